From an optimization exercise on the open Yosys and OpenROAD flow, aimed at small area; shortcuts taken in it are not production practice.
Only simulation tests tie the RTL to the original design; equivalence was not proved.
Runs are listed by start time; runs that overlapped did not see each other's results, and the first one shown may already differ from the original design.
Some runs may be left out. An edit can pass the tests and still lose a function that they never use.
Power figures rest on the tool's default switching activity, not on a simulated workload.

`flow/config.mk`:
```
export PLATFORM = sky130hd
export DESIGN_NAME = DSP
export DESIGN_NICKNAME = DSP
export VERILOG_FILES = /design/flow/design.v
export SDC_FILE = /design/flow/constraint.sdc
export NUM_CORES = 4
export LEC_CHECK = 0
export CAP_MARGIN = 20
export CORE_MARGIN = 2
export CORE_UTILIZATION = 40
export SLEW_MARGIN = 20
```
`flow/constraint.sdc`:
```
create_clock -name core_clock -period 10.0 [get_ports {clock}]
set_input_delay 2.0000 -clock core_clock [delete_from_list [all_inputs] [get_ports {clock}]]
set_output_delay 2.0000 -clock core_clock [all_outputs]
set_load 0.01 [all_outputs]
```
`flow/design.v`:
```
module enable_signal
(
    input clock,
    input i_reset,
    input [1:0] i_sw,
    output BR_clock
);
reg [1:0] count;
reg enable;
always @(posedge clock, negedge i_reset) begin
  if (!i_reset) begin
    count  <= 2'b00;
    enable <= 1'b0;
  end
  else if (i_sw[0] || i_sw[1]) begin
    count  <= count + 1'b1;
    enable <= (count == 2'b11);
  end
end
assign BR_clock = enable;
endmodule
module prbs
(
    input clock,
    input i_reset,
    input i_advance,
    output o_Q,
    output o_I,
    output [4:0] o_hist_Q,
    output [4:0] o_hist_I
);
reg [8:0] s;
reg [2:0] n_adv;    
always @(posedge clock, negedge i_reset) begin
  if (!i_reset) begin
    s     <= 9'h1AA;
    n_adv <= 3'd0;
  end
  else if (i_advance) begin
    s <= {s[7:0], s[8] ^ s[4]};
    if (n_adv != 3'd5)
      n_adv <= n_adv + 1'b1;
  end
end
wire [4:0] valid = {n_adv >= 3'd5, n_adv >= 3'd4, n_adv >= 3'd3,
                    n_adv >= 3'd2, n_adv != 3'd0};
assign o_Q = s[8];
assign o_I = s[6] ^ s[5];
assign o_hist_Q = valid & {s[0] ^ s[4] ^ s[5],
                           s[3] ^ s[8],
                           s[2] ^ s[7],
                           s[1] ^ s[6],
                           s[0] ^ s[5]};
assign o_hist_I = valid & {s[1] ^ s[2] ^ s[6] ^ s[7],
                           s[0] ^ s[1] ^ s[5] ^ s[6],
                           s[0] ^ s[5] ^ s[8],
                           s[7] ^ s[8],
                           s[6] ^ s[7]};
endmodule
module fir
(
    input i_sim,
    input [4:0] i_hist,
    input [1:0] i_phase,
    output signed [8:0] o_sum
);
reg signed [7:0] c0, c1, c2, c3, c4, c5;
always @(*) begin
  case (i_phase)
    2'd0: begin c0 = 8'sd0; c1 = 8'sd0;   c2 = 8'sd0;   c3 = 8'sd127; c4 = 8'sd0;   c5 = 8'sd0; end
    2'd1: begin c0 = 8'sd1; c1 = -8'sd7;  c2 = 8'sd34;  c3 = 8'sd114; c4 = -8'sd16; c5 = 8'sd3; end
    2'd2: begin c0 = 8'sd2; c1 = -8'sd15; c2 = 8'sd77;  c3 = 8'sd77;  c4 = -8'sd15; c5 = 8'sd2; end
    default: begin c0 = 8'sd3; c1 = -8'sd16; c2 = 8'sd114; c3 = 8'sd34; c4 = -8'sd7; c5 = 8'sd1; end
  endcase
end
wire signed [8:0] t0 = i_sim     ? -c0 : c0;
wire signed [8:0] t1 = i_hist[0] ? -c1 : c1;
wire signed [8:0] t2 = i_hist[1] ? -c2 : c2;
wire signed [8:0] t3 = i_hist[2] ? -c3 : c3;
wire signed [8:0] t4 = i_hist[3] ? -c4 : c4;
wire signed [8:0] t5 = i_hist[4] ? -c5 : c5;
assign o_sum = t0 + t1 + t2 + t3 + t4 + t5;
endmodule
module downsampling_slicer
(
    input clock,
    input i_reset,
    input i_fir_sign,
    input [1:0] i_sel_phase,
    output o_bit
);
reg [2:0] r_shift;
always @(posedge clock, negedge i_reset) begin
  if (!i_reset)
    r_shift <= 3'b000;
  else
    r_shift <= {r_shift[1:0], i_fir_sign};
end
wire [3:0] taps = {r_shift, i_fir_sign};
assign o_bit = taps[i_sel_phase];
endmodule
module BER
(
    input clock,
    input i_reset,
    input i_reset_sinc,     
    input i_shift,          
    input i_search,         
    input i_close,          
    input i_count,          
    input i_locked,
    input [8:0] i_pos,      
    input i_PRBS,
    input i_sim,
    output [63:0] o_error_count
);
reg [509:0] hist;
always @(posedge clock) begin
  if (i_shift)
    hist <= {hist[508:0], i_PRBS};
end
reg [8:0] errors_count;
reg [8:0] errors_min;
reg [8:0] index_min;
reg [63:0] error_count;
wire [510:0] taps = {hist, i_PRBS};
wire [8:0] idx = i_locked ? index_min : i_pos;
wire err = i_sim ^ taps[idx];
always @(posedge clock, negedge i_reset) begin
  if (!i_reset) begin
    errors_count <= 9'd0;
    errors_min   <= 9'd511;
    index_min    <= 9'd0;
    error_count  <= 64'd0;
  end
  else if (i_reset_sinc) begin
    errors_count <= 9'd0;
    errors_min   <= 9'd511;
    index_min    <= 9'd0;
    error_count  <= 64'd0;
  end
  else begin
    if (i_close) begin
      errors_count <= 9'd0;
      if (errors_count < errors_min) begin
        errors_min <= errors_count;
        index_min  <= i_pos;
      end
    end
    else if (i_search)
      errors_count <= errors_count + err;
    if (i_count)
      error_count <= error_count + err;
  end
end
assign o_error_count = error_count;
endmodule
module DSP
(
    input clock,
    input i_reset,
    input [3:0] i_sw,
    output signed [10:0] fir_Q,
    output signed [10:0] fir_I,
    output [63:0] o_bits_count_Q,
    output [63:0] o_error_count_Q,
    output [63:0] o_bits_count_I,
    output [63:0] o_error_count_I
);
localparam NB_CHECK = 511;
wire tick;
enable_signal u_enable_signal (
    .clock(clock),
    .i_reset(i_reset),
    .i_sw(i_sw[1:0]),
    .BR_clock(tick)
);
wire prbs_Q, prbs_I;
wire [4:0] hist_Q, hist_I;
prbs u_prbs (
    .clock(clock),
    .i_reset(i_reset),
    .i_advance(i_sw[0] & tick),
    .o_Q(prbs_Q),
    .o_I(prbs_I),
    .o_hist_Q(hist_Q),
    .o_hist_I(hist_I)
);
reg [1:0] address;
always @(posedge clock, negedge i_reset) begin
  if (!i_reset)
    address <= 2'b00;
  else if (tick)
    address <= 2'b00;
  else
    address <= address + 1'b1;
end
wire signed [8:0] sum_Q, sum_I;
fir u_fir_Q (.i_sim(prbs_Q), .i_hist(hist_Q), .i_phase(address), .o_sum(sum_Q));
fir u_fir_I (.i_sim(prbs_I), .i_hist(hist_I), .i_phase(address), .o_sum(sum_I));
reg signed [8:0] sal_fir_Q, sal_fir_I;
always @(posedge clock, negedge i_reset) begin
  if (!i_reset) begin
    sal_fir_Q <= 9'd0;
    sal_fir_I <= 9'd0;
  end
  else begin
    sal_fir_Q <= sum_Q;
    sal_fir_I <= sum_I;
  end
end
assign fir_Q = {{2{sal_fir_Q[8]}}, sal_fir_Q};
assign fir_I = {{2{sal_fir_I[8]}}, sal_fir_I};
wire bit_Q, bit_I;
downsampling_slicer u_slicer_Q (
    .clock(clock), .i_reset(i_reset), .i_fir_sign(sal_fir_Q[8]),
    .i_sel_phase(i_sw[3:2]), .o_bit(bit_Q));
downsampling_slicer u_slicer_I (
    .clock(clock), .i_reset(i_reset), .i_fir_sign(sal_fir_I[8]),
    .i_sel_phase(i_sw[3:2]), .o_bit(bit_I));
reg [1:0] sel_phase_reg;
reg reset_sinc;
always @(posedge clock, negedge i_reset) begin
  if (!i_reset) begin
    sel_phase_reg <= 2'b00;
    reset_sinc    <= 1'b0;
  end
  else begin
    sel_phase_reg <= i_sw[3:2];
    reset_sinc    <= (i_sw[2] & ~sel_phase_reg[0]) |
                     (i_sw[3] & ~sel_phase_reg[1]) |
                     ((sel_phase_reg != 2'b00) & (i_sw[3:2] == 2'b00));
  end
end
reg [8:0] checker_count;
reg [8:0] pos;
reg locked;
reg [63:0] bits_count;
wire shift  = i_sw[1] & tick;
wire ctick  = shift & ~reset_sinc;
wire last   = (checker_count == NB_CHECK-1);
wire close  = ctick & ~locked & last;
wire search = ctick & ~locked & ~last;
wire count  = ctick & locked;
always @(posedge clock, negedge i_reset) begin
  if (!i_reset) begin
    checker_count <= 9'd0;
    pos           <= 9'd0;
    locked        <= 1'b0;
    bits_count    <= 64'd0;
  end
  else if (reset_sinc) begin
    checker_count <= 9'd0;
    pos           <= 9'd0;
    locked        <= 1'b0;
    bits_count    <= 64'd0;
  end
  else begin
    if (close) begin
      checker_count <= 9'd0;
      if (pos == NB_CHECK-1) begin
        pos    <= 9'd0;
        locked <= 1'b1;
      end
      else
        pos <= pos + 1'b1;
    end
    else if (search)
      checker_count <= checker_count + 1'b1;
    if (count)
      bits_count <= bits_count + 1'b1;
  end
end
BER u_BER_Q (
    .clock(clock), .i_reset(i_reset), .i_reset_sinc(reset_sinc),
    .i_shift(shift), .i_search(search), .i_close(close), .i_count(count),
    .i_locked(locked), .i_pos(pos), .i_PRBS(prbs_Q), .i_sim(bit_Q),
    .o_error_count(o_error_count_Q));
BER u_BER_I (
    .clock(clock), .i_reset(i_reset), .i_reset_sinc(reset_sinc),
    .i_shift(shift), .i_search(search), .i_close(close), .i_count(count),
    .i_locked(locked), .i_pos(pos), .i_PRBS(prbs_I), .i_sim(bit_I),
    .o_error_count(o_error_count_I));
assign o_bits_count_Q = bits_count;
assign o_bits_count_I = bits_count;
endmodule
```
`flow/run.sh`:
```
#!/bin/bash
# synth_recipe.tcl (not shown) runs the flow's synth.tcl, then flattens the netlist and writes it again
# the make line also repeats each setting of config.mk as NAME=value (left out here)
make -C /OpenROAD-flow-scripts/flow DESIGN_CONFIG=/design/flow/config.mk WORK_HOME=/design/flow/orfs CLKGATE_MAP_FILE= SYNTH_SCRIPT=/design/flow/synth_recipe.tcl finish
```
==> results list, run 1 <==
* Detail Route Antenna Nets: 0
* Post-synth design cell area: 58000 um2
* CTS H-tree depth: 4
* Setup slack after layout: 2560 ps
- Met3 layer wire length in the routed design: ~7300 um
- Iteration-0 DRC Markers: 3227
- The floorplan step defined a core boundary enclosing 144000 um2.
- Inserted Clock Buffers: 137
* Post-place setup slack: 2670 ps
- Area of the multi-input gates: 17800 um2
- Cells with a size suffix above 1 make up 9.18% of the layout.
- Routability-driven placement finished with a final weighted congestion of 0.834.
* Type of element launching the critical path: flop
- STA puts the critical path data required time at 10600 ps.
* Final max-slew violation count: 0
- Max Cap Viol: 0
* Total grt overflow: 0
- Routed wire length: ~140000 um
- Tightest Hold Check Type: flop to flop
- Across the VDD grid, the largest voltage drop is 0.473 mV.
* Met1 layer wirelength in the final routing: 63300 um
- Fraction of the mapped netlist area in compound gates: under 10%
- Dividing the detail-routed via count by the number of cells gives 5.41.
- Count of clock tree sinks: 1328
* Top flip-flop cell by instance count after synthesis: sky130_fd_sc_hd__edfxtp_1
- Of the post-synthesis cell area, the dominant cell type holds 52.8%.
- Summing the areas of all xor and xnor instances in the mapped netlist gives 3.52% of the synthesized area.
- Fill cell total of the finished layout: roughly 13000
- Floorplan row count: approximately 140
- Worst-skew pair later-pin latency: 760 ps
- Simple-Gate Fraction of Synth Area: 11.8%
* Clk root buf: sky130_fd_sc_hd__clkbuf_16
- Sequential area share after synthesis: between 60% and 70%
- Sequential group share of total power: between 40% and 50%
* Comb power frac: 21.1%
* Overall global routing resource usage: 18.0%
- Area occupied by registers: between 30000 and 40000 um2
- The largest registers in the layout are u_BER_I.hist x510, u_BER_Q.hist x510.
- Synth warn: 6
- Cell internal power was estimated by the tool at 10.5 mW.
* Final hold slack: ~370 ps
- Clock tree from TritonCTS: done
- Measured along the y axis, the die boundary spans 385 um.
- Setup repair after global routing left no endpoint under its margin.
- The share of total power dissipated in the clock network is 34.7%.
- Global-route wire length before repair: 209000 um
* Crit path kind: flop to flop
- The number of setup buffers added after CTS is 0.
- Cell types occupying the most area after synthesis: sky130_fd_sc_hd__edfxtp_1, sky130_fd_sc_hd__dfrtp_1, sky130_fd_sc_hd__nand2_1
* Net count reported at finish: 4642
- In this run the count of I/O pins placed on the die edge is 284.
- The biggest area contributor in the post-synthesis netlist is sky130_fd_sc_hd__edfxtp_1.
- Clock-pin slew was measured on the worst setup and hold paths at 60 ps.
- Setup violators final: 0
- The worst setup path is captured at a flop.
- After detailed routing, no signal wire sits above met4.
- Entering global routing, the biggest net connects 170 pins.
- Port Buf Inserts: 283
- After synthesis, the largest family of logic cells by area is simple AND/OR/NAND/NOR gates.
- Multiplexer cells account for about 6.5% of the synthesized area.
- Synth Instances: 4330
- The number of hold buffers added after CTS was 0.
- Endpoints failing hold: 0
- The floorplan step defined a die boundary enclosing 148000 um2.
- Flop and latch count out of synthesis: 1328
* Count of antenna diodes in the layout: 0
- Achievable clock frequency: 0.134 GHz
* Post-layout util: 46.4%
* Synth Area per Inst: 13.4 um2
* Die width: 385 um
* Slew Limit Headroom: about 25%
- In this run the power density over the cells is 219 nW/um2.
- The library cells used most frequently in the layout, excluding fill and tap cells, are sky130_fd_sc_hd__edfxtp_1, sky130_fd_sc_hd__nand2_1, sky130_fd_sc_hd__nand3_1.
- Leading cell type in the layout, fill and taps excluded: sky130_fd_sc_hd__edfxtp_1
- Switching power of the nets: 4.15 mW
* Final critical delay including setup and external delays: 7440 ps
- The clock passes through at most 3 buffers.
* Leakage power: ~21 nW
- The routed design uses approximately 60000 um of met2 wire.
- The first detailed-routing pass took 6 iterations.
- Of the total power, the share spent switching nets is ~28%.
- Effective utilization at floorplan: 40.3%
- Counting flops with a built-in enable in the synthesized netlist gives 1020.
* DR DRC count: 0
- Across all layers, the routed design uses between 30000 and 40000 vias.
* Antenna violations before repair: 2
- Count of cells resized by post-cts repair: 0
- For the final database, setup skew stands at about 23 ps.
- The final critical path takes up roughly 74% of the cycle.
- Of all flip-flops after synthesis, the portion carrying an async set or reset was 23.2%.
- The area growth from synthesis to layout is 15.2%.
- Post-detail-place hpwl: ~83000 um
* Worst Max-Slew Pin Slew: 1130 ps
- After Yosys synthesis, full adders, half adders and majority gates account for 3.03% of the synthesized area.
- The flow ran to the end and the layout has no timing, DRC or antenna violations.
* Per-cell routed wire length: 20.7 um
* Distinct cell type count after synthesis: 77
- Largest fanout of any net on the critical path: 84
- Vias in the first global route: 34200
- WP data arrival: about 8000 ps
-- power by group through the flow --
stage,clock [mW],sequential [mW],combinational (mW)
6_report,5.08,6.45,3.09
4_1_cts,5.21,6.45,3.20
5_1_grt,5.42,6.47,3.60
3_5_place_dp,0,6.56,3.17
2_1_floorplan,0,7.16,2.37
3_3_place_gp,0,6.56,3.14
-- Yosys cell counts, types with 79 or more instances --
cell,instances
sky130_fd_sc_hd__xnor2_1,89
sky130_fd_sc_hd__xor2_1,144
sky130_fd_sc_hd__nand2_1,643
sky130_fd_sc_hd__nand3_1,306
sky130_fd_sc_hd__buf_4,93
sky130_fd_sc_hd__nor2_1,299
sky130_fd_sc_hd__a21oi_1,90
sky130_fd_sc_hd__edfxtp_1,1020
sky130_fd_sc_hd__buf_2,79
sky130_fd_sc_hd__inv_1,131
sky130_fd_sc_hd__o21ai_0,85
sky130_fd_sc_hd__mux4_2,85
sky130_fd_sc_hd__mux2i_1,157
sky130_fd_sc_hd__dfrtp_1,285
sky130_fd_sc_hd__clkbuf_1,90
-- area by class of cell --
class                   instances  area share [%]
inverters                     131           0.742
multi-input cells            2587            26.6
clock buffers                 175            5.47
well taps                    1903            3.56
repair buffers                338            5.00
clock inverters                79            1.18
flip-flops and latches       1328            57.4
-- layer usage --
metal	vias to the layer above	GRT usage (%)
li1	16200	-
met2	950	26.9
met4	0	5.58
met3	189	3.05
met5	-	0
met1	18100	26.9
-- path summary, 6_finish.rpt --
path,start,to,slack (ps),cells past startpoint
max,locked,u_BER_Q.error_count[61],2560,20
min,u_slicer_I.r_shift[1],u_slicer_I.r_shift[2],370,0
max reg2reg,locked,u_BER_Q.error_count[61],2560,20
min reg2reg,u_slicer_I.r_shift[1],u_slicer_I.r_shift[2],370,0
max in group asynchronous,i_reset,locked,7060,2
min in group asynchronous,i_reset,u_BER_Q.error_count[46],1360,1
-- critical path, stage by stage, from the launching register on --
cell and delay (ps):
sky130_fd_sc_hd__dfrtp_2 650, sky130_fd_sc_hd__buf_4 520, sky130_fd_sc_hd__mux2_8 710, sky130_fd_sc_hd__buf_4 640
sky130_fd_sc_hd__mux2i_1 170, sky130_fd_sc_hd__a221oi_1 370, sky130_fd_sc_hd__o21ai_0 160, sky130_fd_sc_hd__a21o_1 230
sky130_fd_sc_hd__a21oi_1 230, sky130_fd_sc_hd__a311oi_1 110, sky130_fd_sc_hd__a211oi_2 440, sky130_fd_sc_hd__xor2_1 430
sky130_fd_sc_hd__ha_1 280, sky130_fd_sc_hd__nand4_1 80, sky130_fd_sc_hd__nor2_1 460, sky130_fd_sc_hd__and3_1 360
sky130_fd_sc_hd__nand3_1 230, sky130_fd_sc_hd__nor4_1 670, sky130_fd_sc_hd__nand3_1 210, sky130_fd_sc_hd__xor2_1 170
sky130_fd_sc_hd__nor2_1 50
-- metrics by stage --
step	setup TNS, ps	total power, mW	cells	instance area [um2]
3_3_place_gp	0	9.70	6287	62400
6_report	0	14.6	6541	66800
3_5_place_dp	0	9.73	6287	62400
2_1_floorplan	-7989460	9.53	4330	58000
4_1_cts	0	14.9	6541	66800
5_1_grt	0	15.5	6541	66800
-- logic make-up (layout without fill, tap and decap cells) --
logic type | after synthesis | count (layout)
AOI/OAI and AO/OA | 456 | 456
muxes | 265 | 265
xor gates and xnor gates | 233 | 233
buffers and inverters | 415 | 723
DFF | 1328 | 1328
and+or+nand+nor | 1520 | 1520
adders and majority gates | 113 | 113
==> run 2, diff against run 1 <==
--- a/flow/design.v
+++ b/flow/design.v
@@ -19,6 +19,36 @@
 end
 assign BR_clock = enable;
 endmodule
+module counter64
+(
+    input clock,
+    input i_reset,
+    input i_clear,
+    input i_inc,
+    output [63:0] o_count
+);
+reg [63:0] q;
+wire [63:0] t;
+wire [8:0] bc;
+assign bc[0] = i_inc;
+genvar b, i;
+generate
+  for (b = 0; b < 8; b = b + 1) begin : blk
+    assign t[8*b] = bc[b];
+    for (i = 1; i < 8; i = i + 1) begin : bt
+      assign t[8*b+i] = t[8*b+i-1] & q[8*b+i-1];
+    end
+    assign bc[b+1] = bc[b] & (&q[8*b +: 8]);
+  end
+endgenerate
+always @(posedge clock, negedge i_reset) begin
+  if (!i_reset)
+    q <= 64'd0;
+  else
+    q <= i_clear ? 64'd0 : (q ^ t);
+end
+assign o_count = q;
+endmodule
 module prbs
 (
     input clock,
@@ -62,24 +92,101 @@
     input i_sim,
     input [4:0] i_hist,
     input [1:0] i_phase,
-    output signed [8:0] o_sum
+    output [8:0] o_sum
 );
-reg signed [7:0] c0, c1, c2, c3, c4, c5;
+reg [8:0] part_a;
+reg [6:0] part_b;
 always @(*) begin
-  case (i_phase)
-    2'd0: begin c0 = 8'sd0; c1 = 8'sd0;   c2 = 8'sd0;   c3 = 8'sd127; c4 = 8'sd0;   c5 = 8'sd0; end
-    2'd1: begin c0 = 8'sd1; c1 = -8'sd7;  c2 = 8'sd34;  c3 = 8'sd114; c4 = -8'sd16; c5 = 8'sd3; end
-    2'd2: begin c0 = 8'sd2; c1 = -8'sd15; c2 = 8'sd77;  c3 = 8'sd77;  c4 = -8'sd15; c5 = 8'sd2; end
-    default: begin c0 = 8'sd3; c1 = -8'sd16; c2 = 8'sd114; c3 = 8'sd34; c4 = -8'sd7; c5 = 8'sd1; end
+  case ({i_phase, i_hist[2], i_hist[1]})
+    4'd0: part_a = 9'h7f;
+    4'd1: part_a = 9'h7f;
+    4'd2: part_a = 9'h181;
+    4'd3: part_a = 9'h181;
+    4'd4: part_a = 9'h94;
+    4'd5: part_a = 9'h50;
+    4'd6: part_a = 9'h1b0;
+    4'd7: part_a = 9'h16c;
+    4'd8: part_a = 9'h9a;
+    4'd9: part_a = 9'h0;
+    4'd10: part_a = 9'h0;
+    4'd11: part_a = 9'h166;
+    4'd12: part_a = 9'h94;
+    4'd13: part_a = 9'h1b0;
+    4'd14: part_a = 9'h50;
+    4'd15: part_a = 9'h16c;
+    default: part_a = 9'h0;
   endcase
 end
-wire signed [8:0] t0 = i_sim     ? -c0 : c0;
-wire signed [8:0] t1 = i_hist[0] ? -c1 : c1;
-wire signed [8:0] t2 = i_hist[1] ? -c2 : c2;
-wire signed [8:0] t3 = i_hist[2] ? -c3 : c3;
-wire signed [8:0] t4 = i_hist[3] ? -c4 : c4;
-wire signed [8:0] t5 = i_hist[4] ? -c5 : c5;
-assign o_sum = t0 + t1 + t2 + t3 + t4 + t5;
+always @(*) begin
+  case ({i_phase, i_hist[4], i_hist[3], i_hist[0], i_sim})
+    6'd0: part_b = 7'h0;
+    6'd1: part_b = 7'h0;
+    6'd2: part_b = 7'h0;
+    6'd3: part_b = 7'h0;
+    6'd4: part_b = 7'h0;
+    6'd5: part_b = 7'h0;
+    6'd6: part_b = 7'h0;
+    6'd7: part_b = 7'h0;
+    6'd8: part_b = 7'h0;
+    6'd9: part_b = 7'h0;
+    6'd10: part_b = 7'h0;
+    6'd11: part_b = 7'h0;
+    6'd12: part_b = 7'h0;
+    6'd13: part_b = 7'h0;
+    6'd14: part_b = 7'h0;
+    6'd15: part_b = 7'h0;
+    6'd16: part_b = 7'h6d;
+    6'd17: part_b = 7'h6b;
+    6'd18: part_b = 7'h7b;
+    6'd19: part_b = 7'h79;
+    6'd20: part_b = 7'hd;
+    6'd21: part_b = 7'hb;
+    6'd22: part_b = 7'h1b;
+    6'd23: part_b = 7'h19;
+    6'd24: part_b = 7'h67;
+    6'd25: part_b = 7'h65;
+    6'd26: part_b = 7'h75;
+    6'd27: part_b = 7'h73;
+    6'd28: part_b = 7'h7;
+    6'd29: part_b = 7'h5;
+    6'd30: part_b = 7'h15;
+    6'd31: part_b = 7'h13;
+    6'd32: part_b = 7'h66;
+    6'd33: part_b = 7'h62;
+    6'd34: part_b = 7'h4;
+    6'd35: part_b = 7'h0;
+    6'd36: part_b = 7'h4;
+    6'd37: part_b = 7'h0;
+    6'd38: part_b = 7'h22;
+    6'd39: part_b = 7'h1e;
+    6'd40: part_b = 7'h62;
+    6'd41: part_b = 7'h5e;
+    6'd42: part_b = 7'h0;
+    6'd43: part_b = 7'h7c;
+    6'd44: part_b = 7'h0;
+    6'd45: part_b = 7'h7c;
+    6'd46: part_b = 7'h1e;
+    6'd47: part_b = 7'h1a;
+    6'd48: part_b = 7'h6d;
+    6'd49: part_b = 7'h67;
+    6'd50: part_b = 7'hd;
+    6'd51: part_b = 7'h7;
+    6'd52: part_b = 7'h7b;
+    6'd53: part_b = 7'h75;
+    6'd54: part_b = 7'h1b;
+    6'd55: part_b = 7'h15;
+    6'd56: part_b = 7'h6b;
+    6'd57: part_b = 7'h65;
+    6'd58: part_b = 7'hb;
+    6'd59: part_b = 7'h5;
+    6'd60: part_b = 7'h79;
+    6'd61: part_b = 7'h73;
+    6'd62: part_b = 7'h19;
+    6'd63: part_b = 7'h13;
+    default: part_b = 7'h0;
+  endcase
+end
+assign o_sum = part_a + {{2{part_b[6]}}, part_b};
 endmodule
 module downsampling_slicer
 (
@@ -109,7 +216,7 @@
     input i_close,          
     input i_count,          
     input i_locked,
-    input [8:0] i_pos,      
+    input [10:0] i_pos,     
     input i_PRBS,
     input i_sim,
     output [63:0] o_error_count
@@ -121,23 +228,38 @@
 end
 reg [8:0] errors_count;
 reg [8:0] errors_min;
-reg [8:0] index_min;
-reg [63:0] error_count;
-wire [510:0] taps = {hist, i_PRBS};
-wire [8:0] idx = i_locked ? index_min : i_pos;
-wire err = i_sim ^ taps[idx];
+reg [10:0] index_min;
+wire [10:0] idx = i_locked ? index_min : i_pos;
+wire [8:0] sel_c = 9'd1 << idx[3:0];
+wire [8:0] sel_b = 9'd1 << idx[7:4];
+wire [8:0] sel_a = 9'd1 << idx[10:8];
+wire [728:0] taps = {218'd0, hist, i_PRBS};
+wire [80:0] l1;
+wire [8:0] l2;
+wire ref_bit;
+genvar g;
+generate
+  for (g = 0; g < 57; g = g + 1) begin : lv1
+    mux9oh u (.d(taps[9*g +: 9]), .s(sel_c), .o(l1[g]));
+  end
+  for (g = 0; g < 7; g = g + 1) begin : lv2
+    mux9oh u (.d(l1[9*g +: 9]), .s(sel_b), .o(l2[g]));
+  end
+endgenerate
+assign l1[80:57] = 24'd0;
+assign l2[8:7] = 2'd0;
+mux9oh u_lv3 (.d(l2), .s(sel_a), .o(ref_bit));
+wire err = i_sim ^ ref_bit;
 always @(posedge clock, negedge i_reset) begin
   if (!i_reset) begin
     errors_count <= 9'd0;
     errors_min   <= 9'd511;
-    index_min    <= 9'd0;
-    error_count  <= 64'd0;
+    index_min    <= 11'd0;
   end
   else if (i_reset_sinc) begin
     errors_count <= 9'd0;
     errors_min   <= 9'd511;
-    index_min    <= 9'd0;
-    error_count  <= 64'd0;
+    index_min    <= 11'd0;
   end
   else begin
     if (i_close) begin
@@ -149,11 +271,31 @@
     end
     else if (i_search)
       errors_count <= errors_count + err;
-    if (i_count)
-      error_count <= error_count + err;
   end
 end
-assign o_error_count = error_count;
+counter64 u_error_count (
+    .clock(clock), .i_reset(i_reset), .i_clear(i_reset_sinc),
+    .i_inc(i_count & err), .o_count(o_error_count));
+endmodule
+module mux9oh
+(
+    input [8:0] d,
+    input [8:0] s,
+    output o
+);
+wire n0, n1, n2;
+aoi222 u0 (.d(d[2:0]), .s(s[2:0]), .o(n0));
+aoi222 u1 (.d(d[5:3]), .s(s[5:3]), .o(n1));
+aoi222 u2 (.d(d[8:6]), .s(s[8:6]), .o(n2));
+assign o = ~(n0 & n1 & n2);
+endmodule
+module aoi222
+(
+    input [2:0] d,
+    input [2:0] s,
+    output o
+);
+assign o = ~|(d & s);
 endmodule
 module DSP
 (
@@ -233,42 +375,55 @@
   end
 end
 reg [8:0] checker_count;
-reg [8:0] pos;
+reg [2:0] pos_a;
+reg [3:0] pos_b, pos_c;
 reg locked;
-reg [63:0] bits_count;
 wire shift  = i_sw[1] & tick;
 wire ctick  = shift & ~reset_sinc;
 wire last   = (checker_count == NB_CHECK-1);
 wire close  = ctick & ~locked & last;
 wire search = ctick & ~locked & ~last;
 wire count  = ctick & locked;
+wire [10:0] pos = {pos_a, pos_b, pos_c};
+wire pos_end = (pos_a == 3'd6) & (pos_b == 4'd2) & (pos_c == 4'd6);    
 always @(posedge clock, negedge i_reset) begin
   if (!i_reset) begin
     checker_count <= 9'd0;
-    pos           <= 9'd0;
+    pos_a         <= 3'd0;
+    pos_b         <= 4'd0;
+    pos_c         <= 4'd0;
     locked        <= 1'b0;
-    bits_count    <= 64'd0;
   end
   else if (reset_sinc) begin
     checker_count <= 9'd0;
-    pos           <= 9'd0;
+    pos_a         <= 3'd0;
+    pos_b         <= 4'd0;
+    pos_c         <= 4'd0;
     locked        <= 1'b0;
-    bits_count    <= 64'd0;
   end
   else begin
     if (close) begin
       checker_count <= 9'd0;
-      if (pos == NB_CHECK-1) begin
-        pos    <= 9'd0;
+      if (pos_end) begin
+        pos_a  <= 3'd0;
+        pos_b  <= 4'd0;
+        pos_c  <= 4'd0;
         locked <= 1'b1;
       end
-      else
-        pos <= pos + 1'b1;
+      else if (pos_c != 4'd8)
+        pos_c <= pos_c + 1'b1;
+      else begin
+        pos_c <= 4'd0;
+        if (pos_b != 4'd8)
+          pos_b <= pos_b + 1'b1;
+        else begin
+          pos_b <= 4'd0;
+          pos_a <= pos_a + 1'b1;
+        end
+      end
     end
     else if (search)
       checker_count <= checker_count + 1'b1;
-    if (count)
-      bits_count <= bits_count + 1'b1;
   end
 end
 BER u_BER_Q (
@@ -281,6 +436,10 @@
     .i_shift(shift), .i_search(search), .i_close(close), .i_count(count),
     .i_locked(locked), .i_pos(pos), .i_PRBS(prbs_I), .i_sim(bit_I),
     .o_error_count(o_error_count_I));
+wire [63:0] bits_count;
+counter64 u_bits_count (
+    .clock(clock), .i_reset(i_reset), .i_clear(reset_sinc),
+    .i_inc(count), .o_count(bits_count));
 assign o_bits_count_Q = bits_count;
 assign o_bits_count_I = bits_count;
 endmodule
--- a/flow/config.mk
+++ b/flow/config.mk
@@ -9,3 +9,4 @@
 export CORE_MARGIN = 2
 export CORE_UTILIZATION = 40
 export SLEW_MARGIN = 20
+export SYNTH_HIERARCHICAL = 1
==> run 2 against run 1 <==
  * Worst hold slack better by 8.0 ps
  * Via count down 11%
  * Still clean
  * Fmax up 2.4%
  * Highest routed layer unchanged
  * Critical path depth up 4
  * Register-to-register slack better by 170 ps
  * Largest power group unchanged
==> results list, run 2 <==
* Last weighted congestion value of the routability-driven placer: 0.754
- On the worst path, the slowest cell contributes a delay of 680 ps.
* Maximum ir drop on the vdd rail: 0.175 mV
- In this run the worst setup path begins at locked.
- Worst-skew pair later-pin latency: between 700 and 800 ps
- Area of the core: approximately 130000 um2
* Die boundary height: around 370 um
- Post-cts hold buffer count: 0
- Clock tree synthesis selected as its root buffer the cell sky130_fd_sc_hd__clkbuf_16.
* Max Cap Viol: 0
- Leakage power: approximately 20 nW
- After synthesis, the share of flip-flops with an asynchronous set or reset is 23.6%.
- The design draws about 14 mW.
* Met3 layer wire length in the routed design: 11200 um
* Slew Limit Headroom: about a fifth
- Met2 routed WL: about 55000 um
* Flop and latch count out of synthesis: between 1000 and 1500
* Post-detail-place hpwl: 67700 um
- By instance count, the leading cell after synthesis is sky130_fd_sc_hd__edfxtp_1.
- The number of antenna violations at the first check in global routing is 0.
- Slowest cell on crit path: sky130_fd_sc_hd__a21oi_1
- For the finished layout, the period the worst path requires is roughly 7300 ps.
* Top Ports: 284
- The critical path is of the flop to flop type.
- WP data arrival: 7860 ps
- Endpoints failing hold: 0
* Global-route wire length before repair: 189000 um
- Required @ worst endpoint: between 10000 and 15000 ps
* Count of placed standard cells including taps: 5256
- Leading cell type in the layout, fill and taps excluded: sky130_fd_sc_hd__edfxtp_1
- Global routing finished with a remaining overflow of 0.
* Port Buf Inserts: about 280
- Met1 layer wirelength in the final routing: between 50000 and 60000 um
- The highest metal layer carrying signal wires in the routed design is met4.
- OpenSTA, run right after detailed placement, puts the worst setup slack at 2770 ps.
- The H-tree generated during clock tree synthesis spans 4 levels.
- Type of element launching the critical path: flop
- The synthesized netlist contains 80 unique library cells.
* Iteration count of the initial detailed-routing pass: 12
* Endpoint kind of the worst setup timing path: flop
* Last element of the critical path: u_BER_Q.u_error_count.q[62]
- Regs by FF count: u_BER_I.hist x510, u_BER_Q.hist x510
* Die width: 369 um
- Dividing total power by cell area gives a power density of 217 nW/um2.
* Reg2Reg Depth: 24
- For the pin with the worst max-slew slack, the measured transition is 1190 ps.
* Setup violators final: 0
- Outcome: no timing/DRC/antenna violations
- In the routed layout, each cell is associated on average with a via count of 5.73.
- The top cell types in the final layout, fill and taps aside, are sky130_fd_sc_hd__edfxtp_1, sky130_fd_sc_hd__a222oi_1, sky130_fd_sc_hd__dfrtp_1.
- Post-synth design cell area: 53400 um2
- Counting every instance in the synthesized netlist gives 3261.
- Summed over all instances, the cell type with the most area after synthesis is sky130_fd_sc_hd__edfxtp_1.
- R2R Setup Slk: 2730 ps
- Clock-pin slew was measured on the worst setup and hold paths at 60 ps.
- In this run the post-CTS setup repair buffer count came out at 0.
* Startpoint of the most critical register-to-register path: locked
- Achievable clock frequency: approximately 0.14 GHz
- Walking the worst path, the cells encountered are buf_4 -> nor3_1 -> a21oi_1 -> nor2_4 -> buf_4 -> a222oi_1 -> nand3_1 -> a222oi_1 -> nand3_1 -> a222oi_1 -> nand3_1 -> xor2_1 -> and2_1 -> nand3_1 -> or3_1 -> nor4_2 -> ha_1 -> ha_1 -> ha_1 -> ha_1 -> ha_1 -> ha_1 -> ha_1 -> nor2b_1.
- Via count: 31600
- Fraction of final layout cells with drive strength greater than 1: 10.9%
* Maximum root-to-sink buffer count: 3
- Once layout is done, the placed cells without fillers occupy between 60000 and 70000 um2.
* Post-synth top area share: 57.3%
- The count of cells in the finished layout, fillers not included, comes to 5509.
- The detail route stage leaves a number of antenna-violating nets equal to 0.
- For this configuration, the core starts out at a cell density of between 40% and 50%.
- Synth warn: 13
- For this run, the share of the core covered by cells in the final layout is a little under half.
- The die covers 136000 um2.
- Per-cell routed wire length: 22.0 um
- Row generation in the floorplan step produced approximately 130 rows.
- CP dominant cell by count: sky130_fd_sc_hd__ha_1
- The synthesized design contains around 1000 enable-type register cells.
- Among all flip-flop cells after synthesis, the most frequent one is sky130_fd_sc_hd__edfxtp_1.
- Cell types occupying the most area after synthesis: sky130_fd_sc_hd__edfxtp_1, sky130_fd_sc_hd__dfrtp_1, sky130_fd_sc_hd__a222oi_1
- Across every metal layer, demand over resource in global routing totals 17.5%.
- Of the available clock period, the critical path in the final layout requires 72.7%.
- Placed standard-cell area: between 50000 and 60000 um2
* Largest fanout of any net on the critical path: 57
- Setup repair after global routing left no endpoint under its margin.
* Count of cells resized by post-cts repair: 0
- Worst flop-to-flop path endpoint: u_BER_Q.u_error_count.q[62]
- TritonCTS built the clock tree.
* Vias in the first global route: between 30000 and 40000
- Entering global routing, the biggest net connects 216 pins.
* DR DRC count: 0
- After the last flow step, the layout net total stands at 3882.
- Sorting the synthesized cells by how often they occur yields sky130_fd_sc_hd__edfxtp_1, sky130_fd_sc_hd__a222oi_1, sky130_fd_sc_hd__dfrtp_1, sky130_fd_sc_hd__ha_1, sky130_fd_sc_hd__nor2_1.
- Setup slack after layout: approximately 2700 ps
- The routed design has 121000 um of wire.
- Tightest Hold Check Type: flop to flop
* Layout area overhead: 18.6%
- Iteration-0 DRC Markers: roughly 4500
- Final max-slew violation count: 0
- Inserted Clock Buffers: 141
* Count of clock tree sinks: 1335
- Synth Area per Inst: about 16 um2
- On the final layout, the worst clock skew is 20.4 ps.
* Sequential area share after synthesis: 72.1%
run 2: cell count changes in the layout (fill, tap and decap cells not counted), sizes merged, moves of 122 or more:
cell | previous run | this run
nand3 | 307 | 150
nand2 | 643 | 50
xor2 | 144 | 22
nor2b | 9 | 179
a222oi | 1 | 390
ha | 67 | 243
run 2: Yosys stat by module, one instance, submodules excluded:
module	cells inside	flip-flops and latches
prbs	64	12
mux9oh	1	0
enable_signal	8	3
fir	120	0
counter64	227	64
DSP	244	44
downsampling_slicer	4	3
aoi222	1	0
BER	748	539
run 2: cell type report:
type	instances	area, um2
inverter	78	295
multi-input combinational	1732	14500
timing repair buffer	343	3330
clock inverter	64	612
fill	11300	69600
clock buffer	187	3820
sequential	1335	38500
antenna	2	5.00
tap	1768	2210
run 2: how the worst min path moves through the flow:
stage,start,to,slack [ps],cells after the start
3_5_place_dp,u_slicer_Q.r_shift[0],u_slicer_Q.r_shift[1],360,0
4_1_cts,u_slicer_Q.r_shift[0],u_slicer_Q.r_shift[1],380,0
2_1_floorplan,u_slicer_I.r_shift[1],u_slicer_I.r_shift[2],350,0
6_report,u_slicer_Q.r_shift[1],u_slicer_Q.r_shift[2],380,0
3_3_place_gp,u_slicer_Q.r_shift[1],u_slicer_Q.r_shift[2],350,0
5_1_grt,u_slicer_I.r_shift[0],u_slicer_I.r_shift[1],390,0
run 2: routing by layer:
metal  up-vias  GRT usage (%)
li1      14000              -
met1     16100           25.1
met2      1366           26.4
met3       145           4.45
met4         0           4.91
met5         -              0
run 2: cell families after synthesis:
group	after synthesis	share of synthesized area, %
compound gates	548	9.29
xor+xnor	77	1.29
fa+ha+maj	245	5.77
buf+inv	214	2.11
flops	1335	72.1
mux	79	1.56
other cells	4	0.0281
simple gates	759	7.82
run 2: report_power, final:
part	internal (mW)	leakage [nW]	switching, mW	total (mW)
Sequential	6.39	10.5	0.102	6.49
Combinational	0.815	6.89	1.34	2.16
Clock	2.91	2.16	2.17	5.07
Total	10.1	19.6	3.61	13.7
run 2: worst max-delay path, delay by kind of cell (launching register included):
kind                       cells  cell delay (ps)
AOI/OAI and AO/OA              4             2070
and+or+nand+nor               10             2030
adders and majority gates      7             1110
buffers and inverters          2              910
DFF                            1              610
xor gates and xnor gates       1              290
run 2: per-stage QoR:
stage,hold slack (ps),TNS (ps)
final,378,0
after global routing,388,0
after CTS,378,0
after detailed placement,360,0
after global placement,355,0
after floorplan,349,-237990
==> run 3, diff against run 2 <==
--- a/flow/config.mk
+++ b/flow/config.mk
@@ -8,5 +8,6 @@
 export CAP_MARGIN = 20
 export CORE_MARGIN = 2
 export CORE_UTILIZATION = 40
+export CTS_BUF_LIST = sky130_fd_sc_hd__clkbuf_4
 export SLEW_MARGIN = 20
 export SYNTH_HIERARCHICAL = 1
==> run 3 against run 2 <==
  * Register-to-register slack improved by 30 ps
  * Clock skew grew 73 ps
  * Largest power group unchanged
  * Highest routed layer unchanged
  * Worst hold slack better by 1.6 ps
  * Final area is 0.30% lower
  * Clock power fell by 8.9%
  * Combinational power hardly changed
  * Critical endpoint unchanged
  * Sequential share of layout area rose by 0.18 points
  * Core utilization down 0.14 points
  * Worst setup slack better by 28 ps
  * Sequential power is essentially flat
  * Largest cell class unchanged
  * Critical path type unchanged
  * Count of clock-buffer cells in the layout increased by 345
==> results list, run 3 <==
- Synth Area per Inst: 16.4 um2
- Top Ports: about 280
* Top post-synthesis cells by count: sky130_fd_sc_hd__edfxtp_1, sky130_fd_sc_hd__a222oi_1, sky130_fd_sc_hd__dfrtp_1, sky130_fd_sc_hd__ha_1, sky130_fd_sc_hd__nor2_1
* Post-layout util: a little under half
- Setup violators final: 0
* Fill cell total of the finished layout: 11500
* Post-CTS setup buffer count: 0
- Of the cells placed in the final design, the portion with a size suffix greater than 1 is 18.7%.
- Via count: 32900
* Area occupied by registers: 38500 um2
- Measured against its own limit, the worst slew margin works out to 21.5%.
- Distinct cell type count after synthesis: 80
- The number of clock buffers added by TritonCTS is about 360.
- Post-place setup slack: approximately 2800 ps
- The final critical path takes up 72.4% of the cycle.
- Summing all multi-input logic gate instances after layout gives 14500 um2.
* Final max-slew violation count: 0
- The clock passes through at most 4 buffers.
- Total power: 13.3 mW
- Count of cells resized by post-cts repair: 0
* Post-synth top area share: 57.3%
* Iteration count of the initial detailed-routing pass: 11
* Fin Setup TNS: 0 ps
- Cell with the most instances after synthesis: sky130_fd_sc_hd__edfxtp_1
- The mapped netlist covers 53400 um2.
- The count of buffers added on input and output ports is 283.
* Iteration-0 DRC Markers: 4573
* Cell types occupying the most area after synthesis: sky130_fd_sc_hd__edfxtp_1, sky130_fd_sc_hd__dfrtp_1, sky130_fd_sc_hd__a222oi_1
- Clk root buf: sky130_fd_sc_hd__clkbuf_4
* CP dominant cell by count: sky130_fd_sc_hd__ha_1
* Post-cts hold buffer count: 0
* Worst Max-Slew Pin Slew: between 1000 and 1500 ps
- Setup repair after global routing left no endpoint under its margin.
* Endpoints failing hold: 0
* Synth Instances: 3261
- Of the synthesized area, sequential elements account for 72.1%.
- Clock-pin slew was measured on the worst setup and hold paths at 80 ps.
- Antenna violations before repair: 2
- Total die area: approximately 140000 um2
- Across all hold checks on the routed design, the worst slack comes to 379 ps.
* Worst-skew pair later-pin latency: around 1300 ps
- Leakage power: 20.0 nW
- Slowest cell on crit path: sky130_fd_sc_hd__a21oi_1
- The critical path goes through buf_4 -> nor3_1 -> a21oi_1 -> nor2_4 -> buf_4 -> a222oi_1 -> nand3_1 -> a222oi_1 -> nand3_1 -> a222oi_1 -> nand3_1 -> xor2_1 -> and2_1 -> nand3_1 -> or3_1 -> nor4_2 -> ha_1 -> ha_1 -> ha_1 -> ha_1 -> ha_1 -> ha_1 -> ha_1 -> nor2b_1.
- Last weighted congestion value of the routability-driven placer: roughly 0.75
* Fraction of synthesis flops using an asynchronous set or reset pin: 23.6%
- Final critical delay including setup and external delays: 7240 ps
- The clock drives around 1300 sinks.
- The initial utilization of the core area, before any placement, comes to 40.2%.
* Global-route wire length before repair: between 150000 and 200000 um
- Once routing completed, OpenROAD measured the worst setup slack at 2760 ps.
- Global routing used approximately 18% of the available tracks.
* Synth warn: 13
- In this design, the stage delay of the slowest critical-path cell is between 600 and 700 ps.
- Fin Clk Skew: 93.4 ps
* Area of the core: 133000 um2
- Pin count of the biggest net entering global routing: approximately 220
- The worst setup path is captured at a flop.
- Layout area overhead: 18.3%
- For this design the ratio of total power to cell area is 210 nW/um2.
- Achievable clock frequency: around 0.14 GHz
- Clock tree from TritonCTS: done
- Net count reported at finish: 4098
- WP data arrival: 8270 ps
- The total overflow left after global routing is 0.
- The most used flip-flop cell after synthesis is sky130_fd_sc_hd__edfxtp_1.
- Dividing the detail-routed wire length by the instance count gives ~21 um.
- Data on the critical path is required at its endpoint by roughly 11000 ps.
* Largest fanout of any net on the critical path: 57
- Regs by FF count: u_BER_I.hist x510, u_BER_Q.hist x510
- Die width: 369 um
- The via count of the first global-routing pass is 33400.
* Detail Route Antenna Nets: 0
- Floorplan row count: 134
- STA classifies the critical path startpoint as a flop.
* Leading cell type in the layout, fill and taps excluded: sky130_fd_sc_hd__edfxtp_1
- After detailed routing, the number of remaining DRC violations is 0.
- Outcome: no timing/DRC/antenna violations
* Vias per cell: 5.62
- Across the run, the number of max-cap violations was 0.
- By startpoint and endpoint, the worst setup path is classified as flop to flop.
- Number of enable-type register cells in the synthesized netlist: around 1000
- The largest total area in the synthesized netlist belongs to sky130_fd_sc_hd__edfxtp_1.
- Post-detail-place hpwl: 67700 um
* Flop and latch count out of synthesis: 1335
- Maximum ir drop on the vdd rail: 0.135 mV
- The routed design has between 100000 and 150000 um of wire.
- In this run the vertical extent of the chip is 369 um.
- CTS H-tree depth: 5
- Leaving out fill and tap cells, the most frequent cells in the layout are sky130_fd_sc_hd__edfxtp_1, sky130_fd_sc_hd__clkbuf_4, sky130_fd_sc_hd__a222oi_1.
- Tightest Hold Check Type: flop to flop
==> run 3: cell counts after synthesis <==
No cell type changed its count.
==> run 3: routing by layer <==
layer	share of wire [%]	routed length [um]	GRT usage (%)	up-vias
met5	0	0	0	-
met4	1.6	1970	5.54	0
met3	11	13200	5.97	166
met2	44	54900	26.2	1623
met1	43	53800	25.0	16500
li1	-	-	-	14600
==> run 3: layout make-up <==
cell class                 instances  area share, %
tap                             1768           3.50
clock buffer                     532           6.32
multi-input combinational       1732           23.0
antenna                            7         0.0277
inverter                          78          0.467
timing repair buffer             343           5.26
sequential                      1335           61.0
clock inverter                    59          0.378
==> run 3: worst paths after layout <==
path	start	endpoint	slack [ps]	depth (start not counted)
worst max-delay path	locked	u_BER_Q.u_error_count.q[62]	2760	24
worst min-delay path	u_slicer_Q.r_shift[1]	u_slicer_Q.r_shift[2]	380	0
worst max register to register	locked	u_BER_Q.u_error_count.q[62]	2760	24
worst min register to register	u_slicer_Q.r_shift[1]	u_slicer_Q.r_shift[2]	380	0
max in group asynchronous	i_reset	locked	7560	2
min in group asynchronous	i_reset	u_bits_count.q[22]	880	1
==> run 3: power by group <==
part | internal [mW] | switching [mW] | total (mW)
Combinational | 0.814 | 1.34 | 2.15
Clock | 2.41 | 2.21 | 4.62
Sequential | 6.39 | 0.102 | 6.49
==> run 3: metrics by stage <==
stage	instances	cell area, um2
floorplan	3281	54100
global placement	5256	58900
detailed placement	5256	58900
CTS	5847	63200
global route	5850	63200
finish	5854	63200
==> run 3: Yosys stat by module (local to each module, per instance) <==
module / times used / flops+latches / area (um2) / cells inside
prbs: 1 / 12 / 698 / 64
enable_signal: 1 / 3 / 125 / 8
aoi222: 390 / 0 / 10.0 / 1
BER: 2 / 539 / 17300 / 748
downsampling_slicer: 2 / 3 / 97.6 / 4
mux9oh: 130 / 0 / 5.00 / 1
counter64: 3 / 64 / 2970 / 227
fir: 2 / 0 / 880 / 120
DSP: 1 / 44 / 2520 / 244
==> run 3: logic make-up after synthesis <==
group / count (synthesis) / synth area share, %
flops: 1335 / 72.1
simple gates: 759 / 7.82
compound gates: 548 / 9.29
fa+ha+maj: 245 / 5.77
buf+inv: 214 / 2.11
mux: 79 / 1.56
xor+xnor: 77 / 1.29
other cells: 4 / 0.0281
==> run 3: worst max-delay path: cells and delay by family (launching register included) <==
kind	cells	cell delay [ps]
simple gates	10	2000
xor+xnor	1	280
buf+inv	2	920
fa+ha+maj	7	1120
flops	1	610
compound gates	4	2100
==> run 4, diff against run 3 <==
--- a/flow/design.v
+++ b/flow/design.v
@@ -19,33 +19,38 @@
 end
 assign BR_clock = enable;
 endmodule
-module counter64
+module counter
+#(
+    parameter W = 64
+)
 (
     input clock,
     input i_reset,
     input i_clear,
     input i_inc,
-    output [63:0] o_count
+    output [W-1:0] o_count
 );
-reg [63:0] q;
-wire [63:0] t;
-wire [8:0] bc;
-assign bc[0] = i_inc;
+localparam NB = (W + 7) / 8;
+reg [W-1:0] q;
+wire [8*NB-1:0] qp = {{(8*NB-W){1'b0}}, q};
+wire [8*NB-1:0] t;
+wire [NB:0] ones;    
+assign ones[0] = 1'b1;
 genvar b, i;
 generate
-  for (b = 0; b < 8; b = b + 1) begin : blk
-    assign t[8*b] = bc[b];
+  for (b = 0; b < NB; b = b + 1) begin : blk
+    assign t[8*b] = i_inc & ones[b];
     for (i = 1; i < 8; i = i + 1) begin : bt
-      assign t[8*b+i] = t[8*b+i-1] & q[8*b+i-1];
+      assign t[8*b+i] = t[8*b+i-1] & qp[8*b+i-1];
     end
-    assign bc[b+1] = bc[b] & (&q[8*b +: 8]);
+    assign ones[b+1] = ones[b] & (&qp[8*b +: 8]);
   end
 endgenerate
 always @(posedge clock, negedge i_reset) begin
   if (!i_reset)
-    q <= 64'd0;
+    q <= {W{1'b0}};
   else
-    q <= i_clear ? 64'd0 : (q ^ t);
+    q <= i_clear ? {W{1'b0}} : (q ^ t[W-1:0]);
 end
 assign o_count = q;
 endmodule
@@ -216,6 +221,7 @@
     input i_close,          
     input i_count,          
     input i_locked,
+    input i_lock,           
     input [10:0] i_pos,     
     input i_PRBS,
     input i_sim,
@@ -232,24 +238,29 @@
 wire [10:0] idx = i_locked ? index_min : i_pos;
 wire [8:0] sel_c = 9'd1 << idx[3:0];
 wire [8:0] sel_b = 9'd1 << idx[7:4];
-wire [8:0] sel_a = 9'd1 << idx[10:8];
-wire [728:0] taps = {218'd0, hist, i_PRBS};
-wire [80:0] l1;
-wire [8:0] l2;
+wire [6:0] sel_a = 7'd1 << idx[10:8];
+wire [510:0] taps = {hist, i_PRBS};
+wire [56:0] l1;
+wire [6:0] l2;
 wire ref_bit;
 genvar g;
 generate
-  for (g = 0; g < 57; g = g + 1) begin : lv1
+  for (g = 0; g < 56; g = g + 1) begin : lv1
     mux9oh u (.d(taps[9*g +: 9]), .s(sel_c), .o(l1[g]));
   end
-  for (g = 0; g < 7; g = g + 1) begin : lv2
+  for (g = 0; g < 6; g = g + 1) begin : lv2
     mux9oh u (.d(l1[9*g +: 9]), .s(sel_b), .o(l2[g]));
   end
 endgenerate
-assign l1[80:57] = 24'd0;
-assign l2[8:7] = 2'd0;
-mux9oh u_lv3 (.d(l2), .s(sel_a), .o(ref_bit));
-wire err = i_sim ^ ref_bit;
+mux7oh u_lv1_56 (.d(taps[510:504]), .s(sel_c[6:0]), .o(l1[56]));
+mux3oh u_lv2_6 (.d(l1[56:54]), .s(sel_b[2:0]), .o(l2[6]));
+mux7oh u_lv3 (.d(l2), .s(sel_a[6:0]), .o(ref_bit));
+reg ref_r;
+always @(posedge clock)
+  ref_r <= i_reset_sinc ? i_PRBS : ref_bit;
+wire err = i_sim ^ ref_r;
+wire carry_lo = i_count & err & (&errors_count);
+wire carry_mid = carry_lo & (&errors_min);
 always @(posedge clock, negedge i_reset) begin
   if (!i_reset) begin
     errors_count <= 9'd0;
@@ -264,18 +275,24 @@
   else begin
     if (i_close) begin
       errors_count <= 9'd0;
-      if (errors_count < errors_min) begin
-        errors_min <= errors_count;
+      if (errors_count < errors_min)
         index_min  <= i_pos;
-      end
+      if (i_lock)
+        errors_min <= 9'd0;
+      else if (errors_count < errors_min)
+        errors_min <= errors_count;
     end
-    else if (i_search)
+    else if (i_search | i_count)
       errors_count <= errors_count + err;
+    if (carry_lo)
+      errors_min <= errors_min + 1'b1;
   end
 end
-counter64 u_error_count (
+wire [45:0] error_hi;
+counter #(.W(46)) u_error_hi (
     .clock(clock), .i_reset(i_reset), .i_clear(i_reset_sinc),
-    .i_inc(i_count & err), .o_count(o_error_count));
+    .i_inc(carry_mid), .o_count(error_hi));
+assign o_error_count = {error_hi, {errors_min, errors_count} & {18{i_locked}}};
 endmodule
 module mux9oh
 (
@@ -289,6 +306,28 @@
 aoi222 u2 (.d(d[8:6]), .s(s[8:6]), .o(n2));
 assign o = ~(n0 & n1 & n2);
 endmodule
+module mux7oh
+(
+    input [6:0] d,
+    input [6:0] s,
+    output o
+);
+wire n0, n1, n2;
+aoi222 u0 (.d(d[2:0]), .s(s[2:0]), .o(n0));
+aoi222 u1 (.d(d[5:3]), .s(s[5:3]), .o(n1));
+assign n2 = ~(d[6] & s[6]);
+assign o = ~(n0 & n1 & n2);
+endmodule
+module mux3oh
+(
+    input [2:0] d,
+    input [2:0] s,
+    output o
+);
+wire n0;
+aoi222 u0 (.d(d), .s(s), .o(n0));
+assign o = ~n0;
+endmodule
 module aoi222
 (
     input [2:0] d,
@@ -422,24 +461,25 @@
         end
       end
     end
-    else if (search)
+    else if (search | count)
       checker_count <= checker_count + 1'b1;
   end
 end
 BER u_BER_Q (
     .clock(clock), .i_reset(i_reset), .i_reset_sinc(reset_sinc),
     .i_shift(shift), .i_search(search), .i_close(close), .i_count(count),
-    .i_locked(locked), .i_pos(pos), .i_PRBS(prbs_Q), .i_sim(bit_Q),
+    .i_locked(locked), .i_lock(pos_end), .i_pos(pos), .i_PRBS(prbs_Q), .i_sim(bit_Q),
     .o_error_count(o_error_count_Q));
 BER u_BER_I (
     .clock(clock), .i_reset(i_reset), .i_reset_sinc(reset_sinc),
     .i_shift(shift), .i_search(search), .i_close(close), .i_count(count),
-    .i_locked(locked), .i_pos(pos), .i_PRBS(prbs_I), .i_sim(bit_I),
+    .i_locked(locked), .i_lock(pos_end), .i_pos(pos), .i_PRBS(prbs_I), .i_sim(bit_I),
     .o_error_count(o_error_count_I));
-wire [63:0] bits_count;
-counter64 u_bits_count (
+wire [54:0] bits_hi;
+counter #(.W(55)) u_bits_hi (
     .clock(clock), .i_reset(i_reset), .i_clear(reset_sinc),
-    .i_inc(count), .o_count(bits_count));
+    .i_inc(count & (&checker_count)), .o_count(bits_hi));
+wire [63:0] bits_count = {bits_hi, checker_count & {9{locked}}};
 assign o_bits_count_Q = bits_count;
 assign o_bits_count_I = bits_count;
 endmodule
==> flow/flow/run.sh (new file) <==
#!/bin/bash
# The standard layout (standard.sh, standard synthesis unchanged) with
# two changes: the port buffers use the smallest buffer cell, and clock tree
# synthesis clusters up to 24 sinks per leaf buffer without dummy loads.
set -euo pipefail
export BUFFER_PORTS_ARGS="-buffer_cell sky130_fd_sc_hd__buf_1"
export CTS_ARGS="-sink_clustering_enable -repair_clock_nets -dont_use_dummy_load -sink_clustering_size 24 -sink_clustering_max_diameter 70"
bash standard.sh > standard.log 2>&1
==> flow/standard.sh (new file) <==
#!/bin/bash
# synth_recipe.tcl (not shown) runs the flow's synth.tcl, then flattens the netlist and writes it again
# the make line also repeats each setting of config.mk as NAME=value (left out here)
make -C /OpenROAD-flow-scripts/flow DESIGN_CONFIG=/design/flow/config.mk WORK_HOME=/design/flow/orfs CLKGATE_MAP_FILE= SYNTH_SCRIPT=/design/flow/synth_recipe.tcl "${@:-finish}"
--- a/flow/config.mk
+++ b/flow/config.mk
@@ -8,6 +8,5 @@
 export CAP_MARGIN = 20
 export CORE_MARGIN = 2
 export CORE_UTILIZATION = 40
-export CTS_BUF_LIST = sky130_fd_sc_hd__clkbuf_4
 export SLEW_MARGIN = 20
 export SYNTH_HIERARCHICAL = 1
removed: flow/run.sh
==> run 4 against run 3 <==
  * First-iteration DRC count grew 2.1%
  * Critical endpoint is now u_BER_I.u_error_hi.q[30]
  * Core utilization shrank 3.2 points
  * Wire length shrank 2.7%
  * Still clean
  * Global-route usage shrank 0.20 points
  * Critical path type is now primary input to flop
  * Synthesized area shrank 2.6%
  * Power shrank 11%
  * Register-to-register slack gained 2300 ps
  * Combinational power is essentially flat
==> results list, run 4 <==
- Hold repair after CTS inserted 0 buffers.
- Routability-driven placement finished with a final weighted congestion of a little under 0.8.
* Port Buf Inserts: 283
- The floorplan step defined a die boundary enclosing 133000 um2.
- Worst-skew pair later-pin latency: 700 ps
* Clock tree from TritonCTS: done
- Together, buffers and inverters on the worst path number 1.
* CP dominant cell by count: sky130_fd_sc_hd__ha_1
- Placed standard-cell area: 55200 um2
* Cell with the most instances after synthesis: sky130_fd_sc_hd__edfxtp_1
* Leading cell type in the layout, fill and taps excluded: sky130_fd_sc_hd__edfxtp_1
* Outcome: no timing/DRC/antenna violations
- The clock passes through at most 3 buffers.
* Distinct cell type count after synthesis: 92
- After floorplanning, the core was sized to cover about 130000 um2.
- Antenna violations before repair: 4
* Final critical delay including setup and external delays: around 5300 ps
- Summed over all nets, the half-perimeter wirelength after detailed placement is roughly 68000 um.
- Top Ports: 284
- Per-cell routed wire length: 22.9 um
* Die boundary height: 365 um
- Pin count of the biggest net entering global routing: 196
* Fin Setup TNS: 0 ps
* Sequential area share after synthesis: about 70%
- Tightest Hold Check Type: flop to flop
* Final max-slew violation count: 0
- The first global-routing pass estimated approximately 180000 um of wire.
* Achievable clock frequency: 0.189 GHz
- Setup repair after global routing left no endpoint under its margin.
- Area of the multi-input gates: 13600 um2
- Via count: 30900
* Routed wire length: 120000 um
* WP data arrival: 5790 ps
* Inserted Clock Buffers: 87
- Setup violations remaining at the end of the flow were counted as 0.
- Clock transition at path regs: 70 ps
* Regs by FF count: u_BER_I.hist x510, u_BER_Q.hist x510, u_bits_hi.q x55
* Worst Max-Slew Pin Slew: 1200 ps
- Summed over all instances, the cell type with the most area after synthesis is sky130_fd_sc_hd__edfxtp_1.
- STA classifies the critical path startpoint as a primary input.
- Detail Route Antenna Nets: 0
- Across the run, the number of max-cap violations was 0.
- After the first detailed-routing iteration, the DRC count stood at around 4700.
- Prior to clock tree synthesis, the placed netlist has a worst setup slack of 4010 ps.
* Crit path kind: primary input to flop
- Cell types occupying the most area after synthesis: sky130_fd_sc_hd__edfxtp_1, sky130_fd_sc_hd__dfrtp_1, sky130_fd_sc_hd__a222oi_1
- Biggest cell delay along the critical path: 490 ps
- Critical Path, Cell by Cell: buf_1 -> nand2_4 -> nor2_1 -> and2_1 -> nand4_2 -> nor3_1 -> and3_1 -> nand2_1 -> or3_1 -> nor4_1 -> ha_1 -> ha_1 -> ha_1 -> ha_1 -> ha_1 -> ha_1 -> ha_1 -> nor2b_1
* Post-synth design cell area: 52000 um2
- The cell family contributing the most delay on the critical path is simple AND/OR/NAND/NOR gates.
* Synth Area per Inst: 16.1 um2
* Fin Clk Skew: 63.7 ps
- The number of hold violations in the final report came to 0.
* Effective utilization at floorplan: 40.2%
- In this run, synthesis produced a sequential element count of 1292.
* Synth Instances: around 3200
- In the routed layout, each cell is associated on average with a via count of 5.86.
- The H-tree was split into 3 levels.
- In this run, synthesis inferred 1020 flip-flops with an integrated enable.
- Leakage power: approximately 17 nW
- The area growth from synthesis to layout is 10.2%.
* Count of clock tree sinks: between 1000 and 1500
- The library cells used most frequently in the layout, excluding fill and tap cells, are sky130_fd_sc_hd__edfxtp_1, sky130_fd_sc_hd__a222oi_1, sky130_fd_sc_hd__buf_1.
- In this run the power density over the cells is 205 nW/um2.
* Overall global routing resource usage: between 15 and 20%
* Fill cell total of the finished layout: 11400
- Count of cells resized by post-cts repair: 0
* Iteration count of the initial detailed-routing pass: 11
* Slew Limit Headroom: 19.7%
- During synthesis, Yosys emitted a total of 14 warnings.
- The slowest stage of the critical path is the sky130_fd_sc_hd__or3_1 cell.
- Across the VDD grid, the largest voltage drop is 0.322 mV.
- Area occupied by registers: 37500 um2
- The floorplan step set the die width to 365 um.
- After synthesis, the share of flip-flops with an asynchronous set or reset is 20.9%.
* Largest fanout of any net on the critical path: 10
- In the routed design, unresolved DRC markers number 0.
- Layout Cell Area excl Fill: 57300 um2
- The worst setup path is captured at a flop.
- Clock tree synthesis selected as its root buffer the cell sky130_fd_sc_hd__clkbuf_16.
- At the end of the flow, the number of nets in the layout was 3745.
- Fraction of final layout cells with drive strength greater than 1: 7.15%
- The via count of the first global-routing pass was between 20000 and 30000.
- Setup slack after layout: 4720 ps
- Final Cycle Share: 52.8%
- The synthesized design devotes to its leading area cell type a little under 60% of total area.
* Floorplan row count: 132
- In the synthesized netlist the dominant register cell turns out to be sky130_fd_sc_hd__edfxtp_1.
- The total overflow left after global routing is 0.
- Post-CTS setup buffer count: 0
- Top post-synthesis cells by count: sky130_fd_sc_hd__edfxtp_1, sky130_fd_sc_hd__a222oi_1, sky130_fd_sc_hd__dfrtp_1, sky130_fd_sc_hd__ha_1, sky130_fd_sc_hd__nor2_1
- For the worst setup path, the data required time is 10510 ps.
-- run 4: cell count changes in the layout (fill, tap and decap cells not counted), moves of 44 or more --
cell                              before  now
sky130_fd_sc_hd__clkbuf_4            532    1
sky130_fd_sc_hd__dfrtp_1             290  245
sky130_fd_sc_hd__clkdlybuf4s50_1     282    0
sky130_fd_sc_hd__clkbuf_16             0   87
sky130_fd_sc_hd__nor2b_1             177  133
sky130_fd_sc_hd__and2_1                2   46
sky130_fd_sc_hd__buf_1                 0  282
sky130_fd_sc_hd__nand2b_1             56    2
-- run 4: cell type report --
type / count / share of cell area [%]
inverter: 98 / 0.648
timing repair buffer: 339 / 2.70
antenna: 1 / 0.00436
multi-input combinational: 1708 / 23.7
clock buffer: 87 / 3.80
tap: 1742 / 3.80
sequential: 1292 / 65.3
-- run 4: worst paths after layout --
check | slack, ps | start | endpoint | cells after the start
max | 4720 | i_sw[1] | u_BER_I.u_error_hi.q[30] | 18
min | 380 | u_slicer_Q.r_shift[1] | u_slicer_Q.r_shift[2] | 0
max reg2reg | 5060 | locked | u_BER_I.u_error_hi.q[30] | 16
min reg2reg | 380 | u_slicer_Q.r_shift[1] | u_slicer_Q.r_shift[2] | 0
max in group asynchronous | 6980 | i_reset | u_prbs.n_adv[0] | 3
min in group asynchronous | 1460 | i_reset | u_BER_Q.u_error_hi.q[43] | 2
-- run 4: through the flow --
| step | cells | util, % | hold slack (ps) | total power [mW] |
|---|---|---|---|---|
| after floorplan | 3224 | - | 349 | 8.75 |
| after global placement | 5179 | 42.6 | 358 | 8.66 |
| after detailed placement | 5179 | 42.6 | 372 | 8.68 |
| after CTS | 5266 | 44.3 | 377 | 11.9 |
| after global routing | 5266 | 44.3 | 382 | 12.4 |
| final | 5267 | 44.3 | 383 | 11.8 |
-- run 4: cell families after synthesis --
kind of cell	share of synthesized area [%]
fa+ha+maj	5.15
xor+xnor	1.23
compound gates	10.4
mux	1.28
buf+inv	2.16
flops	72.0
simple gates	7.79
other cells	0.0144
-- run 4: routing by layer --
| metal | track usage, % | share of wire [%] |
|---|---|---|
| met5 | 0 | 0.019 |
| met4 | 4.49 | 1.7 |
| met1 | 26.2 | 44 |
| met3 | 3.25 | 8.3 |
| met2 | 26.7 | 46 |
-- run 4: Yosys stat by module (local to each module, per instance), a selection --
module,area (um2),flops+latches,times used,cells inside
downsampling_slicer,97.6,3,2,4
mux9oh,5.00,0,124,1
prbs,708,12,1,66
DSP,2560,44,1,256
enable_signal,125,3,1,8
BER,17700,540,2,812
mux7oh,8.76,0,4,2
fir,853,0,2,112
aoi222,10.0,0,382,1
mux3oh,3.75,0,2,1
-- run 4: where the power goes --
part	internal [mW]	switching (mW)	total (mW)
clock network	1.54	1.69	3.22
registers	6.23	0.144	6.38
logic	0.820	1.35	2.17
total	8.59	3.18	11.8
==> run 5, diff against run 4 <==
==> flow/flow/run.sh (replaced) <==
#!/bin/bash
# The standard layout (standard.sh, standard synthesis unchanged) with
# two changes: the port buffers use the smallest buffer cell, and clock tree
# synthesis clusters up to 26 sinks per leaf buffer without dummy loads.
set -euo pipefail
export BUFFER_PORTS_ARGS="-buffer_cell sky130_fd_sc_hd__buf_1"
export CTS_ARGS="-sink_clustering_enable -repair_clock_nets -dont_use_dummy_load -sink_clustering_size 26 -sink_clustering_max_diameter 90"
bash standard.sh > standard.log 2>&1
--- a/flow/config.mk
+++ b/flow/config.mk
@@ -5,8 +5,9 @@
 export SDC_FILE = /design/flow/constraint.sdc
 export NUM_CORES = 4
 export LEC_CHECK = 0
-export CAP_MARGIN = 20
+export CAP_MARGIN = 10
 export CORE_MARGIN = 2
 export CORE_UTILIZATION = 40
-export SLEW_MARGIN = 20
+export GPL_TIMING_DRIVEN = 0
+export SLEW_MARGIN = 10
 export SYNTH_HIERARCHICAL = 1
==> run 5 against run 4 <==
  * Wire length increased by 1.2%
  * Die area unchanged
  * Critical path depth did not move
  * Register-to-register slack got worse by 190 ps
  * Non-clock buffer count up 146
  * Flip-flop and latch count did not move
  * Still clean
  * Critical path type unchanged
  * Sequential share of layout area decreased by 1.3 points
  * Clock skew rose by 47 ps
  * Synthesized area did not move
  * Clock power decreased by 17%
  * Cell count grew 2.3%
==> results list, run 5 <==
* Final Cycle Share: 52.9%
- STA classifies the critical path startpoint as a primary input.
- Once detailed placement completed, the half-perimeter wirelength came to 77400 um.
- Overall global routing resource usage: 17.7%
* Leakage power: approximately 18 nW
- The via count of the first global-routing pass was 30200.
- After floorplanning, the core was sized to cover about 130000 um2.
- sky130_fd_sc_hd__edfxtp_1 is the most common cell in the netlist.
- The library cell used most frequently in the layout, excluding fill and tap cells, is sky130_fd_sc_hd__edfxtp_1.
- During synthesis, Yosys emitted a total of 14 warnings.
- The number of hold buffers added after CTS was 0.
* Iteration count of the initial detailed-routing pass: 11
- For the pin with the worst max-slew slack, the measured transition is 1300 ps.
* Slowest cell on crit path: sky130_fd_sc_hd__or3_1
* Routed wire length: between 100000 and 150000 um
* Critical Path, Cell by Cell: buf_1 -> nand2_4 -> nor2_1 -> and2_1 -> nand4_2 -> nor3_1 -> and3_1 -> nand2_1 -> or3_1 -> nor4_1 -> ha_1 -> ha_1 -> ha_1 -> ha_1 -> ha_1 -> ha_1 -> ha_1 -> nor2b_1
- Synth Area per Inst: 16.1 um2
* Vias per cell: 5.84
- Maximum ir drop on the vdd rail: 0.305 mV
- In this run the deepest clock path goes through 3 buffers.
* Floorplan row count: 132
- Iteration-0 DRC Markers: 4422
- Biggest cell delay along the critical path: 490 ps
* Required @ worst endpoint: 10510 ps
* Synth Instances: about 3200
- Counting stages on the worst path, the most repeated cell is sky130_fd_sc_hd__ha_1.
* Antenna violations before repair: 3
- Inserted Clock Buffers: 61
- Summing all placed instances gives a cell area of 57000 um2.
- The worst hold path belongs to the class flop to flop.
- STA puts the critical path data arrival time at 5800 ps.
- Total grt overflow: 0
* Clock tree from TritonCTS: done
- Commonest cells after routing, fill and taps aside: sky130_fd_sc_hd__edfxtp_1, sky130_fd_sc_hd__a222oi_1, sky130_fd_sc_hd__buf_1
- Worst-skew pair later-pin latency: 760 ps
* Layout Cell Area excl Fill: just under 60000 um2
- Effective utilization at floorplan: roughly two fifths
* Via count: 31500
- DR DRC count: 0
* Post-synth design cell area: roughly 52000 um2
- Once detail routing completed, the nets flagged for antenna violations numbered 0.
- Achievable clock frequency: 0.189 GHz
* Largest fanout of any net on the critical path: 10
* Total power divided by cell area: a little under 200 nW/um2
* Net count reported at finish: 3865
- Count of cells resized by post-cts repair: 0
- Headroom to the max-slew limit came out at approximately an eighth.
- Total die area: 133000 um2
- The first global-routing pass estimated 185000 um of wire.
- Fin Clk Skew: 110 ps
- Setup violators final: 0
* Die width: 365 um
- Fraction of final layout cells with drive strength greater than 1: 8.78%
- Sequential area share after synthesis: around 72%
- Distinct cell type count after synthesis: between 90 and 100
* Crit path kind: primary input to flop
* Die boundary height: 365 um
* Count of clock tree sinks: 1292
- Final max-slew violation count: 0
* WP buf/inv: 1
- Counting flops and latches in the post-synthesis netlist gives 1292.
* Fin Setup TNS: 0 ps
- Cell type contributing the most total cell area after synthesis: sky130_fd_sc_hd__edfxtp_1
- Port Buf Inserts: between 200 and 300
- Max Cap Viol: 0
- The commonest cells after synthesis are sky130_fd_sc_hd__edfxtp_1, sky130_fd_sc_hd__a222oi_1, sky130_fd_sc_hd__dfrtp_1, sky130_fd_sc_hd__ha_1, sky130_fd_sc_hd__nor2_1.
* Final critical delay including setup and external delays: 5290 ps
- Cell types occupying the most area after synthesis: sky130_fd_sc_hd__edfxtp_1, sky130_fd_sc_hd__dfrtp_1, sky130_fd_sc_hd__a222oi_1
- STA classifies the critical path endpoint as a flop.
- Dominant delay contributor by cell family on the critical path: simple AND/OR/NAND/NOR gates
- Compared with the post-synthesis result, the final layout area differs by 12.5%.
- Setup repair after global routing missed its margin: no
- In the synthesized netlist the async set-or-reset flop fraction comes to 20.9%.
* Per-cell routed wire length: 22.6 um
- For this run, the leading register cell type out of synthesis is sky130_fd_sc_hd__edfxtp_1.
- The largest registers in the layout are u_BER_I.hist x510, u_BER_Q.hist x510, u_bits_hi.q x55.
- Clk root buf: sky130_fd_sc_hd__clkbuf_16
- For this run, the share of the core covered by cells in the final layout is 45.3%.
- Endpoints failing hold: 0
- Last weighted congestion value of the routability-driven placer: slightly above 0.8
- The synthesized design devotes to its leading area cell type 58.9% of total area.
- The H-tree was split into 2 levels.
* Post-CTS setup buffer count: 0
- Top Ports: 284
- Clock-pin slew was measured on the worst setup and hold paths at 100 ps.
* Outcome: no timing/DRC/antenna violations
- Entering global routing, the biggest net connects 43 pins.
- Number of enable-type register cells in the synthesized netlist: around 1000
run 5: cell counts after synthesis:
Identical to the previous run, type by type.
run 5: final cells by class:
type,instances,area [um2]
diodes,1,2.50
plain buffers,126,753
clock buffers,61,1530
fillers,11300,70800
inverters,98,372
multi-input cells,1708,13600
flip-flops and latches,1292,37500
well taps,1742,2180
repair buffers,359,2660
run 5: Yosys stat by module (local to each module, per instance), a selection:
module | cells inside | copies in the design
BER | 812 | 2
DSP | 256 | 1
aoi222 | 1 | 382
downsampling_slicer | 4 | 2
enable_signal | 8 | 1
fir | 112 | 2
mux3oh | 1 | 2
mux7oh | 2 | 4
mux9oh | 1 | 124
prbs | 66 | 1
run 5: power breakdown:
group          internal [mW]  leakage [nW]  switching, mW
logic                  0.938          6.90           1.40
registers               6.20          9.93          0.127
clock network           1.08         0.752           1.59
run 5: logic make-up after synthesis:
kind of cell / Yosys count / share of synthesized area [%]
compound gates: 610 / 10.4
xor+xnor: 69 / 1.23
fa+ha+maj: 213 / 5.15
buf+inv: 224 / 2.16
flops: 1292 / 72.0
mux: 61 / 1.28
other cells: 2 / 0.0144
simple gates: 753 / 7.79
run 5: routing by layer:
layer	share of wire, %	global-route usage [%]	vias to the layer above
met4	2.2	4.34	2
met2	46	27.5	1286
met1	44	25.8	16100
met5	0.011	0	-
li1	-	-	14000
met3	7.8	3.15	162
run 5: metrics by stage:
step	power [mW]	hold slack, ps	cells	setup WS [ps]
2_1_floorplan	8.75	349	3224	-7860
3_3_place_gp	9.50	355	5249	-14080
3_5_place_dp	8.81	363	5324	4020
4_1_cts	11.5	351	5385	4750
5_1_grt	11.9	373	5386	4460
6_report	11.3	367	5387	4710
run 5: final timing paths:
kind | start | to | slack [ps] | depth (start not counted)
max | i_sw[1] | u_BER_Q.u_error_hi.q[30] | 4710 | 18
min | u_BER_Q.hist[70] | u_BER_Q.hist[71] | 370 | 0
max reg2reg | locked | u_BER_I.ref_r | 4870 | 13
min reg2reg | u_BER_Q.hist[70] | u_BER_Q.hist[71] | 370 | 0
max in group asynchronous | i_reset | u_BER_I.errors_min[3] | 7150 | 7
min in group asynchronous | i_reset | u_BER_Q.u_error_hi.q[38] | 1180 | 1
==> run 6, diff against run 5 <==
==> flow/config.mk (replaced) <==
export PLATFORM = sky130hd
export DESIGN_NAME = DSP
export DESIGN_NICKNAME = DSP
export VERILOG_FILES = /design/flow/design.v
export SDC_FILE = /design/flow/constraint.sdc
export NUM_CORES = 4
export LEC_CHECK = 0
export CAP_MARGIN = 20
export CORE_MARGIN = 2
export CORE_UTILIZATION = 40
export SLEW_MARGIN = 20
export SYNTH_HIERARCHICAL = 1
==> run 6 against run 5 <==
  * Largest power group unchanged
  * Core utilization shrank 1.4 points
  * Global-route usage fell by 0.23 points
  * Die area unchanged
  * Still clean on timing, DRC and antenna
  * Critical endpoint is now u_BER_I.u_error_hi.q[30]
  * First-iteration DRC count increased by 7.3%
  * Sequential power up 0.6%
  * Register-to-register slack gained 200 ps
  * Clock skew fell by 17 ps
==> results list, run 6 <==
* Top Ports: 284
* Via count: 30800
* Met1 layer wirelength in the final routing: ~53000 um
* Area of the core: roughly 130000 um2
- After synthesis, flip-flops and latches occupy around 72% of the total area.
* Fraction of final layout cells with drive strength greater than 1: 6.43%
- Port Buf Inserts: 283
* Endpoints failing hold: 0
- Once the floorplan was initialized, standard cells occupied 40.2% of the core.
- Fraction of synthesis flops using an asynchronous set or reset pin: a little over a fifth
- Clk root buf: sky130_fd_sc_hd__clkbuf_16
- Outcome: no timing/DRC/antenna violations
* Count of clock tree sinks: 1292
- Sorting the synthesized cells by area gives the leading types as sky130_fd_sc_hd__edfxtp_1, sky130_fd_sc_hd__dfrtp_1, sky130_fd_sc_hd__a222oi_1.
- Post-CTS setup buffer count: 0
- The first global-routing pass estimated 183000 um of wire.
- Met3 layer wire length in the routed design: 9890 um
* Net count reported at finish: 3718
- Startpoint of the most critical register-to-register path: locked
* Worst Max-Slew Pin Slew: 1190 ps
- Summed over all cells, the static leakage comes to 16.7 nW.
- The die covers 133000 um2.
- Setup violators final: 0
- Of the post-synthesis cell area, the dominant cell type holds 58.9%.
- Post-cts hold buffer count: 0
- Prior to clock tree synthesis, the placed netlist has a worst setup slack of 4010 ps.
* R2R Setup Slk: 5070 ps
* Iteration-0 DRC Markers: 4745
- Fill cell total of the finished layout: about 11000
- Summed over all layers, the global routing overflow is 0.
- Setup slack after layout: 4720 ps
- Crit path kind: primary input to flop
* Layout area overhead: 8.94%
* Synth Area per Inst: about 16 um2
- In this run the worst hold path is classified as flop to flop.
- Synth Instances: 3224
- VDD sags by at most 0.322 mV.
* Vias in the first global route: 29500
- Routed signal wires occupy layers up through met5.
- Endpoint kind of the worst setup timing path: flop
- The H-tree generated during clock tree synthesis spans 2 levels.
- Counting instances, the worst hold path has a depth of 0.
- The number of antenna violations at the first check in global routing was 2.
- After detailed routing, the number of remaining DRC violations is 0.
* Post-synth design cell area: roughly 52000 um2
- The clock period could shrink to 5280 ps.
- Met2 routed WL: 54500 um
- Commonest cells after routing, fill and taps aside: sky130_fd_sc_hd__edfxtp_1, sky130_fd_sc_hd__a222oi_1, sky130_fd_sc_hd__buf_1
* Cell with the most instances after synthesis: sky130_fd_sc_hd__edfxtp_1
- The congestion estimate from routability-driven global placement came to 0.780.
- Die boundary height: 365 um
- Entering global routing, the biggest net connects 196 pins.
- Clock transition at path regs: 80 ps
- STA puts the critical path data required time at 10500 ps.
- Placed standard-cell area: 55200 um2
- The pre-antenna-repair detailed-routing pass consisted of 12 iterations.
- Along the worst path, the maximum fanout reaches 10.
- Die width: between 300 and 400 um
- Count of cells resized by post-cts repair: 0
* Vias per cell: between 5 and 6
- In this run the worst setup path begins at i_sw[1].
- Maximum root-to-sink buffer count: 3
* Final hold slack: 371 ps
- The synthesized design spends more area on one cell type than any other, namely sky130_fd_sc_hd__edfxtp_1.
* Distinct cell type count after synthesis: 92
- The number of max-slew violations in the final report came to 0.
* Setup repair after global routing missed its margin: no
- The library cell used most frequently in the layout, excluding fill and tap cells, is sky130_fd_sc_hd__edfxtp_1.
* Regs by FF count: u_BER_I.hist x510, u_BER_Q.hist x510, u_bits_hi.q x55
* Routed wire length: 120000 um
- The worst register-to-register path ends at u_BER_I.u_error_hi.q[30].
* Max Cap Viol: 0
- On the final layout, the worst clock skew is 93.3 ps.
- Achievable clock frequency: 0.189 GHz
* Clock tree from TritonCTS: done
* Per-cell routed wire length: about 23 um
* Inserted Clock Buffers: 60
- In the global route stage, overall resource usage came out at between 15 and 20%.
- Summed over all failing endpoints, the final setup total negative slack is 0 ps.
- End point of the most critical hold path: u_slicer_Q.r_shift[2]
* Flop and latch count out of synthesis: about 1300
- Reg2Reg Depth: 16
* Type of element launching the critical path: primary input
- The worst path uses 52.8% of the clock period.
- Beginning of the worst hold path: u_slicer_Q.r_shift[1]
* WP data arrival: slightly below 6000 ps
- In this run the power density over the cells is 198 nW/um2.
* Slew Limit Headroom: between 20% and 30%
- The later pin in the worst-skew pair is clocked with a latency of 730 ps.
- Layout Cell Area excl Fill: 56700 um2
- Top post-synthesis cells by count: sky130_fd_sc_hd__edfxtp_1, sky130_fd_sc_hd__a222oi_1, sky130_fd_sc_hd__dfrtp_1, sky130_fd_sc_hd__ha_1, sky130_fd_sc_hd__nor2_1
- Floorplan row count: 132
- The most used flip-flop cell after synthesis is sky130_fd_sc_hd__edfxtp_1.
* Post-detail-place hpwl: 67700 um
- During synthesis, Yosys emitted a total of 14 warnings.
* Detail Route Antenna Nets: 0
- Number of enable-type register cells in the synthesized netlist: 1020
[run 6: cell types whose count changed in the layout (fill, tap and decap cells not counted), sizes merged]
cell | previous run | this run
buf | 437 | 338
diode | 1 | 2
clkbuf | 109 | 61
[run 6: kinds of logic (layout without fill, tap and decap cells)]
group                      Yosys count  after routing  share of synthesized area [%]
DFF                               1292           1292                           72.0
AOI/OAI and AO/OA                  610            610                           10.4
adders and majority gates          213            213                           5.15
buffers and inverters              224            497                           2.16
xor gates and xnor gates            69             69                           1.23
and+or+nand+nor                    753            753                           7.79
muxes                               61             61                           1.28
other                                2              4                         0.0144
[run 6: worst max-delay path: stages]
cell                      delay (ps)
sky130_fd_sc_hd__buf_1           310
sky130_fd_sc_hd__nand2_4         140
sky130_fd_sc_hd__nor2_1          150
sky130_fd_sc_hd__and2_1          360
sky130_fd_sc_hd__nand4_2         190
sky130_fd_sc_hd__nor3_1          200
sky130_fd_sc_hd__and3_1          270
sky130_fd_sc_hd__nand2_1          70
sky130_fd_sc_hd__or3_1           490
sky130_fd_sc_hd__nor4_1          330
sky130_fd_sc_hd__ha_1            200
sky130_fd_sc_hd__ha_1            140
sky130_fd_sc_hd__ha_1            140
sky130_fd_sc_hd__ha_1            140
sky130_fd_sc_hd__ha_1            140
sky130_fd_sc_hd__ha_1            140
sky130_fd_sc_hd__ha_1            210
sky130_fd_sc_hd__nor2b_1         130
[run 6: per-stage QoR]
step / total power, mW / cells / util (%)
detailed placement: 8.68 / 5179 / 42.6
CTS: 11.3 / 5239 / 43.8
finish: 11.2 / 5241 / 43.8
global route: 11.8 / 5239 / 43.8
floorplan: 8.75 / 3224 / -
global placement: 8.66 / 5179 / 42.6
[run 6: Yosys stat by module, one instance, submodules excluded, excerpt]
module               cells  times used  flops+latches  area (um2)
BER                    812           2            540       17700
aoi222                   1         382              0        10.0
downsampling_slicer      4           2              3        97.6
enable_signal            8           1              3         125
fir                    112           2              0         853
mux3oh                   1           2              0        3.75
mux7oh                   2           4              0        8.76
mux9oh                   1         124              0        5.00
prbs                    66           1             12         708
[run 6: where the power goes]
group | leakage, nW | internal, mW | switching (mW)
logic | 6.07 | 0.820 | 1.35
registers | 9.93 | 6.23 | 0.144
clock network | 0.739 | 1.07 | 1.59
[run 6: worst max path at each step]
stage / end / slack (ps) / cells past startpoint
floorplan: u_BER_I.hist[0] / -7860 / 2
global placement: u_BER_Q.u_error_hi.q[30] / 4090 / 18
detailed placement: u_BER_I.u_error_hi.q[30] / 4010 / 18
CTS: u_BER_I.u_error_hi.q[30] / 4720 / 18
global route: u_BER_I.u_error_hi.q[30] / 4380 / 18
finish: u_BER_I.u_error_hi.q[30] / 4720 / 18
[run 6: cell type report]
| cell class | instances | area (um2) | share of cell area (%) |
|---|---|---|---|
| Tap cell | 1742 | 2180 | 3.85 |
| Inverter | 98 | 372 | 0.656 |
| Clock buffer | 60 | 1500 | 2.65 |
| Timing Repair Buffer | 339 | 1550 | 2.73 |
| Sequential cell | 1292 | 37500 | 66.1 |
| Multi-Input combinational cell | 1708 | 13600 | 24.0 |
| Antenna cell | 2 | 5.00 | 0.00883 |
[run 6: per-layer routing]
layer | global-route usage, % | vias to the layer above
met5 | 0 | -
met2 | 26.6 | 1265
met1 | 26.3 | 15800
met3 | 3.06 | 117
met4 | 3.38 | 4
li1 | - | 13700
==> run 7, diff against run 6 <==
--- a/flow/design.v
+++ b/flow/design.v
@@ -463,6 +463,8 @@
     end
     else if (search | count)
       checker_count <= checker_count + 1'b1;
+    if (count & (&checker_count))
+      {pos_a, pos_b, pos_c} <= {pos_a, pos_b, pos_c} + 1'b1;
   end
 end
 BER u_BER_Q (
@@ -475,11 +477,11 @@
     .i_shift(shift), .i_search(search), .i_close(close), .i_count(count),
     .i_locked(locked), .i_lock(pos_end), .i_pos(pos), .i_PRBS(prbs_I), .i_sim(bit_I),
     .o_error_count(o_error_count_I));
-wire [54:0] bits_hi;
-counter #(.W(55)) u_bits_hi (
+wire [43:0] bits_hi;
+counter #(.W(44)) u_bits_hi (
     .clock(clock), .i_reset(i_reset), .i_clear(reset_sinc),
-    .i_inc(count & (&checker_count)), .o_count(bits_hi));
-wire [63:0] bits_count = {bits_hi, checker_count & {9{locked}}};
+    .i_inc(count & (&checker_count) & (&pos)), .o_count(bits_hi));
+wire [63:0] bits_count = {bits_hi, {pos, checker_count} & {20{locked}}};
 assign o_bits_count_Q = bits_count;
 assign o_bits_count_I = bits_count;
 endmodule
==> run 7 against run 6 <==
  * Sequential power is essentially flat
  * Sequential share of layout area fell by 0.14 points
  * Worst setup slack worse by 100 ps
  * Highest routed layer is now met4
  * Die area down 0.51%
  * Global-route usage increased by 0.28 points
  * Clock power is 2% lower
  * Clock skew is 56 ps higher
  * First-iteration DRC count shrank 3.1%
==> results list, run 7 <==
* Area of the core: 128000 um2
- In this run the horizontal extent of the chip is 364 um.
* Final max-slew violation count: 0
- Top flip-flop cell by instance count after synthesis: sky130_fd_sc_hd__edfxtp_1
- In the final design database the tool counted 3717 nets.
- Compared with the post-synthesis result, the final layout area differs by 8.94%.
- After clock tree synthesis, the setup repair step added 0 buffers.
* Endpoint kind of the worst setup timing path: flop
* Placed standard-cell area: 54900 um2
- The critical path runs through a total of 17 cells.
- Flop and latch count out of synthesis: between 1000 and 1500
- Data on the critical path arrives at its endpoint at 5880 ps.
- For the finished layout, the period the worst path requires is 5390 ps.
* Required @ worst endpoint: 10490 ps
- Along the worst path, the maximum fanout reaches 15.
* Hold path cells: 0
* Final hold slack: 318 ps
* Per-cell routed wire length: 23.2 um
- The internal power of the cells totals 8.55 mW.
- Leading cell type in the layout, fill and taps excluded: sky130_fd_sc_hd__edfxtp_1
* Type of element launching the critical path: primary input
- Fill cells in the final layout number 11400.
- Overall global routing resource usage: about 18%
- Excluding fillers, the count of instances in the completed layout stands at 5237.
- Floorplan row count: 131
- Yosys attributes the largest share of cell area to sky130_fd_sc_hd__edfxtp_1, sky130_fd_sc_hd__dfrtp_1, sky130_fd_sc_hd__a222oi_1.
* Cell with the most instances after synthesis: sky130_fd_sc_hd__edfxtp_1
* Total die area: approximately 130000 um2
* Worst-skew pair later-pin latency: 760 ps
- The largest total area in the synthesized netlist belongs to sky130_fd_sc_hd__edfxtp_1.
- The number of hold violations in the final report is 0.
* Iteration count of the initial detailed-routing pass: 12
- Synth Area per Inst: 16.0 um2
* Clk root buf: sky130_fd_sc_hd__clkbuf_16
- Critical Path, Cell by Cell: buf_1 -> and3b_1 -> and3_1 -> nand2_1 -> nor2_1 -> nand2_1 -> or3_1 -> nor4_1 -> ha_1 -> ha_1 -> ha_1 -> ha_1 -> ha_1 -> ha_1 -> ha_1 -> xnor2_1 -> nor2_1
- At the end of routability-driven placement, the weighted congestion stood at between 0.7 and 0.8.
* Tightest Hold Check Type: flop to flop
* Count of placed standard cells including taps: roughly 5200
- Iteration-0 DRC Markers: ~4600
* Setup repair after global routing missed its margin: no
- Leaving out fill and tap cells, the most frequent cells in the layout are sky130_fd_sc_hd__edfxtp_1, sky130_fd_sc_hd__a222oi_1, sky130_fd_sc_hd__buf_1.
- Synthesis instantiated 87 different standard cells from the library.
* Top post-synthesis cells by count: sky130_fd_sc_hd__edfxtp_1, sky130_fd_sc_hd__a222oi_1, sky130_fd_sc_hd__dfrtp_1, sky130_fd_sc_hd__ha_1, sky130_fd_sc_hd__nor2_1
- After clock tree synthesis, the clock-pin slew on the worst setup and hold paths is 100 ps.
- The via count of the first global-routing pass was 29600.
- Detail Route Antenna Nets: 0
- Headroom to the max-slew limit came out at 22.0%.
- Count of cells resized by post-cts repair: 0
* Fin Clk Skew: 149 ps
* Inserted Clock Buffers: 59
- Clock tree from TritonCTS: done
* Outcome: no timing/DRC/antenna violations
* Post-synth design cell area: a little over 50000 um2
- Total power divided by cell area: 223 nW/um2
- Sequential area share after synthesis: 71.9%
- Count of clock tree sinks: roughly 1300
* Switching power of the nets: roughly 4 mW
* Slowest cell on crit path: sky130_fd_sc_hd__and3_1
* Switching part of the total: 32.0%
- Count of antenna diodes in the layout: 0
- For this run the aggregate overflow at the end of global routing stands at 0.
- Together, buffers and inverters on the worst path number 1.
- Routed wire length: between 100000 and 150000 um
- Sequential group share of total power: 50.5%
- For this design the static power due to leakage is 16.8 nW.
- Synth warn: 14
- Entering global routing, the biggest net connects about 220 pins.
* Reg2Reg Depth: 16
* Final Cycle Share: between 50% and 60%
- Effective utilization at floorplan: 40.4%
- Achievable clock frequency: 0.186 GHz
* Worst Max-Slew Pin Slew: 1170 ps
- Post-synth top area share: 59.2%
- Post-cts hold buffer count: 0
- Global-route wire length before repair: ~180000 um
- The critical path in this run is classified as primary input to flop.
- Comb power frac: 28.6%
- Layout Cell Area excl Fill: 56400 um2
* Dominant delay contributor by cell family on the critical path: simple AND/OR/NAND/NOR gates
* Die boundary height: 364 um
* Fraction of final layout cells with drive strength greater than 1: 6.44%
- Synthesis produced a netlist whose cell count is 3238.
- Regs by FF count: u_BER_I.hist x510, u_BER_Q.hist x510
- The largest single stage delay on the critical path is 520 ps.
- In the post-route analysis, the smallest setup slack over all paths is 4610 ps.
* Post-place setup slack: 3900 ps
- The H-tree was split into 2 levels.
* Number of enable-type register cells in the synthesized netlist: 1020
* Maximum ir drop on the vdd rail: 0.372 mV
* Post-detail-place hpwl: about 70000 um
* Antenna violations before repair: 0
- Buffers placed on the I/O ports in this run total 283.
* Via count: around 30000
- Of the total power, the clock network draws 20.9%.
- In the synthesized netlist the async set-or-reset flop fraction comes to 20.2%.
- Setup violations remaining at the end of the flow were counted as 0.
- DR DRC count: 0
* Max Cap Viol: 0
* Top Ports: about 280
* Post-layout util: 44.0%
- Vias per cell: 5.89
* CP dominant cell by count: sky130_fd_sc_hd__ha_1
* Maximum root-to-sink buffer count: 3
## run 7: final cells by class
cell class	instances	area, um2	share of cell area [%]
flip-flops and latches	1281	37200	66.0
multi-input cells	1727	13600	24.1
well taps	1729	2160	3.84
repair buffers	343	1600	2.84
clock buffers	59	1480	2.62
inverters	98	372	0.659
## run 7: power by group through the flow
stage,logic [mW],clock network (mW),registers (mW)
3_3_place_gp,3.60,0,6.47
5_1_grt,3.98,2.89,6.38
4_1_cts,3.63,2.73,6.36
6_report,3.60,2.62,6.36
2_1_floorplan,2.56,0,7.02
3_5_place_dp,3.62,0,6.47
## run 7: per-layer routing
metal | track usage, % | share of wire (%) | vias to the layer above | wire length [um]
met5 | 0 | 0 | - | 0
met4 | 3.68 | 1.9 | 0 | 2260
met3 | 2.42 | 7.5 | 126 | 9130
met2 | 28.1 | 47 | 1215 | 56600
met1 | 26.2 | 44 | 15800 | 53600
li1 | - | - | 13700 | -
## run 7: logic make-up (layout without fill, tap and decap cells)
family          count (synthesis)  count (layout)  share of synthesized area (%)
simple gates                  767             767                           7.94
other cells                     2               2                         0.0145
fa+ha+maj                     201             201                           4.89
buf+inv                       230             500                           2.22
xor+xnor                       75              75                           1.28
flops                        1281            1281                           71.9
compound gates                623             623                           10.5
mux                            59              59                           1.25
## run 7: modules after synthesis (local to each module, per instance), excerpt
| module | copies in the design | cells inside | cell area, um2 |
|---|---|---|---|
| downsampling_slicer | 2 | 4 | 97.6 |
| prbs | 1 | 66 | 708 |
| BER | 2 | 812 | 17700 |
| mux7oh | 4 | 2 | 8.76 |
| mux3oh | 2 | 1 | 3.75 |
| mux9oh | 124 | 1 | 5.00 |
| DSP | 1 | 294 | 2770 |
| aoi222 | 382 | 1 | 10.0 |
| enable_signal | 1 | 8 | 125 |
| fir | 2 | 120 | 880 |
## run 7: worst register-to-register path: stages (launching register included)
cell	delay (ps)
sky130_fd_sc_hd__dfrtp_4	860
sky130_fd_sc_hd__buf_4	660
sky130_fd_sc_hd__and3_1	600
sky130_fd_sc_hd__nand2_1	120
sky130_fd_sc_hd__nor2_1	480
sky130_fd_sc_hd__nand2_1	120
sky130_fd_sc_hd__or3_1	480
sky130_fd_sc_hd__nor4_1	330
sky130_fd_sc_hd__ha_1	200
sky130_fd_sc_hd__ha_1	150
sky130_fd_sc_hd__ha_1	150
sky130_fd_sc_hd__ha_1	160
sky130_fd_sc_hd__ha_1	150
sky130_fd_sc_hd__ha_1	140
sky130_fd_sc_hd__ha_1	150
sky130_fd_sc_hd__xnor2_1	110
sky130_fd_sc_hd__nor2_1	60
## run 7: stage by stage
stage	setup TNS (ps)	power (mW)
floorplan	-8449170	9.58
CTS	0	12.7
global placement	0	10.1
finish	0	12.6
detailed placement	0	10.1
global route	0	13.3
## run 7: final timing paths
check	slack, ps	startpoint	end
worst min register to register	320	u_BER_Q.hist[103]	u_BER_Q.hist[104]
worst max register to register	4920	locked	u_bits_hi.q[31]
min in group asynchronous	1460	i_reset	u_bits_hi.q[36]
max in group asynchronous	7000	i_reset	locked
worst min-delay path	320	u_BER_Q.hist[103]	u_BER_Q.hist[104]
worst max-delay path	4610	i_sw[1]	u_bits_hi.q[31]
==> run 8, diff against run 7 <==
--- a/flow/config.mk
+++ b/flow/config.mk
@@ -7,6 +7,6 @@
 export LEC_CHECK = 0
 export CAP_MARGIN = 20
 export CORE_MARGIN = 2
-export CORE_UTILIZATION = 40
+export CORE_UTILIZATION = 60
 export SLEW_MARGIN = 20
 export SYNTH_HIERARCHICAL = 1
==> run 8 against run 7 <==
  * Still clean on timing, DRC and antenna
  * Fmax rose by 0.84%
  * Combinational power barely moved
  * Critical path depth fell by 5
  * Worst setup slack improved by 45 ps
  * Clock skew fell by 93 ps
  * Final area fell by 1.6%
  * Die area fell by 33%
  * Global-route usage rose by 8.2 points
==> results list, run 8 <==
* Leakage power: 16.7 nW
- Derived from the worst setup path, the maximum achievable clock frequency is between 0.15 and 0.2 GHz.
- Count of cells resized by post-cts repair: 0
- Synth Area per Inst: 16.0 um2
- Detail Route Antenna Nets: 0
* Fill cell total of the finished layout: 6125
* Regs by FF count: u_BER_I.hist x510, u_BER_Q.hist x510
* Cell types occupying the most area after synthesis: sky130_fd_sc_hd__edfxtp_1, sky130_fd_sc_hd__dfrtp_1, sky130_fd_sc_hd__a222oi_1
- Of the available clock period, the critical path in the final layout requires a little over half.
- Tightest Hold Check Type: flop to flop
* Vias in the first global route: between 30000 and 40000
* Routed wire length: 118000 um
- Outcome: no timing/DRC/antenna violations
* Overall global routing resource usage: 25.9%
- The die is 298 um wide.
* Fin Clk Skew: around 56 ps
- Dividing total power by cell area gives a power density of 225 nW/um2.
* Total power: 12.5 mW
- Portion of total power attributed to the clock network: 20.3%
* Switching power of the nets: 3.98 mW
- Setup repair after global routing left no endpoint under its margin.
- After clock tree synthesis, the clock-pin slew on the worst setup and hold paths is roughly 100 ps.
- Leaving out fill and tap cells, the most frequent cell in the layout is sky130_fd_sc_hd__edfxtp_1.
* Top flip-flop cell by instance count after synthesis: sky130_fd_sc_hd__edfxtp_1
* Sequential area share after synthesis: 71.9%
- After detailed routing, the average wire length per cell comes to 25.5 um.
* Fraction of synthesis flops using an asynchronous set or reset pin: 20.2%
* Post-layout util: 65.1%
- Count of clock tree sinks: between 1000 and 1500
- For this run the aggregate overflow at the end of global routing stands at 0.
- For this block, the initial DRC count from the detailed router was 4976.
* Max Cap Viol: 0
- The worst path meets setup with between 4000 and 5000 ps of slack.
- Internal power of the cells: 8.50 mW
* Post-place setup slack: between 4000 and 5000 ps
* Cell type contributing the most total cell area after synthesis: sky130_fd_sc_hd__edfxtp_1
* Synth Instances: approximately 3200
* Last weighted congestion value of the routability-driven placer: 0.884
* Endpoints failing hold: 0
* Floorplan row count: approximately 110
- The worst setup path is launched from a flop.
* Worst-skew pair later-pin latency: 670 ps
- Net count reported at finish: 3706
* Final critical delay including setup and external delays: 5340 ps
- Cell with the most instances after synthesis: sky130_fd_sc_hd__edfxtp_1
- The die is 298 um tall.
- Inserted Clock Buffers: 56
* Number of enable-type register cells in the synthesized netlist: 1020
- 284 I/O pins were placed.
- WP data arrival: 5890 ps
* Antenna violations before repair: 1
* Comb power frac: 28.8%
* Fraction of final layout cells with drive strength greater than 1: ~6.1%
- The Yosys step of the flow raised 14 warnings.
- The worst setup path is of the flop to flop kind.
* Switching part of the total: 31.9%
* Post-synth top area share: 59.2%
- No sink is reached through more buffers than the 3 on the longest clock path.
- DR DRC count: 0
- The region available for standard cell placement spans around 85000 um2.
- Global-route wire length before repair: about 180000 um
- Required @ worst endpoint: 10540 ps
- The share of total power dissipated in sequential elements is roughly half.
- Setup violators final: 0
- Slew Limit Headroom: 22.2%
* Post-synth design cell area: 51700 um2
* Post-cts hold buffer count: 0
* Maximum ir drop on the vdd rail: 0.377 mV
- After synthesis, the most frequently instantiated cells are sky130_fd_sc_hd__edfxtp_1, sky130_fd_sc_hd__a222oi_1, sky130_fd_sc_hd__dfrtp_1, sky130_fd_sc_hd__ha_1, sky130_fd_sc_hd__nor2_1.
- Before antenna repair, the detailed router went through 11 iterations.
- 0 antenna diodes ended up in the layout.
* Vias per cell: between 6 and 7
- Total die area: 88600 um2
* Via count: about 31000
- Layout area overhead: 7.25%
* Clk root buf: sky130_fd_sc_hd__clkbuf_16
* Post-CTS setup buffer count: 0
- CTS H-tree depth: 2
* Final max-slew violation count: 0
* Flop and latch count out of synthesis: 1281
- Commonest cells after routing, fill and taps aside: sky130_fd_sc_hd__edfxtp_1, sky130_fd_sc_hd__a222oi_1, sky130_fd_sc_hd__buf_1
* Pin count of the biggest net entering global routing: 203
- Endpoint kind of the worst setup timing path: flop
* Largest fanout of any net on the critical path: 76
- The count of buffers added on input and output ports is 283.
- For this configuration, the core starts out at a cell density of 60.7%.
- TritonCTS built the clock tree.
- Worst Max-Slew Pin Slew: about 1200 ps
* Distinct cell type count after synthesis: 87
- Post-detail-place hpwl: 68200 um
## run 8: worst max-delay path: stages, from the launching register on
cell	delay [ps]
sky130_fd_sc_hd__dfrtp_4	800
sky130_fd_sc_hd__buf_4	650
sky130_fd_sc_hd__nor3_1	90
sky130_fd_sc_hd__a21oi_1	680
sky130_fd_sc_hd__nor2_4	270
sky130_fd_sc_hd__buf_4	440
sky130_fd_sc_hd__a222oi_1	440
sky130_fd_sc_hd__nand3_1	110
sky130_fd_sc_hd__a222oi_1	470
sky130_fd_sc_hd__nand3_1	400
sky130_fd_sc_hd__a222oi_1	420
sky130_fd_sc_hd__nand3_1	120
sky130_fd_sc_hd__mux2_2	270
## run 8: area by class of cell
type | instances | area [um2] | share of cell area [%]
Clock buffer | 56 | 1400 | 2.53
Inverter | 98 | 372 | 0.670
Multi-Input combinational cell | 1727 | 13600 | 24.4
Sequential cell | 1281 | 37200 | 67.0
Tap cell | 1144 | 1430 | 2.58
Timing Repair Buffer | 335 | 1540 | 2.77
## run 8: per-stage QoR
stage | instance area, um2 | hold WS (ps) | cells | setup TNS, ps
after floorplan | 51700 | 349 | 3238 | -8449170
after global placement | 54000 | 356 | 4582 | 0
after detailed placement | 54000 | 361 | 4582 | 0
after CTS | 55400 | 364 | 4638 | 0
after global routing | 55500 | 372 | 4641 | 0
final | 55500 | 369 | 4641 | 0
## run 8: power by group through the flow
stage	clock network, mW	logic [mW]	registers, mW
after CTS	2.61	3.59	6.35
final	2.53	3.59	6.35
after detailed placement	0	3.58	6.47
after global placement	0	3.50	6.46
after global routing	2.78	3.93	6.38
after floorplan	0	2.56	7.02
## run 8: per-module statistics from Yosys, one instance, submodules excluded, a selection
module	flip-flops and latches	times used	cell area (um2)
fir	0	2	880
DSP	44	1	2770
aoi222	0	382	10.0
mux7oh	0	4	8.76
downsampling_slicer	3	2	97.6
prbs	12	1	708
BER	540	2	17700
enable_signal	3	1	125
mux3oh	0	2	3.75
mux9oh	0	124	5.00
## run 8: worst paths after layout
path / start / to / slack, ps / cells after the start
max: locked / u_BER_Q.ref_r / 4660 / 12
min: u_slicer_I.r_shift[1] / u_slicer_I.r_shift[2] / 370 / 0
max reg2reg: locked / u_BER_Q.ref_r / 4660 / 12
min reg2reg: u_slicer_I.r_shift[1] / u_slicer_I.r_shift[2] / 370 / 0
max in group asynchronous: i_reset / reset_sinc / 7180 / 2
min in group asynchronous: i_reset / u_BER_Q.u_error_hi.q[36] / 1500 / 1
## run 8: logic make-up after synthesis
| family | Yosys count | synth area share [%] |
|---|---|---|
| AO/OA/AOI/OAI | 623 | 10.5 |
| XOR/XNOR | 75 | 1.28 |
| adder cells (fa/ha/maj) | 201 | 4.89 |
| buffers and inverters | 230 | 2.22 |
| flip-flops | 1281 | 71.9 |
| multiplexers | 59 | 1.25 |
| other | 2 | 0.0145 |
| AND/OR/NAND/NOR | 767 | 7.94 |
## run 8: routing by layer
metal	global-route usage (%)	wire length (um)	vias up
li1	-	-	13600
met1	37.1	48100	16000
met2	41.4	56200	1552
met3	3.78	10300	184
met4	8.71	3550	0
met5	0	0	-
==> run 9, diff against run 8 <==
--- a/flow/design.v
+++ b/flow/design.v
@@ -99,95 +99,67 @@
     input [1:0] i_phase,
     output [8:0] o_sum
 );
+wire [5:0] x = {i_hist, i_sim};
+wire rev = (i_phase == 2'd3);
+wire [5:0] u = rev ? {x[0], x[1], x[2], x[3], x[4], x[5]} : x;
+wire [1:0] ph = rev ? 2'd1 : i_phase;
 reg [8:0] part_a;
 reg [6:0] part_b;
 always @(*) begin
-  case ({i_phase, i_hist[2], i_hist[1]})
-    4'd0: part_a = 9'h7f;
-    4'd1: part_a = 9'h7f;
-    4'd2: part_a = 9'h181;
-    4'd3: part_a = 9'h181;
-    4'd4: part_a = 9'h94;
-    4'd5: part_a = 9'h50;
-    4'd6: part_a = 9'h1b0;
-    4'd7: part_a = 9'h16c;
-    4'd8: part_a = 9'h9a;
-    4'd9: part_a = 9'h0;
-    4'd10: part_a = 9'h0;
-    4'd11: part_a = 9'h166;
-    4'd12: part_a = 9'h94;
-    4'd13: part_a = 9'h1b0;
-    4'd14: part_a = 9'h50;
-    4'd15: part_a = 9'h16c;
+  case ({ph, u[5], u[3], u[2]})
+    5'd0: part_a = 9'h7f;
+    5'd1: part_a = 9'h7f;
+    5'd2: part_a = 9'h181;
+    5'd3: part_a = 9'h181;
+    5'd4: part_a = 9'h7f;
+    5'd5: part_a = 9'h7f;
+    5'd6: part_a = 9'h181;
+    5'd7: part_a = 9'h181;
+    5'd8: part_a = 9'h97;
+    5'd9: part_a = 9'h53;
+    5'd10: part_a = 9'h1b3;
+    5'd11: part_a = 9'h16f;
+    5'd12: part_a = 9'h91;
+    5'd13: part_a = 9'h4d;
+    5'd14: part_a = 9'h1ad;
+    5'd15: part_a = 9'h169;
+    5'd16: part_a = 9'h9c;
+    5'd17: part_a = 9'h2;
+    5'd18: part_a = 9'h2;
+    5'd19: part_a = 9'h168;
+    5'd20: part_a = 9'h98;
+    5'd21: part_a = 9'h1fe;
+    5'd22: part_a = 9'h1fe;
+    5'd23: part_a = 9'h164;
     default: part_a = 9'h0;
   endcase
 end
 always @(*) begin
-  case ({i_phase, i_hist[4], i_hist[3], i_hist[0], i_sim})
-    6'd0: part_b = 7'h0;
-    6'd1: part_b = 7'h0;
-    6'd2: part_b = 7'h0;
-    6'd3: part_b = 7'h0;
-    6'd4: part_b = 7'h0;
-    6'd5: part_b = 7'h0;
-    6'd6: part_b = 7'h0;
-    6'd7: part_b = 7'h0;
-    6'd8: part_b = 7'h0;
-    6'd9: part_b = 7'h0;
-    6'd10: part_b = 7'h0;
-    6'd11: part_b = 7'h0;
-    6'd12: part_b = 7'h0;
-    6'd13: part_b = 7'h0;
-    6'd14: part_b = 7'h0;
-    6'd15: part_b = 7'h0;
-    6'd16: part_b = 7'h6d;
-    6'd17: part_b = 7'h6b;
-    6'd18: part_b = 7'h7b;
-    6'd19: part_b = 7'h79;
-    6'd20: part_b = 7'hd;
-    6'd21: part_b = 7'hb;
-    6'd22: part_b = 7'h1b;
-    6'd23: part_b = 7'h19;
-    6'd24: part_b = 7'h67;
-    6'd25: part_b = 7'h65;
-    6'd26: part_b = 7'h75;
-    6'd27: part_b = 7'h73;
-    6'd28: part_b = 7'h7;
-    6'd29: part_b = 7'h5;
-    6'd30: part_b = 7'h15;
-    6'd31: part_b = 7'h13;
-    6'd32: part_b = 7'h66;
-    6'd33: part_b = 7'h62;
-    6'd34: part_b = 7'h4;
-    6'd35: part_b = 7'h0;
-    6'd36: part_b = 7'h4;
-    6'd37: part_b = 7'h0;
-    6'd38: part_b = 7'h22;
-    6'd39: part_b = 7'h1e;
-    6'd40: part_b = 7'h62;
-    6'd41: part_b = 7'h5e;
-    6'd42: part_b = 7'h0;
-    6'd43: part_b = 7'h7c;
-    6'd44: part_b = 7'h0;
-    6'd45: part_b = 7'h7c;
-    6'd46: part_b = 7'h1e;
-    6'd47: part_b = 7'h1a;
-    6'd48: part_b = 7'h6d;
-    6'd49: part_b = 7'h67;
-    6'd50: part_b = 7'hd;
-    6'd51: part_b = 7'h7;
-    6'd52: part_b = 7'h7b;
-    6'd53: part_b = 7'h75;
-    6'd54: part_b = 7'h1b;
-    6'd55: part_b = 7'h15;
-    6'd56: part_b = 7'h6b;
-    6'd57: part_b = 7'h65;
-    6'd58: part_b = 7'hb;
-    6'd59: part_b = 7'h5;
-    6'd60: part_b = 7'h79;
-    6'd61: part_b = 7'h73;
-    6'd62: part_b = 7'h19;
-    6'd63: part_b = 7'h13;
+  case ({ph, u[4], u[1], u[0]})
+    5'd0: part_b = 7'h0;
+    5'd1: part_b = 7'h0;
+    5'd2: part_b = 7'h0;
+    5'd3: part_b = 7'h0;
+    5'd4: part_b = 7'h0;
+    5'd5: part_b = 7'h0;
+    5'd6: part_b = 7'h0;
+    5'd7: part_b = 7'h0;
+    5'd8: part_b = 7'h6a;
+    5'd9: part_b = 7'h68;
+    5'd10: part_b = 7'h78;
+    5'd11: part_b = 7'h76;
+    5'd12: part_b = 7'ha;
+    5'd13: part_b = 7'h8;
+    5'd14: part_b = 7'h18;
+    5'd15: part_b = 7'h16;
+    5'd16: part_b = 7'h64;
+    5'd17: part_b = 7'h60;
+    5'd18: part_b = 7'h2;
+    5'd19: part_b = 7'h7e;
+    5'd20: part_b = 7'h2;
+    5'd21: part_b = 7'h7e;
+    5'd22: part_b = 7'h20;
+    5'd23: part_b = 7'h1c;
     default: part_b = 7'h0;
   endcase
 end
==> run 9 against run 8 <==
  * Register-to-register slack improved by 120 ps
  * Synthesized cell count fell by 0.59%
  * Clock power hardly changed
  * Wire length shrank 1.5%
  * Critical path type unchanged
  * Critical endpoint is now u_BER_I.ref_r
==> results list, run 9 <==
- Top flip-flop cell by instance count after synthesis: sky130_fd_sc_hd__edfxtp_1
- At the end of routability-driven placement, the weighted congestion stood at 0.853.
- Once detailed placement completed, the half-perimeter wirelength came to between 60000 and 70000 um.
- For this run, the detailed router's first-pass iteration total came to 11.
* Post-cts hold buffer count: 0
* Antenna violations before repair: 0
* Critical Path, Cell by Cell: buf_4 -> nor3_1 -> a21oi_1 -> nor2_4 -> buf_4 -> a222oi_1 -> nand3_1 -> a222oi_1 -> nand3_1 -> a222oi_1 -> nand3_1 -> mux2_2
- For this run, global-route usage on met2 was measured as 42.8%.
* Type of element launching the critical path: flop
- Count of non-filler cells in the finished layout: 4625
- The worst setup path is of the flop to flop kind.
* Effective utilization at floorplan: approximately 61%
* Worst-skew pair later-pin latency: roughly 670 ps
- The mapped netlist covers slightly above 50000 um2.
* Synth Instances: 3219
- Maximum root-to-sink buffer count: 3
* Reg2Reg Depth: 12
- The Yosys step of the flow raised 14 warnings.
* Area of the core: 85100 um2
- Setup slack after layout: 4780 ps
* Inserted Clock Buffers: 57
* R2R Setup Slk: between 4000 and 5000 ps
- The final layout contains routed wiring with a total length of 116000 um.
- Largest fanout of any net on the critical path: 79
- Final Cycle Share: between 50% and 60%
* Worst Max-Slew Pin Slew: 1240 ps
- The number of gates resized after CTS was 0.
* Sequential area share after synthesis: between 70 and 80%
* Achievable clock frequency: around 0.19 GHz
- Final critical delay including setup and external delays: 5220 ps
- Met1 routing resource usage after global routing: between 30% and 40%
* DR DRC count: 0
- Required @ worst endpoint: 10520 ps
* Slew Limit Headroom: between 10% and 20%
- Post-CTS setup buffer count: 0
- The synthesized design devotes to its leading area cell type between 50 and 60% of total area.
- Leading cell type in the layout, fill and taps excluded: sky130_fd_sc_hd__edfxtp_1
* Count of clock tree sinks: 1281
* Total power divided by cell area: 222 nW/um2
- The synthesized design spends more area on one cell type than any other, namely sky130_fd_sc_hd__edfxtp_1.
- Count of placed standard cells including taps: 4565
- Clock-pin slew was measured on the worst setup and hold paths at 100 ps.
- Maximum ir drop on the vdd rail: 0.291 mV
* Total grt overflow: 0
* Clock tree from TritonCTS: done
- The tool flagged a number of max-cap violations equal to 0.
- Setup repair after global routing missed its margin: no
* Pin count of the biggest net entering global routing: roughly 230
- Number of enable-type register cells in the synthesized netlist: 1020
* Layout Cell Area excl Fill: 55300 um2
* Die boundary height: 297 um
- The largest registers in the layout are u_BER_I.hist x510, u_BER_Q.hist x510.
* Slowest cell on crit path: sky130_fd_sc_hd__dfrtp_4
- In the global route stage, met3 resource usage came out at 3.62%.
- Global routing consumed, over all layers together, 25.7% of the routing resources.
* CTS H-tree depth: 2
- Row generation in the floorplan step produced 107 rows.
* Top post-synthesis cells by count: sky130_fd_sc_hd__edfxtp_1, sky130_fd_sc_hd__a222oi_1, sky130_fd_sc_hd__dfrtp_1, sky130_fd_sc_hd__ha_1, sky130_fd_sc_hd__nor2_1
* Port Buf Inserts: 283
- Along the worst hold path, the cell count comes to 0.
* Final max-slew violation count: 0
- Compared with the post-synthesis result, the final layout area differs by 7.39%.
* Post-place setup slack: 4140 ps
- For hold timing, the worst endpoint is u_slicer_I.r_shift[1].
* Fraction of synthesis flops using an asynchronous set or reset pin: 20.2%
- The worst setup path is captured at a flop.
- Global-route wire length before repair: 180000 um
- For this run, the post-layout net count is 3680.
- The startpoint identified for the worst register-to-register timing path is locked.
- Most heavily used metal layer in global routing: met2
* Distinct cell type count after synthesis: 86
- For the worst setup path, the data arrival time is 5740 ps.
- Outcome: no timing/DRC/antenna violations
- Summed over all cells, the static leakage comes to 16.7 nW.
* Cell types occupying the most area after synthesis: sky130_fd_sc_hd__edfxtp_1, sky130_fd_sc_hd__dfrtp_1, sky130_fd_sc_hd__a222oi_1
* Endpoints failing hold: 0
- Vias per cell: approximately 6.7
- For this block, the via count after detailed routing is 31100.
- Cell with the most instances after synthesis: sky130_fd_sc_hd__edfxtp_1
- Beginning of the worst hold path: u_slicer_I.r_shift[0]
* Tightest Hold Check Type: flop to flop
* Fraction of final layout cells with drive strength greater than 1: 6.09%
- Fin Setup TNS: 0 ps
* Worst flop-to-flop path endpoint: u_BER_I.ref_r
- Dividing the detail-routed wire length by the instance count gives 25.2 um.
* Synth Area per Inst: 16.0 um2
- Commonest cells after routing, fill and taps aside: sky130_fd_sc_hd__edfxtp_1, sky130_fd_sc_hd__a222oi_1, sky130_fd_sc_hd__buf_1
- Detail Route Antenna Nets: 0
- Setup violators final: 0
- Clock tree synthesis selected as its root buffer the cell sky130_fd_sc_hd__clkbuf_16.
- For this run, the slowest stage of the critical path takes 750 ps.
- In this run, synthesis produced a sequential element count of 1281.
- After detailed placement, the total cell area comes to roughly 54000 um2.
* Count of antenna diodes in the layout: 0
- The detailed router finished its first iteration with 4931 violations.
- The floorplan step defined a die boundary enclosing 88300 um2.
* Fin Clk Skew: between 70 and 80 ps
- 284 I/O pins were placed.
- Die width: 297 um
* Vias in the first global route: 30600
run 9: area by class of cell:
class | instances | area (um2)
multi-input combinational | 1711 | 13400
sequential | 1281 | 37200
fill | 6133 | 29800
inverter | 97 | 368
tap | 1144 | 1430
timing repair buffer | 335 | 1570
clock buffer | 57 | 1430
run 9: how the worst max path moves through the flow:
stage	from	endpoint	slack [ps]
floorplan	i_sw[1]	u_BER_I.hist[0]	-7870
global placement	i_sw[1]	u_BER_I.u_error_hi.q[30]	4220
detailed placement	i_sw[1]	u_BER_I.u_error_hi.q[30]	4140
CTS	locked	u_BER_I.ref_r	4780
global route	locked	u_BER_I.ref_r	4390
finish	locked	u_BER_I.ref_r	4780
run 9: where the power goes:
group / leakage (nW) / internal [mW] / total (mW) / switching, mW
Combinational: 6.24 / 1.22 / 3.42 / 2.20
Sequential: 9.77 / 6.18 / 6.34 / 0.160
Clock: 0.702 / 1.02 / 2.55 / 1.53
run 9: logic make-up (layout without fill, tap and decap cells):
logic type / after synthesis / after routing / share of synthesized area (%)
flops: 1281 / 1281 / 72.1
simple gates: 767 / 767 / 7.90
compound gates: 619 / 619 / 10.5
buf+inv: 227 / 489 / 2.22
fa+ha+maj: 191 / 191 / 4.67
xor+xnor: 73 / 73 / 1.27
mux: 61 / 61 / 1.34
run 9: critical path, delay by kind of cell (launching register included):
kind                   cells  cell delay [ps]
DFF                        1              750
muxes                      1              280
buffers and inverters      2             1090
and+or+nand+nor            5              980
AOI/OAI and AO/OA          4             1960
run 9: through the flow:
stage                     utilization, %  power (mW)  hold slack (ps)
after floorplan                        -        9.42              349
final                               65.0        12.3              385
after global placement              63.2        9.75              355
after global routing                65.0        12.9              404
after CTS                           64.9        12.4              388
after detailed placement            63.2        9.85              361
run 9: metal layers:
layer / wire [um] / up-vias
met2: 57300 / 1497
met5: 0 / -
met1: 46700 / 15900
met4: 2800 / 0
li1: - / 13600
met3: 9530 / 155
run 9: modules after synthesis, one instance, submodules excluded, a selection:
module               area, um2  flip-flops and latches  cells inside  times used
BER                      17700                     540           812           2
DSP                       2770                      44           294           1
prbs                       714                      12            65           1
enable_signal              125                       3             8           1
downsampling_slicer       97.6                       3             4           2
aoi222                    10.0                       0             1         382
==> run 10, diff against run 9 <==
--- a/flow/design.v
+++ b/flow/design.v
@@ -174,12 +174,8 @@
     output o_bit
 );
 reg [2:0] r_shift;
-always @(posedge clock, negedge i_reset) begin
-  if (!i_reset)
-    r_shift <= 3'b000;
-  else
-    r_shift <= {r_shift[1:0], i_fir_sign};
-end
+always @(posedge clock)
+  r_shift <= {r_shift[1:0], i_fir_sign};
 wire [3:0] taps = {r_shift, i_fir_sign};
 assign o_bit = taps[i_sel_phase];
 endmodule
--- a/flow/config.mk
+++ b/flow/config.mk
@@ -7,6 +7,6 @@
 export LEC_CHECK = 0
 export CAP_MARGIN = 20
 export CORE_MARGIN = 2
-export CORE_UTILIZATION = 60
+export CORE_UTILIZATION = 68
 export SLEW_MARGIN = 20
 export SYNTH_HIERARCHICAL = 1
==> run 10 against run 9 <==
  * Fmax decreased by 0.88%
  * Wire length decreased by 3.2%
  * First-iteration DRC count increased by 3.7%
  * Worst hold slack got worse by 25 ps
  * Cell count decreased by 3.8%
  * Global-route usage increased by 2.5 points
  * Clock power decreased by 2%
  * Core utilization increased by 8.7 points
  * Synthesized cell count unchanged
  * Clock skew decreased by 1.2 ps
  * Largest power group unchanged
  * Highest routed layer unchanged
==> results list, run 10 <==
- Post-place setup slack: 3920 ps
- Count of cells resized by post-cts repair: 0
* Switching power of the nets: 3.80 mW
- The count of nets left with antenna violations once routing finished came out at 0.
- For this run, the slowest stage of the critical path takes 480 ps.
- The via count of the first global-routing pass came to between 30000 and 40000.
* Synth Area per Inst: 16.0 um2
* Critical Path, Cell by Cell: buf_1 -> and3b_1 -> and2_1 -> nand4_2 -> nor3_1 -> and3_1 -> nand2_1 -> or3_1 -> nor4_1 -> ha_1 -> ha_1 -> ha_1 -> ha_1 -> ha_1 -> ha_1 -> ha_1 -> xnor2_1 -> nor2_1
- Last element of the critical path: u_BER_Q.u_error_hi.q[31]
- Routed wire length: approximately 110000 um
- The number of antenna diodes in the final layout is 0.
- At the end of the flow, the number of nets in the layout was about 3700.
- Total die area: 78000 um2
- Setup violations remaining at the end of the flow were counted as 0.
- Slew Limit Headroom: 18.2%
- The first global-routing pass estimated 173000 um of wire.
- Clock-pin slew was measured on the worst setup and hold paths at 90 ps.
- For this run, the leading register cell type out of synthesis is sky130_fd_sc_hd__edfxtp_1.
- Leakage power: 16.7 nW
- Global routing consumed, over all layers together, 28.1% of the routing resources.
- The endpoint identified for the worst register-to-register timing path is u_BER_Q.ref_r.
- STA puts the critical path data arrival time at 5740 ps.
* CP dominant cell by count: sky130_fd_sc_hd__ha_1
- Synthesis instantiated 86 different standard cells from the library.
* Endpoint kind of the worst setup timing path: flop
* Number of enable-type register cells in the synthesized netlist: 1020
- Portion of total power attributed to the clock network: 20.5%
* WP buf/inv: 1
- The kind of cell with the highest combined delay along the critical path is simple AND/OR/NAND/NOR gates.
- The worst register-to-register path begins at locked.
* Synth Instances: 3219
* Clock tree from TritonCTS: done
- At the later pin of the worst-skew pair, clock insertion delay measures 670 ps.
* Reg2Reg Depth: 12
* Post-detail-place hpwl: 64100 um
- Final Cycle Share: 52.7%
- For this run, design rule violations remaining after detail routing come to 0.
- Count of clock tree sinks: 1281
- Maximum root-to-sink buffer count: 3
* Final critical delay including setup and external delays: around 5300 ps
- The final route contains 31400 vias.
- Sequential cells burn 52.0% of the power.
- STA classifies the critical path startpoint as a primary input.
- Fraction of synthesis flops using an asynchronous set or reset pin: 19.8%
* Cell type contributing the most total cell area after synthesis: sky130_fd_sc_hd__edfxtp_1
- Global routing finished with a remaining overflow of 0.
- Entering global routing, the biggest net connects 193 pins.
- Clock skew on the completed layout was measured at 69.2 ps.
* Maximum ir drop on the vdd rail: ~0.34 mV
- By area the synthesized netlist is led by sky130_fd_sc_hd__edfxtp_1, sky130_fd_sc_hd__dfrtp_1, sky130_fd_sc_hd__a222oi_1.
* Post-CTS setup buffer count: 0
- Antenna violations before repair: 0
- Inserted Clock Buffers: 56
* Regs by FF count: u_BER_I.hist x510, u_BER_Q.hist x510
- During synthesis, Yosys emitted a total of 14 warnings.
- Post-synth top area share: 59.5%
- Largest fanout of any net on the critical path: 10
* Total power divided by cell area: 222 nW/um2
- Effective utilization at floorplan: 69.0%
* Top Ports: 284
- Clk root buf: sky130_fd_sc_hd__clkbuf_16
* Setup slack after layout: 4730 ps
* Per-cell routed wire length: 25.3 um
* Top post-synthesis cells by count: sky130_fd_sc_hd__edfxtp_1, sky130_fd_sc_hd__a222oi_1, sky130_fd_sc_hd__dfrtp_1, sky130_fd_sc_hd__ha_1, sky130_fd_sc_hd__nor2_1
* Cell with the most instances after synthesis: sky130_fd_sc_hd__edfxtp_1
- Leading cell type in the layout, fill and taps excluded: sky130_fd_sc_hd__edfxtp_1
* Area occupied by registers: 37200 um2
- Sequential area share after synthesis: 72.1%
* Floorplan row count: 100
* Die width: 279 um
- From bottom edge to top edge, the die measures 279 um.
- Max-cap violations in this run came to 0.
* Fill cell total of the finished layout: 4710
* Port Buf Inserts: 283
- Internal power of the cells: 8.39 mW
- The number of max-slew violations in the final report is 0.
- Last weighted congestion value of the routability-driven placer: 0.901
- Counting buffers and inverters, the worst setup path is 18 cells deep.
- The top cell types in the final layout, fill and taps aside, are sky130_fd_sc_hd__edfxtp_1, sky130_fd_sc_hd__a222oi_1, sky130_fd_sc_hd__buf_1.
- Required @ worst endpoint: approximately 10000 ps
- Hold path cells: 0
- Post-synth design cell area: 51500 um2
- Fraction of final layout cells with drive strength greater than 1: 6.01%
- At the end of the flow the core is filled with cells to 73.7%.
- In this run the register-to-register setup slack is roughly 4800 ps.
* Setup repair after global routing missed its margin: no
- Iteration-0 DRC Markers: 5111
* Area of the core: 74700 um2
- For the pin with the worst max-slew slack, the measured transition is roughly 1200 ps.
* Endpoints failing hold: 0
* Vias per cell: around 7
- Comb power frac: about 28%
* Switching part of the total: 31.2%
- Synthesis inferred 1281 register bits.
* Outcome: no timing/DRC/antenna violations
* Crit path kind: primary input to flop
- Post-cts hold buffer count: 0
- Tracing the worst setup path back leads to its startpoint at i_sw[1].
- In this run the worst hold path is classified as flop to flop.
* Area of the multi-input gates: about 13000 um2
* CTS H-tree depth: 2
* Slowest cell on crit path: sky130_fd_sc_hd__or3_1
- For this run, the top clock speed supported by timing is 0.190 GHz.
- From synthesis to final layout, the design area changed by 6.86%.
- Before antenna repair, the detailed router went through 13 iterations.
## run 10: cell count changes in the layout (fill, tap and decap cells not counted)
cell                        delta
sky130_fd_sc_hd__dfrtp_1       -6
sky130_fd_sc_hd__buf_4         -2
sky130_fd_sc_hd__nor2_2        -1
sky130_fd_sc_hd__dfxtp_1       +6
sky130_fd_sc_hd__nor2_1        +1
sky130_fd_sc_hd__buf_12        -1
sky130_fd_sc_hd__buf_6         +3
sky130_fd_sc_hd__buf_16        -1
sky130_fd_sc_hd__clkbuf_16     -1
## run 10: layout make-up
cell class | instances | area share, %
flip-flops and latches | 1281 | 67.5
multi-input cells | 1711 | 24.3
repair buffers | 334 | 2.79
clock buffers | 56 | 2.55
well taps | 969 | 2.20
inverters | 97 | 0.668
## run 10: worst min-delay path by stage
stage,endpoint,slack [ps],from
floorplan,u_slicer_I.r_shift[2],330,u_slicer_I.r_shift[1]
global placement,u_slicer_I.r_shift[2],330,u_slicer_I.r_shift[1]
detailed placement,u_slicer_I.r_shift[2],340,u_slicer_I.r_shift[1]
CTS,u_slicer_I.r_shift[2],360,u_slicer_I.r_shift[1]
global route,u_slicer_Q.r_shift[2],370,u_slicer_Q.r_shift[1]
finish,u_slicer_I.r_shift[2],360,u_slicer_I.r_shift[1]
## run 10: Yosys stat by module (local to each module, per instance), excerpt
module               cells inside  copies in the design  area [um2]
DSP                           294                     1        2770
mux3oh                          1                     2        3.75
downsampling_slicer             4                     2        82.6
prbs                           65                     1         714
fir                           111                     2         777
enable_signal                   8                     1         125
BER                           812                     2       17700
mux9oh                          1                   124        5.00
mux7oh                          2                     4        8.76
## run 10: logic make-up after synthesis
logic type,Yosys count,synth area share (%)
AO/OA/AOI/OAI,619,10.5
adder cells (fa/ha/maj),191,4.67
XOR/XNOR,73,1.27
buffers and inverters,227,2.22
flip-flops,1281,72.1
multiplexers,61,1.35
AND/OR/NAND/NOR,767,7.91
## run 10: stage by stage
step	total power, mW	cell area (um2)	TNS [ps]	hold slack [ps]	instances
2_1_floorplan	9.42	51500	-8449170	326	3219
3_3_place_gp	9.69	53600	0	332	4389
3_5_place_dp	9.79	53600	0	341	4389
4_1_cts	12.2	55000	0	359	4445
5_1_grt	12.8	55000	0	365	4448
6_report	12.2	55000	0	360	4448
## run 10: worst reg2reg max path: cells and delay by family, from the launching register on
family | cells | cell delay, ps
flops | 1 | 810
buf+inv | 2 | 1100
mux | 1 | 300
simple gates | 5 | 850
compound gates | 4 | 2090
## run 10: power by group through the flow
stage / logic, mW / registers (mW) / clock network, mW
finish: 3.36 / 6.34 / 2.50
global route: 3.68 / 6.36 / 2.72
CTS: 3.34 / 6.34 / 2.56
detailed placement: 3.33 / 6.45 / 0
global placement: 3.24 / 6.44 / 0
floorplan: 2.39 / 7.02 / 0
## run 10: per-layer routing
| layer | share of wire [%] | routed length (um) | vias to the layer above | GRT usage, % |
|---|---|---|---|---|
| met1 | 39 | 44200 | 15800 | 40.4 |
| met4 | 2.9 | 3320 | 0 | 9.10 |
| met5 | 0 | 0 | - | 0 |
| met2 | 49 | 54900 | 1760 | 45.7 |
| li1 | - | - | 13600 | - |
| met3 | 9.0 | 10200 | 197 | 3.48 |

[separate check: timing with driven ports]
Ports are ideal in the flow. The routed layouts listed here were re-timed in OpenROAD.
Step 1 (the two cells are an assumption about what drives the block):
set clk [get_ports {clock}]
set_driving_cell -lib_cell sky130_fd_sc_hd__clkbuf_16 $clk
set_driving_cell -lib_cell sky130_fd_sc_hd__buf_2 [delete_from_list [all_inputs] $clk]
Step 2, shift: input delay + t, output delay - t, t = (earliest + latest rising clock arrival at the registers) / 2. This alone moves slack from input paths to output paths.
a / b / c = no drivers / after step 1 / after step 2; a / b = the first two.
| run | shift t [ns] | setup slack, ns | worst data-port slew with drivers (ns) |
|---|---|---|---|
| run 1 | 0.827 | 2.560 / 2.560 / 2.560 | 0.05 |
| run 2 | 0.821 | 2.733 / 2.733 / 2.733 | 0.07 |
| run 3 | 1.269 | 2.761 / 2.761 / 2.761 | 0.08 |
| run 4 | 0.747 | 4.718 / 4.768 / 4.021 | 0.08 |
| run 5 | 0.748 | 4.711 / 4.751 / 4.003 | 0.09 |
| run 6 | 0.754 | 4.718 / 4.770 / 4.016 | 0.07 |
| run 7 | 0.770 | 4.614 / 4.653 / 3.883 | 0.05 |
| run 8 | 0.702 | 4.659 / 4.659 / 4.064 | 0.07 |
| run 9 | 0.705 | 4.777 / 4.777 / 4.087 | 0.06 |
| run 10 | 0.707 | 4.730 / 4.724 / 4.017 | 0.07 |
After both steps every run listed still meets setup and hold. For run 7, which loses most, drivers alone change the setup slack by +0.039 ns; drivers and shift together by -0.731 ns.
